From an optimization exercise on the open Yosys and OpenROAD flow, aimed at small area; shortcuts taken in it are not production practice.
Where RTL was checked, it was by simulation tests only, not by an equivalence proof against the original.
Order is by start time. A run may have started before the one above it ended, and the first run may already hold edits.
Some runs may be left out. An edit can pass the tests and still lose a function that they never use.
The RTL of runs 1 and 6 was laid out without a check of its function.
No activity file was given, so power comes from the tool's default toggle rates.

## run.sh

```bash
#!/bin/bash
# synth_recipe.tcl (not shown) runs the flow's synth.tcl, then flattens the netlist and writes it again
# the make line also repeats each setting of config.mk as NAME=value (left out here)
make -C /OpenROAD-flow-scripts/flow DESIGN_CONFIG=/design/flow/config.mk WORK_HOME=/design/flow/orfs CLKGATE_MAP_FILE= SYNTH_SCRIPT=/design/flow/synth_recipe.tcl finish
```

## config.mk

```make
export PLATFORM = sky130hd
export DESIGN_NAME = myModule
export DESIGN_NICKNAME = myModule
export VERILOG_FILES = /design/flow/design.v
export SDC_FILE = /design/flow/constraint.sdc
export NUM_CORES = 4
export LEC_CHECK = 0
export CAP_MARGIN = 20
export CORE_MARGIN = 2
export CORE_UTILIZATION = 40
export SLEW_MARGIN = 20
```

## constraint.sdc

```tcl
create_clock -name core_clock -period 5.0 [get_ports {clock}]
set_input_delay 1.0000 -clock core_clock [delete_from_list [all_inputs] [get_ports {clock}]]
set_output_delay 1.0000 -clock core_clock [all_outputs]
set_load 0.01 [all_outputs]
```

## design.v

```verilog
module myModule(readerClockActive, C, D, V, clock, rst, three, faultLED, rstLED, doneLED);
        output reg rstLED;
        input wire clock;
        input wire rst;
        input wire D;
        output reg V;
        output reg readerClockActive;
        output reg C;
        output reg three;
        output reg faultLED;
        output reg doneLED;
        localparam integer WINDOW      = 1000;   
        localparam integer LOW_START   = 5000;   
        localparam integer HIGH_START  = 5100;   
        localparam integer STEP        = 1000;   
        localparam integer DOWN_LIMIT  = 5;      
        localparam integer DONE_COUNT  = 20;     
        integer regClockCounter;
        integer prevOneCount;
        integer numOneBlocks;
        integer prevZeroCount;
        integer numZeroBlocks;
        integer numFPGAClocks;
        integer threeConsecutive;
        integer timeUp;
        integer timeDown;
        reg firstTime;
        integer incrementCount;
        reg hasBeenActive;
        reg prevRST;
        integer lowVal;
        integer highVal;
        always @ (posedge clock)
        if (rst)
        begin
                regClockCounter <= 0;
                prevOneCount <= 0;
                numOneBlocks <= 0;
                prevZeroCount <= 0;
                numZeroBlocks <= 0;
                numFPGAClocks <= 0;
                threeConsecutive <= 0;
                timeUp <= 0;
                timeDown <= 0;
                firstTime <= 0;
                incrementCount <= 0;
                hasBeenActive <= 0;
                prevRST <= 0;
                lowVal <= LOW_START;
                highVal <= HIGH_START;
                rstLED <= 0;
                V <= 0;
                readerClockActive <= 0;
                C <= 0;
                three <= 0;
                faultLED <= 0;
                doneLED <= 0;
        end else
        begin
                V<=1;
                if(timeUp<lowVal || timeUp>highVal)
                begin
                        faultLED <= 0;
                        if((regClockCounter>=10 && regClockCounter<=14) || (regClockCounter>=23 || regClockCounter<=1))
                        begin
                                C <= 1;
                        end else
                        begin
                                C <= 0;
                        end    
                end
                if(timeUp>=lowVal && timeUp<=highVal)
                begin
                        faultLED <= 1;
                        rstLED <= 0;
                        if((regClockCounter>=2 && regClockCounter<=3) || (regClockCounter>=5 && regClockCounter<=6) ||
                           (regClockCounter>=8 && regClockCounter<=9) || (regClockCounter>=12 && regClockCounter <=13) ||
                           (regClockCounter>=15 && regClockCounter<=16) || (regClockCounter>=18 && regClockCounter<=19) ||
                           (regClockCounter>=21 && regClockCounter<=22) || (regClockCounter>=24 && regClockCounter<=25))
                        begin
                                C <= 1;
                        end else
                        begin
                                C <= 0;
                        end    
                end
                if(regClockCounter<25)
                begin
                        regClockCounter <= regClockCounter + 1;
                end else
                begin
                        regClockCounter <= 0;
                end
                if(D==0)
                begin
                        prevZeroCount <= prevZeroCount + 1;
                        prevOneCount <= 0;
                end
                if(D==1)
                begin
                        prevOneCount <= prevOneCount + 1;
                        prevZeroCount <= 0;
                end
                if(prevOneCount > 3)
                begin
                        prevOneCount <= 0;
                        prevZeroCount <= 0;
                        numOneBlocks <= numOneBlocks + 1;
                end
                if(prevZeroCount > 3)
                begin
                        prevZeroCount <= 0;
                        prevOneCount <= 0;
                        numZeroBlocks <= numZeroBlocks + 1;
                end
                if(numFPGAClocks < WINDOW)
                begin
                        numFPGAClocks <= numFPGAClocks + 1;
                end
                if(numFPGAClocks == WINDOW && (numOneBlocks < 3 || numZeroBlocks < 3))
                begin
                        readerClockActive <= 0;
                        numOneBlocks <= 0;
                        numZeroBlocks <= 0;
                        numFPGAClocks <= 0;
                        threeConsecutive <= 0;
                        timeDown <= timeDown + 1;
                end
                if(numFPGAClocks == WINDOW && numOneBlocks > 2 && numZeroBlocks > 2)
                begin
                        readerClockActive <= 1;
                        numOneBlocks <= 0;
                        numZeroBlocks <= 0;
                        numFPGAClocks <= 0;
                        threeConsecutive <= threeConsecutive + 1;
                        timeDown <= 0;
                end
                if(threeConsecutive >= 3)
                begin
                        three <= 1;
                        hasBeenActive <= 1;
                        if(firstTime==0)
                        begin
                                firstTime <= 1;
                        end
                end else
                begin
                        three <= 0;
                end
                if(timeDown >= DOWN_LIMIT)
                begin
                        rstLED <= 1;
                        hasBeenActive <= 0;
                        timeUp <= 0;
                end
                if(prevRST==0 && rstLED==1 && firstTime!=0)
                begin
                        lowVal <= lowVal + STEP;
                        highVal <= highVal + STEP;
                        incrementCount <= incrementCount + 1;
                end
                if(rstLED==0)
                begin
                        prevRST <= 0;
                end else
                begin
                        prevRST <= 1;
                end
                if(incrementCount>DONE_COUNT)
                begin
                        doneLED <= 1;
                end else
                begin
                        doneLED <= 0;
                end
                if(hasBeenActive == 1)
                begin
                        timeUp <= timeUp + 1;
                end else
                begin
                        timeUp <= 0;
                end
        end
endmodule
```

==> reports/results.ini, run 1 <==
[global_routing]
first_global_vias=14600
overflow=0
track_usage_pct=15.4
grt_pass1_wl_um=66700
antenna_found_initial=0
grt_max_degree=64

[floorplanning]
initial_core_util_pct=40.7
die_y_um=222
io_pins=10
coreArea_um2=46800
dieArea_um2=49400
rows=79
die_x_um=222

[sta]
slew_viol_final=0
holdWs_ns=0.448
max_freq_mhz=293
fin_setup_tns_ns=0
rsz0062_at_grt=false
setup_viol=0
period_needed_ns=3.42
tightest_slew_ns=1.13
worst_clock_skew_ns=0.0118
final_hold_viol_count=0
slew_headroom_pct=24.6
fin_crit_sh_pct=68.3

[routing]
drc_errors=0
vias=15400
drt-initial-drc-count=719
first_pass_iters=5
final_antenna_net_count=0
routed_via_density=5.23
wl_um=38500
wl_per_cell_um=13.1

[synth]
synth_enable_flop_cells=0
synth_fp_nets=2387
synthArstFlopShare_pct=0
synthCells=2303
ys.flop_type=dfxtp_1
syn_area_per_cell_um2=8.27
ys_seq_elements=388
syn-cell-area_um2=19000
ys_warn_count=1
ys_types=65
ys_seq_area_share_pct=40.8

[worst_setup_path]
slowest_delay_ns=0.84
crit_path_start_kind=flip-flop
crit_path_max_fanout=56
rr_worst_depth=7
cp_slowest_cell=or3_2
required_ns=5.41
path_class=reg2reg
cp_cell_sequence=nor4_1 > nand4_1 > o31ai_1 > o21a_1 > or3_2 > buf_4 > nor2_1
r2r_end=numFPGAClocks[26]
r2r_setup_slack_ns=1.58
cp.arrival_ns=3.83
end_kind=flip-flop
reg2reg_from=numZeroBlocks[2]

[min_path]
hp-start=lowVal[26]
hold_depth=2
worst_hold_path_type=reg2reg
holdPathEnd=lowVal[26]

[placed_design]
gp_congestion=0.808
dp_cells=2861
dp_hpwl_um=26400
port-buffer-count=9

[final_layout]
drive_above_1_share_pct=5.15
finalNonFillerCells=2937
area_growth_syn_to_layout_pct=11.1
fin_util_pct=45.3
layout.nets=2384
diodes=0

[clock_tree]
htree_levels=2
cts_tree=yes
hold_buffers=0
cts_sinks=388
cts_resized=0
cts_buffers=43
clock_latency_ns=0.54
cts_buffer_depth=3
cts_root_buf=clkbuf_16
clk_pin_slew_worst_paths_ns=0.06
post_cts_buffers=0

[power_and_ir_drop]
p_per_area_nw_per_um2=301
ir_worst_vdd_mv=0.234
p_leak_nw=7.42

[run_status]
outcome=timing/DRC/antenna clean

[flow_run]
maxCapViolCount=0

## per-stage QoR
step | setup slack (ns) | power (mW) | instance area, um^2
finish | 1.58 | 6.38 | 21200
global route | 1.14 | 6.61 | 21200
CTS | 1.53 | 6.48 | 21100
detailed placement | 1.54 | 3.27 | 19700
global placement | 1.70 | 3.26 | 19700
floorplan | 2.56 | 3.24 | 19000
## worst max-delay path, delay by kind of cell, from the launching register on
kind,cells,cell delay (ns)
AND/OR/NAND/NOR,4,1.48
flip-flops,1,0.35
buffers and inverters,1,0.44
AO/OA/AOI/OAI,2,0.98
## placed cells by master (no fill, tap or decap), types with 6 or more instances in the layout
master             n
a211oi_1          10
a21oi_1          109
a31o_2             6
and2_1            20
and3_1            50
and4_1            34
buf_4             14
clkbuf_1           6
clkbuf_16         43
clkbuf_8          10
clkdlybuf4s50_1    8
clkinv_2           9
dfxtp_1          388
ha_1              81
inv_1            121
nand2_1          165
nand3_1          122
nand3b_1          11
nand4_1           83
nor2_1           379
nor2b_1            7
nor3_1            60
nor4_1            78
nor4_2             6
o211ai_1           9
o21ai_0           63
or2_2              8
or3_1             45
or4_1              9
xnor2_1          153
xor2_1           137
## Yosys cell counts, types with 4 or more instances
cell type | instances | area [um^2]
a31o_2 | 6 | 52.6
clkbuf_1 | 53 | 199
and3_1 | 50 | 313
xor2_1 | 137 | 1200
nor4_2 | 4 | 50.1
nor3_1 | 60 | 300
inv_1 | 121 | 454
and4_1 | 34 | 298
buf_1 | 6 | 22.5
ha_1 | 81 | 1010
nor4_1 | 80 | 500
o211ai_1 | 9 | 67.6
nor3b_1 | 5 | 37.5
and2_1 | 20 | 125
dfxtp_1 | 388 | 7770
nand2_1 | 167 | 627
nand2b_1 | 4 | 25.0
xnor2_1 | 153 | 1340
buf_2 | 10 | 50.1
o31ai_1 | 4 | 30.0
a21o_1 | 5 | 37.5
o2111ai_1 | 6 | 52.6
nor2_1 | 379 | 1420
a211oi_1 | 10 | 75.1
a21oi_1 | 109 | 546
or2_2 | 8 | 50.1
a31oi_1 | 4 | 25.0
nand3b_1 | 11 | 82.6
or4_1 | 9 | 67.6
o21ai_0 | 63 | 315
or3_1 | 46 | 288
nand3_1 | 122 | 611
nand4_1 | 83 | 519
nor2b_1 | 7 | 43.8
## cell type report
type / count / area (um^2)
Clock buffer: 59 / 1240
Clock inverter: 16 / 190
Fill cell: 4636 / 25600
Inverter: 122 / 458
Multi-Input combinational cell: 1722 / 10600
Sequential cell: 388 / 7770
Tap cell: 607 / 759
Timing Repair Buffer: 23 / 200
## report_power, final
| part | switching, mW | internal (mW) | total, mW |
|---|---|---|---|
| registers | 0.00935 | 3.10 | 3.11 |
| logic | 0.0659 | 0.0229 | 0.0888 |
| clock network | 1.25 | 1.93 | 3.18 |
| total | 1.33 | 5.05 | 6.38 |
## metal layers
metal | vias up | GRT usage [%] | wire length, um
li1 | 7969 | - | -
met1 | 7178 | 20.7 | 19300
met2 | 139 | 25.8 | 17400
met3 | 64 | 2.33 | 1060
met4 | 0 | 3.97 | 736
met5 | - | 0 | 0
## state kept, by name, summed over array words and instances, names as in the netlist
name	flops
timeDown	32
prevZeroCount	32
V	1
readerClockActive	1
rstLED	1
firstTime	1
prevRST	1
C	1
prevOneCount	32
three	1
doneLED	1
numFPGAClocks	32
highVal	29
hasBeenActive	1
numOneBlocks	32
lowVal	29
timeUp	32
incrementCount	32
numZeroBlocks	32
threeConsecutive	32
faultLED	1
regClockCounter	32
## logic make-up after synthesis
logic type / after synthesis / share of synthesized area (%)
flip-flops: 388 / 40.8
AND/OR/NAND/NOR: 1105 / 28.9
buffers and inverters: 193 / 3.96
AO/OA/AOI/OAI: 243 / 7.51
adder cells (fa/ha/maj): 81 / 5.32
multiplexers: 3 / 0.158
XOR/XNOR: 290 / 13.3
## worst max path at each step
| stage | slack (ns) | start | end |
|---|---|---|---|
| floorplan | 2.56 | numFPGAClocks[17] | threeConsecutive[17] |
| global placement | 1.70 | numZeroBlocks[16] | numZeroBlocks[2] |
| detailed placement | 1.54 | numZeroBlocks[2] | numFPGAClocks[26] |
| CTS | 1.53 | numZeroBlocks[2] | numFPGAClocks[26] |
| global route | 1.14 | numOneBlocks[2] | numFPGAClocks[26] |
| finish | 1.58 | numZeroBlocks[2] | numFPGAClocks[26] |
==> inputs of run 2 (changes only) <==
==> design.v (replaced) <==
module myModule(readerClockActive, C, D, V, clock, rst, three, faultLED, rstLED, doneLED);
        output reg rstLED;
        input wire clock;
        input wire rst;
        input wire D;
        output reg V;
        output wire readerClockActive;
        output reg C;
        output reg three;
        output reg faultLED;
        output reg doneLED;
        reg [4:0] rc;
        reg [6:0] q;
        reg       pol;
        reg [2:0] cnt;
        reg [1:0] nOne, nZero;
        reg       A;
        reg [2:0] n;
        reg       hBA, firstTime, prevRST;
        reg [11:0] K;
        reg [11:0] hi;
        reg [9:0]  lo;
        reg        past;
        assign readerClockActive = A;
        wire rcEnd  = (rc == 5'd25);
        wire winEnd = (q == 7'd38 && rc == 5'd12) || (q == 7'd76 && rcEnd);
        wire blk    = (cnt == 3'd4);
        wire active = (nOne == 2'd3) && (nZero == 2'd3);
        wire tc3    = A && (n == 3'd3);
        wire td5    = !A && (n == 3'd5);
        wire inWin  = !past && (hi == K) && (lo <= 10'd100);
        wire cNorm  = (rc >= 5'd10 && rc <= 5'd14) || rc >= 5'd23 || rc <= 5'd1;
        wire cFast  = (rc == 2) || (rc == 3) || (rc == 5) || (rc == 6) || (rc == 8) || (rc == 9) ||
                      (rc == 12) || (rc == 13) || (rc == 15) || (rc == 16) || (rc == 18) || (rc == 19) ||
                      (rc == 21) || (rc == 22) || (rc == 24) || (rc == 25);
        always @(posedge clock)
        if (rst) begin
                rc <= 0; q <= 0; pol <= 0; cnt <= 0; nOne <= 0; nZero <= 0;
                A <= 0; n <= 0; hBA <= 0; firstTime <= 0; prevRST <= 0;
                K <= 12'd5; hi <= 0; lo <= 0; past <= 0;
                rstLED <= 0; V <= 0; C <= 0; three <= 0; faultLED <= 0; doneLED <= 0;
        end else begin
                V <= 1;
                rc <= rcEnd ? 5'd0 : rc + 5'd1;
                if (rcEnd) q <= (q == 7'd76) ? 7'd0 : q + 7'd1;
                pol <= D;
                cnt <= blk ? 3'd0 : (D == pol) ? cnt + 3'd1 : 3'd1;
                if (winEnd) begin
                        nOne <= 0; nZero <= 0;
                        A <= active;
                        if (active) n <= !A ? 3'd1 : (n == 3'd3) ? n : n + 3'd1;
                        else        n <=  A ? 3'd1 : (n == 3'd5) ? n : n + 3'd1;
                end else if (blk) begin
                        if (pol && nOne != 2'd3) nOne <= nOne + 2'd1;
                        if (!pol && nZero != 2'd3) nZero <= nZero + 2'd1;
                end
                three <= tc3;
                if (td5) hBA <= 0; else if (tc3) hBA <= 1;
                if (tc3) firstTime <= 1;
                faultLED <= inWin;
                C <= inWin ? cFast : cNorm;
                if (td5) rstLED <= 1; else if (inWin) rstLED <= 0;
                prevRST <= rstLED;
                if (!prevRST && rstLED && firstTime) K <= K + 12'd1;
                doneLED <= (K > 12'd25);
                if (!hBA) begin
                        hi <= 0; lo <= 0; past <= 0;
                end else begin
                        lo <= (lo == 10'd999) ? 10'd0 : lo + 10'd1;
                        if (lo == 10'd999) hi <= hi + 12'd1;
                        if (hi == K && lo == 10'd100) past <= 1;
                end
        end
endmodule
==> run 2 against run 1 <==
  * Largest power group is now registers
  * Synthesized cell count is 84% lower
  * Clock skew decreased by 0.0038 ns
  * Total power shrank 84%
  * Synthesized area down 83%
  * Flip-flop and latch count decreased by 320
  * Sequential power decreased by 82%
  * Critical path type is now in2reg
  * Worst setup slack gained 0.94 ns
  * Via count is 84% lower
==> reports/results.ini, run 2 <==
[min_path]
worst_hold_path_type=reg2reg

[floorplanning]
rows=33
initial_core_util_pct=40.7
die_x_um=94.8
die_y_um=94.8
coreArea_um2=8090
io_pins=10
dieArea_um2=8980

[synth]
ys_seq_area_share_pct=41.3
synthCells=367
synth_top_cell_by_area=dfxtp_1
synth_common_cells=dfxtp_1, nor2_1, xnor2_1, nand2_1
syn-cell-area_um2=3300
ys.flop_type=dfxtp_1
synth_enable_flop_cells=0
synth_fa_ha_area_share_pct=7.97
ys_warn_count=1
synth.most_common_cell=dfxtp_1
synthTopCellsByArea=dfxtp_1, ha_1, xnor2_1, nor2_1, xor2_1
synth-compound-area-share_pct=6.91
ys_types=47
syn_area_per_cell_um2=8.98
synth_mux_area_share_pct=1.82
synthArstFlopShare_pct=0
synth-simple-area-share_pct=24.8
ys_seq_elements=68
synth_top_family_by_area=simple AND/OR/NAND/NOR gates
synth_xor_area_share_pct=12.8
synth_fp_nets=391
synth_top_area_share_pct=41.3

[worst_setup_path]
cp_cell_sequence=clkdlybuf4s50_1 > buf_4 > inv_2 > nand2_1 > or2_2 > nor2_1
required_ns=5.30
slowest_delay_ns=0.50
cp_top_family=simple AND/OR/NAND/NOR gates
path_class=in2reg
path_buf_inv=3
crit_path_max_fanout=24
cp_slowest_cell=or2_2
end_kind=flip-flop
crit_path_start_kind=input pin
cp.arrival_ns=2.77

[placed_design]
gp_congestion=0.768
port-buffer-count=9
dp_hpwl_um=4150

[sta]
final_hold_viol_count=0
worst_clock_skew_ns=0.00803
max_freq_mhz=404
slew_headroom_pct=63.0
tightest_slew_ns=0.554
rsz0062_at_grt=false
fin_crit_sh_pct=49.5
fin_setup_tns_ns=0
period_needed_ns=2.47
setup_viol=0
slew_viol_final=0

[final_layout]
layout.nets=401
area_growth_syn_to_layout_pct=10.4
layout_commonest_cell=dfxtp_1
largestRegisters=K (12), hi (12), lo (10)
diodes=0
final_cell_mix=dfxtp_1, nor2_1, xnor2_1
drive_above_1_share_pct=7.09

[routing]
routed_via_density=4.98
vias=2419
wl_um=5900
drc_errors=0
drt-initial-drc-count=66
final_antenna_net_count=0
first_pass_iters=4
wl_per_cell_um=12.1

[flow_run]
maxCapViolCount=0

[clock_tree]
post_cts_buffers=0
cts_buffers=9
cts_sinks=68
cts_tree=yes
hold_buffers=0
cts_root_buf=clkbuf_8
clk_pin_slew_worst_paths_ns=0.07
cts_buffer_depth=2
cts_resized=0
clock_latency_ns=0.35
htree_levels=3

[global_routing]
first_global_vias=2260
antenna_found_initial=0
overflow=0
track_usage_pct=14.6
grt_pass1_wl_um=10100
grt_max_degree=25

[power_and_ir_drop]
p_leak_nw=1.32
ir_worst_vdd_mv=0.118
finalPower_mw=1.00
p_per_area_nw_per_um2=275

[run_status]
outcome=timing/DRC/antenna clean

-- run 2: cell count changes after synthesis, sizes merged, moves of 99 or more --
cell	before	now
dfxtp	388	68
inv	121	22
nand2	167	23
nand3	123	10
nor2	379	56
xnor2	153	28
xor2	137	20
-- run 2: final cells by class --
cell class,count,area [um^2]
clock buffer,11,151
clock inverter,4,25.0
fill,811,4450
inverter,22,82.6
multi-input combinational,266,1790
sequential,68,1360
tap,105,131
timing repair buffer,10,97.6
-- run 2: path summary, 6_finish.rpt --
check | start | to | slack (ns) | cells past startpoint
max | rst | lo[5] | 2.53 | 6
min | firstTime | firstTime | 0.45 | 1
max reg2reg | rc[1] | n[1] | 2.97 | 7
min reg2reg | firstTime | firstTime | 0.45 | 1
-- run 2: through the flow --
step / hold WS, ns / util [%] / setup WS [ns] / instances / instance area [um^2]
detailed placement: 0.440 / 42.8 / 2.14 / 471 / 3460
finish: 0.452 / 45.0 / 2.53 / 486 / 3640
global placement: 0.431 / 42.8 / 2.13 / 471 / 3460
floorplan: 0.418 / - / 3.15 / 367 / 3300
global route: 0.489 / 45.0 / 2.39 / 486 / 3640
CTS: 0.456 / 45.0 / 2.50 / 486 / 3640
-- run 2: cell families (layout without fill, tap and decap cells) --
| kind of cell | Yosys count | in the layout |
|---|---|---|
| xor+xnor | 48 | 48 |
| flops | 68 | 68 |
| buf+inv | 33 | 47 |
| fa+ha+maj | 21 | 21 |
| simple gates | 155 | 155 |
| mux | 6 | 6 |
| compound gates | 36 | 36 |
-- run 2: layer usage --
layer	wire length (um)	share of wire [%]	GRT usage (%)
met1	2990	51	18.3
met2	2540	43	22.6
met3	198	3.4	3.11
met4	161	2.7	9.66
met5	0	0	0
-- run 2: worst register-to-register path: cells and delay by family, from the launching register on --
family / cells / cell delay [ns]
AO/OA/AOI/OAI: 2 / 0.24
adder cells (fa/ha/maj): 1 / 0.22
buffers and inverters: 1 / 0.12
flip-flops: 1 / 0.37
AND/OR/NAND/NOR: 3 / 1.03
-- run 2: power by group --
group          total [mW]  internal (mW)  leakage, nW  switching, mW
sequential          0.553          0.547        0.550        0.00616
clock               0.413          0.202       0.0872          0.211
combinational      0.0358         0.0165        0.681         0.0193
==> inputs of run 3 (changes only) <==
==> design.v (replaced) <==
module myModule(readerClockActive, C, D, V, clock, rst, three, faultLED, rstLED, doneLED);
        output reg rstLED;
        input wire clock;
        input wire rst;
        input wire D;
        output reg V;
        output wire readerClockActive;
        output wire C;
        output reg three;
        output reg faultLED;
        output reg doneLED;
        reg        p;
        reg [3:0]  m;
        reg [2:0]  a;
        reg [3:0]  b;
        reg        pol;
        reg [2:0]  cnt;
        reg [1:0]  nOne, nZero;
        reg        A;
        reg [2:0]  n;
        reg        hBA, firstTime, prevRST;
        reg [11:0] K;
        reg [11:0] hd;
        reg [9:0]  lo;
        reg        P;
        assign readerClockActive = A;
        wire winEnd = (m == 4'b1111) && (a[0] & a[2]) && (!b[1] & !b[2]);
        wire same   = (D == pol);
        wire blk    = cnt[0] & cnt[2];
        wire active = nOne[1] & !nOne[0] & nZero[1] & !nZero[0];
        wire tc3    = A & n[2] & n[0];
        wire td5    = !A & n[2] & !n[1];
        wire nsat   = A ? (n[2] & n[0]) : (n[2] & !n[1]);
        wire hdE    = (hd == 12'b0);
        wire inWin  = hdE && (faultLED ? !(!lo[0] & lo[1] & !lo[4] & lo[7] & lo[9]) : !P);
        wire wrap   = (lo == 10'b1010110010);
        wire inc    = !prevRST && rstLED && firstTime;
        assign C = V & (faultLED ? ((!m[2] & !m[3]) | (!m[0] & m[2]) | (!m[1] & m[2] & !p) | (m[1] & m[2] & m[3] & p))
                                 : ((m[0] & m[2]) | (m[1] & m[3])));
        always @(posedge clock) begin
                if (rst) begin
                        p <= 0; m <= 4'd14; a <= 3'd2; b <= 4'd3;
                end else begin
                        p <= !p;
                        m <= {m[2:0], (m[0] & !m[3]) | (!m[0] & m[3]) | (m[0] & !m[1] & m[2])};
                        a <= {a[1:0], (!a[1] & !a[2]) | (a[1] & a[2])};
                        b <= {b[2:0], (b[0] & !b[3]) | (!b[1] & !b[2]) | (!b[0] & b[3])};
                end
                pol <= D;
                if (rst) cnt <= 3'b001;
                else cnt <= {!(blk | (cnt[0] & cnt[1] & same) | (cnt[2] & same)), !blk, blk | (!cnt[0] & same)};
                if (rst || winEnd) begin
                        nOne <= 0; nZero <= 0;
                end else if (blk) begin
                        if (pol) nOne <= {nOne[1] | nOne[0], !nOne[1]};
                        else nZero <= {nZero[1] | nZero[0], !nZero[1]};
                end
                if (rst) begin
                        A <= 0; n <= 0;
                end else if (winEnd) begin
                        A <= active;
                        if (active != A) n <= 3'b001;
                        else if (!nsat) n <= {n[1:0], !n[2]};
                end
                three     <= !rst && tc3;
                hBA       <= !rst && !td5 && (tc3 || hBA);
                firstTime <= !rst && (firstTime || tc3);
                faultLED  <= !rst && inWin;
                rstLED    <= !rst && (td5 || (rstLED && !inWin));
                prevRST   <= rstLED;
                V         <= !rst;
                if (rst) K <= 12'b000000010100;
                else if (inc) K <= {K[10:0], ~(K[11] ^ K[0] ^ K[3] ^ K[5])};
                doneLED   <= !rst && (doneLED || (!K[1] & !K[4] & K[6]));
                P         <= rst || (hBA && (P || faultLED));
                if (!hBA) begin
                        lo <= 0;
                        hd <= K;
                end else begin
                        lo <= wrap ? 10'd0 : {lo[8:0], ~(lo[9] ^ lo[6])};
                        if (wrap) hd <= {~(hd[0] ^ hd[1] ^ hd[4] ^ hd[6]), hd[11:1]};
                end
        end
endmodule
==> run 3 against run 2 <==
  * Still clean on timing, DRC and antenna
  * Sequential power is 3.6% higher
  * Design area is 22% lower
  * First-iteration DRC count is 39% higher
  * Global-route usage is 0.51 points higher
  * Die area is 24% lower
  * Synthesized area is 26% lower
  * Non-clock buffer count stayed put
  * Sequential share of layout area is 14 points higher
  * Combinational power is 14% lower
  * Critical path type is now reg2out
==> reports/results.ini, run 3 <==
[sta]
setup_viol=0
holdWs_ns=0.417
fin_setup_tns_ns=0
final_hold_viol_count=0
max_freq_mhz=357
fin_ws_ns=2.20
worst_clock_skew_ns=0.00485
rsz0062_at_grt=false
slew_viol_final=0
tightest_slew_ns=0.812
fin_crit_sh_pct=56.1
period_needed_ns=2.80
slew_headroom_pct=45.8

[synth]
syn_area_per_cell_um2=10.5
synth_top_area_share_pct=44.8
ys_seq_area_share_pct=59.5
ys_types=44
synth_top_family_by_area=simple AND/OR/NAND/NOR gates
synthArstFlopShare_pct=0
syn-cell-area_um2=2460
synthCells=234
synth-simple-area-share_pct=18.4
synth_common_cells=dfxtp_1, nand2_1, a21oi_1, nor2_1, edfxtp_1
synth_fa_ha_area_share_pct=0.509
ys_warn_count=1
synth.most_common_cell=dfxtp_1
synth_top_cell_by_area=dfxtp_1
ys.flop_type=dfxtp_1
synth_mux_area_share_pct=5.45
synth_fp_nets=238
synth_enable_flop_cells=12
synth_xor_area_share_pct=3.77
ys_seq_elements=67
synthTopCellsByArea=dfxtp_1, edfxtp_1, mux2_2, nand2_1, a21oi_1
synth-compound-area-share_pct=9.83

[worst_setup_path]
reg2reg_from=hBA
cp.arrival_ns=1.80
cp_slowest_cell=clkdlybuf4s50_1
cp_num_cells=5
rr_worst_depth=2
crit_start=m[3]
crit_path_start_kind=flip-flop
cp_top_family=buffers and inverters
end_kind=output pin
path_class=reg2out
r2r_end=hd[10]
setup.worst_path.end=C
cp_cell_sequence=nand3_1 > o2111a_1 > o21ai_0 > and3_1 > clkdlybuf4s50_1
path_buf_inv=1
crit_path_max_fanout=6
required_ns=4.00
slowest_delay_ns=0.53
r2r_setup_slack_ns=3.19

[routing]
routed_via_density=4.95
first_pass_iters=4
wl_um=4170
wl_per_cell_um=12.7
final_antenna_net_count=0
vias=1619
drt-initial-drc-count=92
drc_errors=0

[placed_design]
dp_hpwl_um=2820
dp_cells=311
port-buffer-count=9
placed_area_um2=2620
pre_cts_slack_ns=2.52
gp_congestion=0.747

[global_routing]
grt_pass1_wl_um=7560
overflow=0
antenna_found_initial=0
track_usage_pct=15.1
first_global_vias=1620
grt_max_degree=33

[clock_tree]
clk_pin_slew_worst_paths_ns=0.06
cts_root_buf=clkbuf_8
cts_sinks=67
cts_buffers=9
cts_buffer_depth=2
clock_latency_ns=0.33
cts_resized=0
htree_levels=3
cts_tree=yes
post_cts_buffers=0
hold_buffers=0

[floorplanning]
dieArea_um2=6780
coreArea_um2=5920
die_x_um=82.4
initial_core_util_pct=41.5
io_pins=10
die_y_um=82.4
rows=28

[final_layout]
largestRegisters=K (12), hd (12), lo (10)
final_cell_mix=dfxtp_1, nand2_1, a21oi_1
fin_util_pct=47.8
area_growth_syn_to_layout_pct=15.1
drive_above_1_share_pct=13.1
finalNonFillerCells=327
fin_area_um2=2830
layout.nets=251
diodes=0
layout_commonest_cell=dfxtp_1

[power_and_ir_drop]
finalPower_mw=1.05
p_per_area_nw_per_um2=373
ir_worst_vdd_mv=0.190
p_leak_nw=1.05

[run_status]
outcome=timing/DRC/antenna clean

[min_path]
worst_hold_path_type=reg2reg

[flow_run]
maxCapViolCount=0

run 3: cell families (layout without fill, tap and decap cells):
logic type,after synthesis,after routing
adder cells (fa/ha/maj),1,1
AND/OR/NAND/NOR,88,88
buffers and inverters,16,34
AO/OA/AOI/OAI,41,41
XOR/XNOR,9,9
flip-flops,67,67
multiplexers,12,12
run 3: how the worst min path moves through the flow:
stage | cells past startpoint | endpoint | from
after floorplan | 0 | prevRST | rstLED
after global placement | 0 | prevRST | rstLED
after detailed placement | 0 | prevRST | rstLED
after CTS | 0 | prevRST | rstLED
after global routing | 0 | prevRST | rstLED
final | 0 | prevRST | rstLED
run 3: power breakdown:
group | switching [mW] | internal [mW] | leakage [nW]
registers | 0.0109 | 0.562 | 0.588
clock network | 0.185 | 0.265 | 0.108
logic | 0.0145 | 0.0163 | 0.357
total | 0.211 | 0.843 | 1.05
run 3: area by class of cell:
class                           instances  area [um^2]
Clock buffer                           16          211
Tap cell                               75         93.8
Fill cell                             556         3090
Inverter                                8         30.0
Timing Repair Buffer                   10         97.6
Multi-Input combinational cell        151          933
Sequential cell                        67         1460
run 3: per-layer routing:
| metal | share of wire [%] | vias to the layer above | wire length, um | global-route usage (%) |
|---|---|---|---|---|
| met5 | 0 | - | 0 | 0 |
| met4 | 1.6 | 0 | 67 | 7.67 |
| li1 | - | 833 | - | - |
| met2 | 44 | 25 | 1820 | 21.1 |
| met3 | 3.1 | 10 | 129 | 4.57 |
| met1 | 52 | 751 | 2150 | 21.0 |
==> inputs of run 4 (changes only) <==
==> flow/run.sh (new file) <==
#!/bin/bash
# Standard ORFS layout (standard.sh, unchanged synthesis) with:
#  - port buffers of the smallest buffer cell,
#  - a clock tree of few large buffers without dummy loads,
#  - power recovery (downsizing of non-critical gates) after global routing.
set -o pipefail
bash standard.sh finish \
  BUFFER_PORTS_ARGS="-buffer_cell sky130_fd_sc_hd__buf_1" \
  CTS_ARGS="-sink_clustering_enable -sink_clustering_size 100 -sink_clustering_max_diameter 1000 -buf_list sky130_fd_sc_hd__clkbuf_16 -root_buf sky130_fd_sc_hd__clkbuf_16 -dont_use_dummy_load -repair_clock_nets" \
  RECOVER_POWER=100 \
  > standard.log 2>&1
==> standard.sh (new file) <==
#!/bin/bash
# synth_recipe.tcl (not shown) runs the flow's synth.tcl, then flattens the netlist and writes it again
# the make line also repeats each setting of config.mk as NAME=value (left out here)
make -C /OpenROAD-flow-scripts/flow DESIGN_CONFIG=/design/flow/config.mk WORK_HOME=/design/flow/orfs CLKGATE_MAP_FILE= SYNTH_SCRIPT=/design/flow/synth_recipe.tcl "${@:-finish}"
removed: run.sh
==> run 4 against run 3 <==
  * Still clean on timing, DRC and antenna
  * Design area shrank 1.6%
  * Final cell count fell by 2.1%
  * Worst setup slack gained 0.098 ns
  * Routed wire length fell by 0.50%
  * Synthesized area did not move
  * Die area is the same
  * Combinational power down 9.7%
  * Utilization fell by 0.78 points
  * Sequential share of layout area up 0.86 points
  * Flip-flop and latch count did not move
  * Clock power rose by 11%
  * Critical endpoint is now nZero[0]
  * Largest power group unchanged
==> reports/results.ini, run 4 <==
[power_and_ir_drop]
ir_worst_vdd_mv=0.186
p_per_area_nw_per_um2=397
finalPower_mw=1.10
p_leak_nw=1.03

[final_layout]
layout.nets=251
final_cell_mix=dfxtp_1, nand2_1, a21oi_1
largestRegisters=K (12), hd (12), lo (10)
drive_above_1_share_pct=11.0
fin_area_um2=2780
layout_commonest_cell=dfxtp_1
area_growth_syn_to_layout_pct=13.2
fillers=565
diodes=0
fin_util_pct=47.0

[routing]
drt-initial-drc-count=104
routed_via_density=5.00
wl_um=4150
final_antenna_net_count=0
wl_per_cell_um=13.0
drc_errors=0
vias=1601
first_pass_iters=4

[global_routing]
grt_pass1_wl_um=6930
first_global_vias=1498
track_usage_pct=14.2
antenna_found_initial=0
overflow=0
grt_max_degree=33

[worst_setup_path]
slowest_delay_ns=0.93
cp_num_cells=5
end_kind=flip-flop
path_class=in2reg
crit_path_max_fanout=32
cp_slowest_cell=clkbuf_1
cp_cell_sequence=buf_1 > clkbuf_1 > clkinv_1 > nand2_1 > a211oi_1
crit_start=rst
cp.arrival_ns=2.91
r2r_setup_slack_ns=3.22
required_ns=5.21
reg2reg_from=hBA
r2r_end=hd[1]
rr_worst_depth=2
path_buf_inv=3
setup.worst_path.end=nZero[0]
crit_path_start_kind=input pin
cp_top_family=buffers and inverters

[floorplanning]
io_pins=10
coreArea_um2=5920
die_x_um=82.4
die_y_um=82.4
dieArea_um2=6780
rows=28
initial_core_util_pct=41.5

[synth]
synthArstFlopShare_pct=0
synthTopCellsByArea=dfxtp_1, edfxtp_1, mux2_2, nand2_1, a21oi_1
syn-cell-area_um2=2460
synthCells=234
synth_top_area_share_pct=44.8
ys_types=44
synth_enable_flop_cells=12
ys.flop_type=dfxtp_1
synth_common_cells=dfxtp_1, nand2_1, a21oi_1, nor2_1, edfxtp_1
synth.most_common_cell=dfxtp_1
synth_fp_nets=238
ys_seq_elements=67
syn_area_per_cell_um2=10.5
ys_seq_area_share_pct=59.5
synth_top_cell_by_area=dfxtp_1
ys_warn_count=1

[flow_run]
maxCapViolCount=0

[clock_tree]
clock_latency_ns=0.32
cts_buffer_depth=2
post_cts_buffers=0
cts_sinks=67
hold_buffers=0
cts_root_buf=clkbuf_16
cts_tree=yes
cts_buffers=9
cts_resized=0
htree_levels=3
clk_pin_slew_worst_paths_ns=0.05

[sta]
tightest_slew_ns=1.28
period_needed_ns=2.71
slew_viol_final=0
slew_headroom_pct=14.5
final_hold_viol_count=0
max_freq_mhz=370
fin_crit_sh_pct=54.1
setup_viol=0
fin_setup_tns_ns=0
worst_clock_skew_ns=0.00970
rsz0062_at_grt=false

[placed_design]
placed_area_um2=2560
dp_hpwl_um=2740
port-buffer-count=9
gp_congestion=0.764

[min_path]
hold_depth=0
worst_hold_path_type=reg2reg

[run_status]
outcome=timing/DRC/antenna clean

[run 4: cell counts after synthesis]
No cell type changed its count.
[run 4: worst min-delay path by stage]
| stage | from | end | slack (ns) |
|---|---|---|---|
| after global routing | rstLED | prevRST | 0.43 |
| after CTS | rstLED | prevRST | 0.42 |
| after detailed placement | rstLED | prevRST | 0.41 |
| after floorplan | rstLED | prevRST | 0.41 |
| after global placement | rstLED | prevRST | 0.40 |
| final | rstLED | prevRST | 0.42 |
[run 4: per-layer routing]
layer	GRT usage, %	vias up	part of all wire (%)
li1	-	829	-
met5	0	-	0
met3	4.02	13	3.5
met1	18.6	736	51
met4	10.0	0	3.3
met2	19.9	23	42
[run 4: kinds of logic (layout without fill, tap and decap cells)]
family | count (synthesis) | after routing | share of synthesized area, %
AOI/OAI and AO/OA | 41 | 41 | 9.83
xor gates and xnor gates | 9 | 9 | 3.77
adders and majority gates | 1 | 1 | 0.509
buffers and inverters | 16 | 27 | 2.50
DFF | 67 | 67 | 59.5
muxes | 12 | 12 | 5.45
and+or+nand+nor | 88 | 88 | 18.4
[run 4: area by class of cell]
type                       count  area (um^2)  share of cell area [%]
sequential                    67         1460                    52.5
multi-input combinational    151          933                    33.6
clock buffer                   9          225                    8.10
tap                           75         93.8                    3.37
timing repair buffer          10         37.5                    1.35
inverter                       8         30.0                    1.08
[run 4: worst reg2reg max path: cells and delay by family, from the launching register on]
kind / cells / cell delay, ns
buffers and inverters: 1 / 0.25
DFF: 1 / 0.86
AOI/OAI and AO/OA: 1 / 0.34
[run 4: where the power goes]
part | leakage [nW] | switching, mW | total [mW] | internal (mW)
Sequential | 0.588 | 0.0108 | 0.574 | 0.563
Clock | 0.111 | 0.188 | 0.502 | 0.314
Combinational | 0.328 | 0.0143 | 0.0278 | 0.0136
[run 4: stage by stage]
step / instances / worst slack [ns] / hold slack, ns
final: 320 / 2.29 / 0.419
after global routing: 320 / 1.93 / 0.433
after CTS: 320 / 2.57 / 0.419
after detailed placement: 311 / 2.90 / 0.410
after global placement: 311 / 2.94 / 0.399
after floorplan: 234 / 3.10 / 0.410
==> inputs of run 5 (changes only) <==
==> flow/run.sh (replaced) <==
#!/bin/bash
# Standard ORFS layout (standard.sh, unchanged synthesis) with:
#  - port buffers of the smallest buffer cell,
#  - a clock tree of small clock buffers without dummy loads,
#  - power recovery (downsizing of non-critical gates) after global routing.
# The whole make output goes to standard.log; ORFS's per-step logs stay under orfs/logs.
set -o pipefail
bash standard.sh finish \
  BUFFER_PORTS_ARGS="-buffer_cell sky130_fd_sc_hd__buf_1" \
  CTS_ARGS="-sink_clustering_enable -buf_list sky130_fd_sc_hd__clkbuf_4 -root_buf sky130_fd_sc_hd__clkbuf_4 -tree_buf sky130_fd_sc_hd__clkbuf_4 -sink_clustering_buffer sky130_fd_sc_hd__clkbuf_4 -dont_use_dummy_load -repair_clock_nets" \
  RECOVER_POWER=100 \
  > standard.log 2>&1
==> run 5 against run 4 <==
  * Largest cell class unchanged
  * Highest routed layer unchanged
  * Maximum frequency rose by 3.9%
  * Total power down 24%
  * Sequential power about the same
  * Utilization fell by 2.7 points
  * Non-clock buffer count unchanged
==> reports/results.ini, run 5 <==
[final_layout]
diodes=0
layout.nets=251
drive_above_1_share_pct=11.0
final_cell_mix=dfxtp_1, nand2_1, a21oi_1
fillers=580
area_growth_syn_to_layout_pct=6.83
largestRegisters=K (12), hd (12), lo (10)
layout_commonest_cell=dfxtp_1

[synth]
synth.most_common_cell=dfxtp_1
synth_fp_nets=238
ys_seq_area_share_pct=59.5
ys_types=44
ys.flop_type=dfxtp_1
ys_warn_count=1
syn-cell-area_um2=2460
synthCells=234
syn_area_per_cell_um2=10.5
synth_common_cells=dfxtp_1, nand2_1, a21oi_1, nor2_1, edfxtp_1
synth_top_cell_by_area=dfxtp_1
synthTopCellsByArea=dfxtp_1, edfxtp_1, mux2_2, nand2_1, a21oi_1
synthArstFlopShare_pct=0
ys_seq_elements=67
synth_enable_flop_cells=12
synth_top_area_share_pct=44.8

[power_and_ir_drop]
pwr-share-comb_pct=3.3
p_seq_share_pct=67.9
p_sw_mw=0.184
switching_share_pct=21.8
ir_worst_vdd_mv=0.136
p_per_area_nw_per_um2=321
clkPwrFrac_pct=28.8
p_leak_nw=0.958
p_int_mw=0.658

[worst_setup_path]
crit_path_max_fanout=32
r2r_setup_slack_ns=3.20
reg2reg_from=hBA
crit_path_start_kind=input pin
crit_start=rst
path_class=in2reg
cp.arrival_ns=2.90
end_kind=flip-flop
required_ns=5.30

[routing]
wl_per_cell_um=12.7
vias=1603
drt-initial-drc-count=85
final_antenna_net_count=0
first_pass_iters=4
wl_um=4060
routed_via_density=5.01
drc_errors=0

[placed_design]
dp_hpwl_um=2740
port-buffer-count=9
gp_congestion=0.764

[floorplanning]
rows=28
initial_core_util_pct=41.5
dieArea_um2=6780
io_pins=10
die_y_um=82.4
coreArea_um2=5920
die_x_um=82.4

[run_status]
outcome=timing/DRC/antenna clean

[sta]
period_needed_ns=2.60
worst_clock_skew_ns=0.0215
slew_viol_final=0
fin_crit_sh_pct=52.1
final_hold_viol_count=0
holdWs_ns=0.424
max_freq_mhz=384
setup_viol=0
rsz0062_at_grt=false
tightest_slew_ns=1.29
slew_headroom_pct=13.9
fin_setup_tns_ns=0

[min_path]
hp-start=rstLED
worst_hold_path_type=reg2reg

[clock_tree]
htree_levels=3
cts_root_buf=clkbuf_4
clk_pin_slew_worst_paths_ns=0.09
cts_sinks=67
cts_resized=0
hold_buffers=0
cts_buffer_depth=2
post_cts_buffers=0
cts_tree=yes
cts_buffers=9
clock_latency_ns=0.41

[global_routing]
grt_pass1_wl_um=6840
overflow=0
first_global_vias=1486
track_usage_pct=14.0
antenna_found_initial=0
grt_max_degree=33

[flow_run]
maxCapViolCount=0

## run 5: worst max-delay path, cell delays in order
cell      delay (ns)
buf_1           0.06
clkbuf_1        0.94
clkinv_1        0.55
nand2_1         0.27
a211oi_1        0.06
## run 5: cell type report
class | count | area [um^2] | area share (%)
clock buffer | 9 | 67.6 | 2.58
inverter | 8 | 30.0 | 1.14
multi-input combinational | 151 | 933 | 35.6
sequential | 67 | 1460 | 55.7
tap | 75 | 93.8 | 3.58
timing repair buffer | 10 | 37.5 | 1.43
## run 5: metrics by stage
step                utilization [%]  worst slack [ns]  cell area (um^2)  instances  power (mW)
floorplan                         -              3.10              2460        234       0.605
global placement               43.2              2.94              2560        311       0.612
detailed placement             43.2              2.90              2560        311       0.613
CTS                            44.4              2.47              2630        320       0.852
global route                   44.3              2.05              2620        320       0.879
finish                         44.3              2.40              2620        320       0.842
## run 5: kinds of logic (layout without fill, tap and decap cells)
group | Yosys count | in the layout | share of synthesized area [%]
simple gates | 88 | 88 | 18.4
compound gates | 41 | 41 | 9.83
flops | 67 | 67 | 59.5
mux | 12 | 12 | 5.45
fa+ha+maj | 1 | 1 | 0.509
buf+inv | 16 | 27 | 2.50
xor+xnor | 9 | 9 | 3.77
## run 5: power by group through the flow
stage / combinational [mW] / sequential, mW / clock [mW]
3_5_place_dp: 0.0286 / 0.585 / 0
4_1_cts: 0.0287 / 0.572 / 0.251
6_report: 0.0277 / 0.572 / 0.243
5_1_grt: 0.0321 / 0.575 / 0.272
3_3_place_gp: 0.0280 / 0.584 / 0
2_1_floorplan: 0.0225 / 0.582 / 0
## run 5: path summary, 6_finish.rpt
check             end  depth (start not counted)
max          nZero[0]                          5
min           prevRST                          0
max reg2reg     hd[1]                          2
min reg2reg   prevRST                          0
## run 5: routing by layer
metal,vias to the layer above,part of all wire (%),GRT usage (%)
li1,831,-,-
met1,735,52,18.9
met2,27,41,18.9
met3,10,4.2,5.00
met4,0,2.4,9.00
met5,-,0,0
==> inputs of run 6 (changes only) <==
--- a/design.v
+++ b/design.v
@@ -4,5 +4,5 @@
         input wire rst;
         input wire D;
-        output reg V;
+        output wire V;
         output wire readerClockActive;
         output wire C;
@@ -29,7 +29,7 @@
         wire blk    = cnt[0] & cnt[2];
         wire active = nOne[1] & !nOne[0] & nZero[1] & !nZero[0];
-        wire tc3    = A & n[2] & n[0];
-        wire td5    = !A & n[2] & !n[1];
-        wire nsat   = A ? (n[2] & n[0]) : (n[2] & !n[1]);
+        wire tc3    = A & !n[0] & !n[2];
+        wire td5    = n[0] & n[1] & n[2];
+        assign V    = !(n[2] & !n[1]);
         wire hdE    = (hd == 12'b0);
         wire inWin  = hdE && (faultLED ? !(!lo[0] & lo[1] & !lo[4] & lo[7] & lo[9]) : !P);
@@ -57,10 +57,11 @@
                 end
                 if (rst) begin
-                        A <= 0; n <= 0;
+                        A <= 0; n <= 3'b101;
                 end else if (winEnd) begin
                         A <= active;
-                        if (active != A) n <= 3'b001;
-                        else if (!nsat) n <= {n[1:0], !n[2]};
-                end
+                        n <= {(n[0] & !A & !active) | (n[0] & A & active),
+                              !((!n[0] & !n[1]) | (A & !active) | (!A & active)),
+                              (!n[0] & !n[2] & !A) | (n[0] & n[1]) | (A & !active) | (!A & active)};
+                end else if (!V) n <= 3'b000;
                 three     <= !rst && tc3;
                 hBA       <= !rst && !td5 && (tc3 || hBA);
@@ -69,5 +70,4 @@
                 rstLED    <= !rst && (td5 || (rstLED && !inWin));
                 prevRST   <= rstLED;
-                V         <= !rst;
                 if (rst) K <= 12'b000000010100;
                 else if (inc) K <= {K[10:0], ~(K[11] ^ K[0] ^ K[3] ^ K[5])};
==> flow/run.sh (replaced) <==
#!/bin/bash
# Layout flow: the standard ORFS flow (standard.sh) with these changes:
#  - synthesis: the standard script, except that the final ABC technology
#    mapping uses an area-oriented script (flow/area.abc) instead of ORFS's
#    speed script; every step before it, so every register, is unchanged;
#  - port buffers use the smallest buffer cell;
#  - a clock tree of clkbuf_4 buffers, without dummy loads;
#  - power recovery (downsizing of non-critical gates) after global routing.
# make's full output goes to standard.log; ORFS's per-step logs are under orfs/logs.
set -o pipefail
HERE=$(pwd)
{
  echo 'proc abc {args} { set i [lsearch -exact $args -script]; if {$i >= 0} { lset args [expr {$i+1}] $::env(MY_ABC_SCRIPT) }; yosys abc {*}$args }'
  cat synth_recipe.tcl
} > my_synth.tcl
export MY_ABC_SCRIPT=$HERE/flow/area.abc
bash standard.sh finish \
  SYNTH_SCRIPT=$HERE/my_synth.tcl \
  BUFFER_PORTS_ARGS="-buffer_cell sky130_fd_sc_hd__buf_1" \
  CTS_ARGS="-sink_clustering_enable -buf_list sky130_fd_sc_hd__clkbuf_4 -root_buf sky130_fd_sc_hd__clkbuf_4 -tree_buf sky130_fd_sc_hd__clkbuf_4 -sink_clustering_buffer sky130_fd_sc_hd__clkbuf_4 -dont_use_dummy_load -repair_clock_nets" \
  RECOVER_POWER=100 \
  > standard.log 2>&1
==> flow/area.abc (new file) <==
&get -n
&st
&syn2
&dch -f
&nf -a -R 1000
&put
strash
dch -f
amap
==> run 6 against run 5 <==
  * Still clean on timing, DRC and antenna
  * Clock skew decreased by 0.0028 ns
  * Synthesized area is 6.0% lower
  * First-iteration DRC count down 28%
  * Clock power fell by 3%
  * Die area down 5.7%
  * Critical endpoint is now n[0]
  * Largest power group unchanged
==> reports/results.ini, run 6 <==
[clock_tree]
cts_buffers=9
cts_sinks=66
clock_latency_ns=0.39
cts_tree=yes
post_cts_buffers=0
clk_pin_slew_worst_paths_ns=0.10
cts_buffer_depth=2
htree_levels=3
cts_root_buf=clkbuf_4
hold_buffers=0
cts_resized=0

[sta]
slew_viol_final=0
tightest_slew_ns=1.05
rsz0062_at_grt=false
worst_clock_skew_ns=0.0188
fin_crit_sh_pct=54.6
slew_headroom_pct=29.8
max_freq_mhz=366
setup_viol=0
holdWs_ns=0.394
fin_setup_tns_ns=0
final_hold_viol_count=0
period_needed_ns=2.73

[synth]
ys_warn_count=1
synthCells=237
synth_top_cell_by_area=dfxtp_1
syn_area_per_cell_um2=9.74
synth_fp_nets=241
ys.flop_type=dfxtp_1
ys_types=29
ys_seq_area_share_pct=62.4
synth_top_area_share_pct=46.8
ys_seq_elements=66
syn-cell-area_um2=2310
synthTopCellsByArea=dfxtp_1, edfxtp_1, nor2_1, clkinv_1, a21oi_1
synth.most_common_cell=dfxtp_1
synth_enable_flop_cells=12
synthArstFlopShare_pct=0
synth_common_cells=dfxtp_1, nor2_1, clkinv_1, a21oi_1, nand2_1

[routing]
wl_um=4040
wl_per_cell_um=12.3
drc_errors=0
vias=1658
first_pass_iters=4
drt-initial-drc-count=61
routed_via_density=5.05
final_antenna_net_count=0

[worst_setup_path]
slowest_delay_ns=0.78
cp_cell_sequence=buf_1 > clkbuf_1 > clkinv_1 > nand2_1 > a21oi_1 > a41oi_1
end_kind=flip-flop
required_ns=5.31
crit_path_start_kind=input pin
path_class=in2reg
cp_top_family=buffers and inverters
cp.arrival_ns=3.04
path_buf_inv=3
cp_slowest_cell=clkbuf_1
crit_path_max_fanout=25

[global_routing]
grt_pass1_wl_um=7020
grt_max_degree=26
track_usage_pct=14.5
antenna_found_initial=0
first_global_vias=1546
overflow=0

[final_layout]
final_cell_mix=dfxtp_1, nor2_1, clkinv_1
largestRegisters=K (12), hd (12), lo (10)
drive_above_1_share_pct=3.52
layout_commonest_cell=dfxtp_1
fin_util_pct=45.2
layout.nets=262
area_growth_syn_to_layout_pct=8.46
finalNonFillerCells=328
diodes=0

[floorplanning]
rows=27
io_pins=10
initial_core_util_pct=41.7
die_y_um=80.0
dieArea_um2=6400
die_x_um=80.0
coreArea_um2=5540

[placed_design]
port-buffer-count=9
dp_hpwl_um=2770
gp_congestion=0.806
dp_cells=319

[flow_run]
maxCapViolCount=0

[min_path]
worst_hold_path_type=reg2reg

[power_and_ir_drop]
ir_worst_vdd_mv=0.171
p_per_area_nw_per_um2=330
p_leak_nw=0.899

[run_status]
outcome=timing/DRC/antenna clean

## run 6: changes by cell type after synthesis, sizes merged, moves of 7 or more
cell,delta
mux2,-11
nand2,-16
inv,-7
nor2,+24
clkinv,+34
clkbuf,-7
and2,-9
## run 6: final timing paths
kind / endpoint / slack [ns] / startpoint / cells after the start
worst max-delay path: n[0] / 2.27 / rst / 6
worst min-delay path: prevRST / 0.39 / rstLED / 0
worst max register to register: K[0] / 3.02 / rstLED / 5
worst min register to register: prevRST / 0.39 / rstLED / 0
## run 6: kinds of logic after synthesis
group / Yosys count / share of synthesized area, %
AO/OA/AOI/OAI: 61 / 17.2
adder cells (fa/ha/maj): 1 / 0.542
buffers and inverters: 35 / 5.69
flip-flops: 66 / 62.4
AND/OR/NAND/NOR: 74 / 14.1
## run 6: metrics by stage
step | instance area, um^2 | setup WS, ns | power [mW]
6_report | 2500 | 2.27 | 0.827
5_1_grt | 2500 | 2.02 | 0.867
4_1_cts | 2510 | 2.31 | 0.844
3_5_place_dp | 2440 | 2.67 | 0.604
3_3_place_gp | 2440 | 2.75 | 0.604
2_1_floorplan | 2310 | 2.97 | 0.593
## run 6: per-layer routing
layer	vias to the layer above	share of wire, %	GRT usage [%]
met2	21	44	20.9
met4	0	1.0	7.29
met3	4	3.4	5.88
li1	879	-	-
met1	754	51	18.8
met5	-	0	0
## run 6: power by group
part           switching (mW)  internal, mW  total [mW]
registers             0.00855         0.552       0.561
logic                  0.0189        0.0114      0.0304
clock network           0.152        0.0836       0.236
total                   0.180         0.647       0.827
## run 6: final cells by class
class                           count  area [um^2]
Multi-Input combinational cell    136          736
Clock buffer                        9         67.6
Fill cell                         554         3040
Tap cell                           72         90.1
Inverter                           35          131
Timing Repair Buffer               10         37.5
Sequential cell                    66         1440
==> inputs of run 7 (changes only) <==
--- a/design.v
+++ b/design.v
@@ -24,4 +24,10 @@
         reg [9:0]  lo;
         reg        P;
+        localparam [11:0] K_INV  = 12'b101010101010;
+        localparam [11:0] HD_INV = 12'b010101010101;
+        localparam [9:0]  LO_INV = 10'b1010101010;
+        wire [11:0] KT  = K ^ K_INV;
+        wire [11:0] hdT = hd ^ HD_INV;
+        wire [9:0]  loT = lo ^ LO_INV;
         assign readerClockActive = A;
         wire winEnd = (m == 4'b1111) && (a[0] & a[2]) && (!b[1] & !b[2]);
@@ -32,7 +38,7 @@
         wire td5    = n[0] & n[1] & n[2];
         assign V    = !(n[2] & !n[1]);
-        wire hdE    = (hd == 12'b0);
-        wire inWin  = hdE && (faultLED ? !(!lo[0] & lo[1] & !lo[4] & lo[7] & lo[9]) : !P);
-        wire wrap   = (lo == 10'b1010110010);
+        wire hdE    = (hdT == 12'b0);
+        wire inWin  = hdE && (faultLED ? !(!loT[0] & loT[1] & !loT[4] & loT[7] & loT[9]) : !P);
+        wire wrap   = (loT == 10'b1010110010);
         wire inc    = !prevRST && rstLED && firstTime;
         assign C = V & (faultLED ? ((!m[2] & !m[3]) | (!m[0] & m[2]) | (!m[1] & m[2] & !p) | (m[1] & m[2] & m[3] & p))
@@ -70,14 +76,14 @@
                 rstLED    <= !rst && (td5 || (rstLED && !inWin));
                 prevRST   <= rstLED;
-                if (rst) K <= 12'b000000010100;
-                else if (inc) K <= {K[10:0], ~(K[11] ^ K[0] ^ K[3] ^ K[5])};
-                doneLED   <= !rst && (doneLED || (!K[1] & !K[4] & K[6]));
+                if (rst) K <= 12'b000000010100 ^ K_INV;
+                else if (inc) K <= {KT[10:0], ~(KT[11] ^ KT[0] ^ KT[3] ^ KT[5])} ^ K_INV;
+                doneLED   <= !rst && (doneLED || (!KT[1] & !KT[4] & KT[6]));
                 P         <= rst || (hBA && (P || faultLED));
                 if (!hBA) begin
-                        lo <= 0;
-                        hd <= K;
+                        lo <= LO_INV;
+                        hd <= KT ^ HD_INV;
                 end else begin
-                        lo <= wrap ? 10'd0 : {lo[8:0], ~(lo[9] ^ lo[6])};
-                        if (wrap) hd <= {~(hd[0] ^ hd[1] ^ hd[4] ^ hd[6]), hd[11:1]};
+                        lo <= (wrap ? 10'd0 : {loT[8:0], ~(loT[9] ^ loT[6])}) ^ LO_INV;
+                        if (wrap) hd <= {~(hdT[0] ^ hdT[1] ^ hdT[4] ^ hdT[6]), hdT[11:1]} ^ HD_INV;
                 end
         end
==> run 7 against run 6 <==
  * Routed wire length grew 0.84%
  * Design area shrank 1.8%
  * Register-to-register slack lost 0.60 ns
  * Critical path type is now reg2reg
  * Non-clock buffer count grew 1
  * First-iteration DRC count grew 62%
  * Largest cell class unchanged
==> reports/results.ini, run 7 <==
[clock_tree]
cts_sinks=66
cts_tree=yes
post_cts_buffers=0
clk_pin_slew_worst_paths_ns=0.09
cts_buffers=9
cts_buffer_depth=2
htree_levels=3
cts_root_buf=clkbuf_4
hold_buffers=0
cts_resized=0
clock_latency_ns=0.40

[routing]
vias=1615
first_pass_iters=4
wl_per_cell_um=12.8
final_antenna_net_count=0
routed_via_density=5.08
drc_errors=0
wl_um=4080
drt-initial-drc-count=99

[placed_design]
pre_cts_slack_ns=2.04
gp_congestion=0.791
port-buffer-count=9
placed_area_um2=2410
dp_cells=309
dp_hpwl_um=2830

[flow_run]
maxCapViolCount=0

[power_and_ir_drop]
finalPower_mw=0.830
ir_worst_vdd_mv=0.170
p_leak_nw=0.871
p_per_area_nw_per_um2=338

[synth]
syn-cell-area_um2=2260
ys_types=31
synth_top_area_share_pct=47.8
ys_warn_count=1
synth_fa_ha_area_share_pct=0.554
synthArstFlopShare_pct=0
synth_mux_area_share_pct=0
synthTopCellsByArea=dfxtp_1, edfxtp_1, clkinv_1, nor2_1, o22ai_1
synth_top_cell_by_area=dfxtp_1
synth_enable_flop_cells=12
ys.flop_type=dfxtp_1
synth.most_common_cell=dfxtp_1
synth-compound-area-share_pct=18.4
synthCells=226
synth_fp_nets=230
syn_area_per_cell_um2=10.0
synth_xor_area_share_pct=0.388
synth_common_cells=dfxtp_1, clkinv_1, nor2_1, nand2_1, a21oi_1
ys_seq_elements=66
ys_seq_area_share_pct=63.8
synth_top_family_by_area=compound AO/OA/AOI/OAI gates
synth-simple-area-share_pct=11.9

[sta]
rsz0062_at_grt=false
final_hold_viol_count=0
setup_viol=0
fin_crit_sh_pct=51.6
slew_viol_final=0
fin_setup_tns_ns=0
fin_ws_ns=2.42
slew_headroom_pct=46.3
max_freq_mhz=387
holdWs_ns=0.386
period_needed_ns=2.58
tightest_slew_ns=0.806
worst_clock_skew_ns=0.0257

[final_layout]
area_growth_syn_to_layout_pct=8.80
fin_util_pct=44.9
diodes=0
final_cell_mix=dfxtp_1, clkinv_1, nor2_1
layout.nets=252
drive_above_1_share_pct=3.66
finalNonFillerCells=318
fin_area_um2=2460
largestRegisters=K (12), hd (12), lo (10)
layout_commonest_cell=dfxtp_1

[worst_setup_path]
cp.arrival_ns=2.59
slowest_delay_ns=0.70
crit_path_start_kind=flip-flop
path_buf_inv=1
rr_worst_depth=3
cp_slowest_cell=o41ai_1
cp_num_cells=3
cp_top_family=compound AO/OA/AOI/OAI gates
crit_path_max_fanout=14
cp_cell_sequence=or4_1 > o41ai_1 > clkbuf_1
required_ns=5.01
path_class=reg2reg
end_kind=flip-flop

[min_path]
hold_depth=1
worst_hold_path_type=reg2reg

[global_routing]
grt_pass1_wl_um=6820
first_global_vias=1464
overflow=0
track_usage_pct=14.5
grt_max_degree=20
antenna_found_initial=0

[floorplanning]
coreArea_um2=5470
io_pins=10
rows=27
die_y_um=79.2
dieArea_um2=6270
die_x_um=79.2
initial_core_util_pct=41.3

[run_status]
outcome=timing/DRC/antenna clean

run 7: kinds of logic (layout without fill, tap and decap cells):
| logic type | after synthesis | count (layout) |
|---|---|---|
| DFF | 66 | 66 |
| xor gates and xnor gates | 1 | 1 |
| AOI/OAI and AO/OA | 66 | 66 |
| and+or+nand+nor | 62 | 62 |
| adders and majority gates | 1 | 1 |
| buffers and inverters | 30 | 50 |
run 7: area by class of cell:
cell class	count	area, um^2
clock buffers	9	67.6
flip-flops and latches	66	1440
fillers	547	3010
repair buffers	11	41.3
multi-input cells	130	706
well taps	72	90.1
inverters	30	113
run 7: power by group:
group | internal [mW] | switching (mW) | total [mW]
Sequential | 0.552 | 0.00855 | 0.561
Clock | 0.0836 | 0.154 | 0.237
Combinational | 0.0115 | 0.0202 | 0.0317
run 7: worst paths after layout:
check,start,to,slack (ns)
worst max-delay path,lo[7],hd[5],2.42
worst min-delay path,lo[0],lo[1],0.39
worst max register to register,lo[7],hd[5],2.42
worst min register to register,lo[0],lo[1],0.39
run 7: worst reg2reg max path, stage by stage, from the launching register on:
cell,delay (ns)
dfxtp_1,0.32
or4_1,0.55
o41ai_1,0.70
clkbuf_1,0.63
run 7: per-layer routing:
metal | vias up | track usage [%] | share of wire (%)
li1 | 852 | - | -
met1 | 734 | 18.6 | 51
met4 | 0 | 5.69 | 1.6
met5 | - | 0 | 0
met2 | 24 | 21.1 | 43
met3 | 5 | 6.82 | 4.3
==> inputs of run 8 (changes only) <==
--- a/config.mk
+++ b/config.mk
@@ -8,4 +8,4 @@
 export CAP_MARGIN = 20
 export CORE_MARGIN = 2
-export CORE_UTILIZATION = 40
+export CORE_UTILIZATION = 70
 export SLEW_MARGIN = 20
==> run 8 against run 7 <==
  * Still clean on timing, DRC and antenna
  * Utilization is 34 points higher
  * Non-clock buffer count unchanged
  * Sequential power about the same
  * Worst hold slack improved by 0.010 ns
  * Synthesized area stayed put
  * Routed wire length is 3.0% higher
  * Flip-flop and latch count stayed put
  * Global-route usage increased by 12 points
  * Combinational power rose by 2%
  * Sequential share of layout area rose by 0.85 points
  * Total power is 0.18% higher
  * Highest routed layer unchanged
==> reports/results.ini, run 8 <==
[run_status]
outcome=timing/DRC/antenna clean

[clock_tree]
hold_buffers=0
post_cts_buffers=0
cts_sinks=66
cts_root_buf=clkbuf_4
htree_levels=3
cts_buffer_depth=2
cts_buffers=9
cts_resized=0
clk_pin_slew_worst_paths_ns=0.09
clock_latency_ns=0.40
cts_tree=yes

[global_routing]
antenna_found_initial=0
overflow=0
track_usage_pct=26.7
grt_max_degree=20
busiest_layer=met2
first_global_vias=1607
grtUsageMet1_pct=31.9
grtUsageMet3_pct=9.17
grt_pass1_wl_um=7000
gr-usage-met2_pct=43.2

[routing]
routed_via_density=5.83
first_pass_iters=4
vias=1692
wl_um=4200
drc_errors=0
final_antenna_net_count=0
drt-initial-drc-count=112
wl_per_cell_um=14.5

[synth]
synth_top_area_share_pct=47.8
ys.flop_type=dfxtp_1
synth_enable_flop_cells=12
ys_seq_elements=66
synthArstFlopShare_pct=0
synthCells=226
ys_warn_count=1
syn-cell-area_um2=2260
synth_top_cell_by_area=dfxtp_1
synthTopCellsByArea=dfxtp_1, edfxtp_1, clkinv_1, nor2_1, o22ai_1
synth_common_cells=dfxtp_1, clkinv_1, nor2_1, nand2_1, a21oi_1
syn_area_per_cell_um2=10.0
ys_seq_area_share_pct=63.8
ys_types=31
synth.most_common_cell=dfxtp_1
synth_fp_nets=230

[final_layout]
diodes=0
largestRegisters=K (12), hd (12), lo (10)
layout.nets=252
layout_commonest_cell=dfxtp_1
final_cell_mix=dfxtp_1, clkinv_1, nor2_1
area_growth_syn_to_layout_pct=7.25
drive_above_1_share_pct=3.66

[worst_setup_path]
crit_path_max_fanout=4
required_ns=4.00
end_kind=output pin
cp.arrival_ns=1.61
path_class=reg2out
crit_path_start_kind=flip-flop

[sta]
holdWs_ns=0.397
period_needed_ns=2.61
setup_viol=0
slew_headroom_pct=40.7
fin_crit_sh_pct=52.1
worst_clock_skew_ns=0.0149
final_hold_viol_count=0
slew_viol_final=0
rsz0062_at_grt=false
fin_setup_tns_ns=0
tightest_slew_ns=0.879
max_freq_mhz=384

[power_and_ir_drop]
p_per_area_nw_per_um2=343
ir_worst_vdd_mv=0.226
p_leak_nw=0.871

[floorplanning]
rows=20
initial_core_util_pct=74.0
dieArea_um2=3700
die_x_um=60.8
coreArea_um2=3050
io_pins=10
die_y_um=60.8

[min_path]
worst_hold_path_type=reg2reg

[placed_design]
gp_congestion=0.783
dp_hpwl_um=3000
port-buffer-count=9

[flow_run]
maxCapViolCount=0

run 8: final cells by class:
cell class | instances | area (um^2)
Multi-Input combinational cell | 130 | 706
Tap cell | 44 | 55.1
Sequential cell | 66 | 1440
Timing Repair Buffer | 11 | 41.3
Fill cell | 223 | 629
Inverter | 30 | 113
Clock buffer | 9 | 67.6
run 8: cells by family (layout without fill, tap and decap cells):
family / Yosys count / count (layout) / synth area share, %
flops: 66 / 66 / 63.8
xor+xnor: 1 / 1 / 0.388
simple gates: 62 / 62 / 11.9
compound gates: 66 / 66 / 18.4
fa+ha+maj: 1 / 1 / 0.554
buf+inv: 30 / 50 / 4.98
run 8: per-stage QoR:
stage | power (mW) | area [um^2] | util (%) | worst slack (ns) | cells
floorplan | 0.595 | 2260 | - | 1.80 | 226
global placement | 0.602 | 2370 | 77.7 | 2.25 | 281
detailed placement | 0.606 | 2370 | 77.7 | 2.07 | 281
CTS | 0.836 | 2440 | 79.9 | 2.37 | 290
global route | 0.862 | 2420 | 79.4 | 2.23 | 290
finish | 0.831 | 2420 | 79.4 | 2.39 | 290
run 8: path summary, 6_finish.rpt:
kind / slack (ns) / startpoint / endpoint / cells after the start
worst max-delay path: 2.39 / m[3] / C / 5
worst min-delay path: 0.40 / rstLED / prevRST / 0
worst max register to register: 2.41 / lo[7] / hd[11] / 3
worst min register to register: 0.40 / rstLED / prevRST / 0
run 8: routing by layer:
| metal | vias to the layer above | wire (um) |
|---|---|---|
| met3 | 13 | 222 |
| met2 | 57 | 2030 |
| li1 | 860 | - |
| met4 | 0 | 117 |
| met5 | - | 0 |
| met1 | 762 | 1830 |
run 8: power breakdown:
part	total (mW)	leakage [nW]	internal (mW)	switching [mW]
Combinational	0.0323	0.257	0.0116	0.0208
Sequential	0.561	0.572	0.552	0.00885
Clock	0.238	0.0414	0.0835	0.154
Total	0.831	0.871	0.648	0.184
run 8: worst max-delay path: stages (launching register included):
cell and delay (ns):
dfxtp_1 0.38, nand2_1 0.11, a22oi_1 0.16, o21ai_0 0.11
a221oi_1 0.28, buf_1 0.18
==> inputs of run 9 (changes only) <==
==> design.v (replaced) <==
module myModule(readerClockActive, C, D, V, clock, rst, three, faultLED, rstLED, doneLED);
        output wire rstLED;
        input wire clock;
        input wire rst;
        input wire D;
        output wire V;
        output wire readerClockActive;
        output wire C;
        output wire three;
        output wire faultLED;
        output wire doneLED;
        localparam [3:0]  M_INV  = 4'b1010;
        localparam [2:0]  A3_INV = 3'b010;
        localparam [3:0]  B_INV  = 4'b0000;
        localparam [2:0]  CNT_INV = 3'b000;
        localparam [1:0]  N1_INV = 2'b00;
        localparam [1:0]  N0_INV = 2'b00;
        localparam [2:0]  N_INV  = 3'b000;
        localparam [11:0] K_INV  = 12'b101010101010;
        localparam [11:0] HD_INV = 12'b010101010101;
        localparam [9:0]  LO_INV = 10'b1010101010;
        localparam [12:0] F_INV  = 13'b0000000010000;    
        reg [3:0]  m;
        reg [2:0]  a;
        reg [3:0]  b;
        reg [2:0]  cnt;
        reg [1:0]  nOne, nZero;
        reg [2:0]  n;
        reg [11:0] K;
        reg [11:0] hd;
        reg [9:0]  lo;
        reg [10:0] f;
        wire [3:0]  mT = m ^ M_INV;
        wire [2:0]  aT = a ^ A3_INV;
        wire [3:0]  bT = b ^ B_INV;
        wire [2:0]  cntT = cnt ^ CNT_INV;
        wire [1:0]  nOneT = nOne ^ N1_INV;
        wire [1:0]  nZeroT = nZero ^ N0_INV;
        wire [2:0]  nT = n ^ N_INV;
        wire [11:0] KT  = K ^ K_INV;
        wire [11:0] hdT = hd ^ HD_INV;
        wire [9:0]  loT = lo ^ LO_INV;
        wire [10:0] fT = f ^ F_INV[10:0];
        wire p = fT[0], pol = fT[1], A = fT[2], threeT = fT[3], hBA = fT[4], firstTime = fT[5];
        wire prevRST = fT[6], rstLEDT = fT[7], faultLEDT = fT[8], doneLEDT = fT[9], P = fT[10];
        assign readerClockActive = A;
        assign three = threeT;
        assign rstLED = rstLEDT;
        assign faultLED = faultLEDT;
        assign doneLED = doneLEDT;
        wire winEnd = (mT == 4'b1111) && (aT[0] & aT[2]) && (!bT[1] & !bT[2]);
        wire same   = (D == pol);
        wire blk    = cntT[0] & cntT[2];
        wire active = nOneT[1] & !nOneT[0] & nZeroT[1] & !nZeroT[0];
        wire tc3    = A & !nT[0] & !nT[2];
        wire td5    = nT[0] & nT[1] & nT[2];
        assign V    = !(nT[2] & !nT[1]);
        wire hdE    = (hdT == 12'b0);
        wire inWin  = hdE && (faultLEDT ? !(!loT[0] & loT[1] & !loT[4] & loT[7] & loT[9]) : !P);
        wire wrap   = (loT == 10'b1010110010);
        wire inc    = !prevRST && rstLEDT && firstTime;
        assign C = V & (faultLEDT ? ((!mT[2] & !mT[3]) | (!mT[0] & mT[2]) | (!mT[1] & mT[2] & !p) | (mT[1] & mT[2] & mT[3] & p))
                                  : ((mT[0] & mT[2]) | (mT[1] & mT[3])));
        wire [3:0] mN = rst ? 4'd14 : {mT[2:0], (mT[0] & !mT[3]) | (!mT[0] & mT[3]) | (mT[0] & !mT[1] & mT[2])};
        wire [2:0] aN = rst ? 3'd2 : {aT[1:0], (!aT[1] & !aT[2]) | (aT[1] & aT[2])};
        wire [3:0] bN = rst ? 4'd3 : {bT[2:0], (bT[0] & !bT[3]) | (!bT[1] & !bT[2]) | (!bT[0] & bT[3])};
        wire [2:0] cntN = rst ? 3'b001 : {!(blk | (cntT[0] & cntT[1] & same) | (cntT[2] & same)), !blk, blk | (!cntT[0] & same)};
        wire [1:0] nOneN = (rst || winEnd) ? 2'b00 : (blk & pol) ? {nOneT[1] | nOneT[0], !nOneT[1]} : nOneT;
        wire [1:0] nZeroN = (rst || winEnd) ? 2'b00 : (blk & !pol) ? {nZeroT[1] | nZeroT[0], !nZeroT[1]} : nZeroT;
        wire AN = rst ? 1'b0 : winEnd ? active : A;
        wire [2:0] nN = rst ? 3'b101 :
                        winEnd ? {(nT[0] & !A & !active) | (nT[0] & A & active),
                                  !((!nT[0] & !nT[1]) | (A & !active) | (!A & active)),
                                  (!nT[0] & !nT[2] & !A) | (nT[0] & nT[1]) | (A & !active) | (!A & active)} :
                        !V ? 3'b000 : nT;
        wire [11:0] KN = rst ? 12'b000000010100 : inc ? {KT[10:0], ~(KT[11] ^ KT[0] ^ KT[3] ^ KT[5])} : KT;
        wire [9:0] loN = (!hBA || wrap) ? 10'd0 : {loT[8:0], ~(loT[9] ^ loT[6])};
        wire [10:0] fN;
        assign fN[0]  = !rst && !p;
        assign fN[1]  = D;
        assign fN[2]  = AN;
        assign fN[3]  = !rst && tc3;
        assign fN[4]  = !rst && !td5 && (tc3 || hBA);
        assign fN[5]  = !rst && (firstTime || tc3);
        assign fN[6]  = rstLEDT;
        assign fN[7]  = !rst && (td5 || (rstLEDT && !inWin));
        assign fN[8]  = !rst && inWin;
        assign fN[9]  = !rst && (doneLEDT || (!KT[1] & !KT[4] & KT[6]));
        assign fN[10] = rst || (hBA && (P || faultLEDT));
        always @(posedge clock) begin
                m <= mN ^ M_INV;
                a <= aN ^ A3_INV;
                b <= bN ^ B_INV;
                cnt <= cntN ^ CNT_INV;
                nOne <= nOneN ^ N1_INV;
                nZero <= nZeroN ^ N0_INV;
                n <= nN ^ N_INV;
                K <= KN ^ K_INV;
                if (!hBA) hd <= KT ^ HD_INV;
                else if (wrap) hd <= {~(hdT[0] ^ hdT[1] ^ hdT[4] ^ hdT[6]), hdT[11:1]} ^ HD_INV;
                lo <= loN ^ LO_INV;
                f <= fN ^ F_INV[10:0];
        end
endmodule
--- a/config.mk
+++ b/config.mk
@@ -8,4 +8,4 @@
 export CAP_MARGIN = 20
 export CORE_MARGIN = 2
-export CORE_UTILIZATION = 70
+export CORE_UTILIZATION = 40
 export SLEW_MARGIN = 20
==> run 9 against run 8 <==
  * Final cell count grew 6.6%
  * Sequential power hardly changed
  * Clock-buffer cell count stayed put
  * Register-to-register slack got worse by 0.10 ns
  * Highest routed layer unchanged
  * Worst setup slack worse by 0.084 ns
  * Worst hold slack worse by 0.034 ns
  * First-iteration DRC count down 54%
  * Synthesized cell count fell by 3.5%
  * Total power is essentially flat
  * Non-clock buffer count decreased by 1
==> reports/results.ini, run 9 <==
[synth]
ys.flop_type=dfxtp_1
synth_common_cells=dfxtp_1, nor2_1, clkinv_1, nand2_1, a21oi_1
ys_seq_area_share_pct=64.5
synth.most_common_cell=dfxtp_1
synthCells=218
synthArstFlopShare_pct=0
synthTopCellsByArea=dfxtp_1, edfxtp_1, nor2_1, o22ai_1, clkinv_1
ys_seq_elements=66
synth_top_cell_by_area=dfxtp_1
syn-cell-area_um2=2230
synth_top_area_share_pct=48.4
synth_enable_flop_cells=12
ys_types=27
ys_warn_count=1
synth_fp_nets=222
syn_area_per_cell_um2=10.2

[sta]
fin_crit_sh_pct=53.8
final_hold_viol_count=0
setup_viol=0
max_freq_mhz=372
fin_setup_tns_ns=0
tightest_slew_ns=0.936
slew_headroom_pct=37.6
worst_clock_skew_ns=0.0239
slew_viol_final=0
period_needed_ns=2.69
rsz0062_at_grt=false

[run_status]
outcome=timing/DRC/antenna clean

[min_path]
hp-start=f[7]
worst_hold_path_type=reg2reg

[global_routing]
gr-usage-met2_pct=20.1
antenna_found_initial=0
first_global_vias=1458
overflow=0
grtUsageMet1_pct=18.4
busiest_layer=met2
track_usage_pct=14.0
grt_max_degree=22
grtUsageMet3_pct=3.64
grt_pass1_wl_um=6640

[worst_setup_path]
slowest_delay_ns=0.72
cp.arrival_ns=3.03
crit_path_start_kind=flip-flop
end_kind=flip-flop
required_ns=5.34
crit_path_max_fanout=17
path_common_cell=clkinv_1
cp_cell_sequence=clkinv_1 > o21ai_0 > clkbuf_1 > clkinv_1 > nand2_1
reg2reg_from=f[4]
cp_slowest_cell=clkbuf_1
path_class=reg2reg
crit_start=f[4]

[clock_tree]
clk_pin_slew_worst_paths_ns=0.10
cts_resized=0
clock_latency_ns=0.39
cts_root_buf=clkbuf_4
cts_buffer_depth=2
cts_tree=yes
cts_sinks=66
hold_buffers=0
htree_levels=3
cts_buffers=9
post_cts_buffers=0

[final_layout]
drive_above_1_share_pct=3.80
register_area_um2=1440
fillers=534
fin_area_um2=2430
area_growth_syn_to_layout_pct=8.74
final_cell_mix=dfxtp_1, nor2_1, clkinv_1
finalNonFillerCells=309
layout.nets=243
layout_commonest_cell=dfxtp_1
diodes=0
fin_util_pct=44.7
largestRegisters=K (12), hd (12), f (11)
multi_input_area_um2=713

[floorplanning]
rows=27
coreArea_um2=5440
die_x_um=78.7
initial_core_util_pct=41.1
io_pins=10
dieArea_um2=6200
die_y_um=78.7

[routing]
wl_per_cell_um=12.4
vias=1569
final_antenna_net_count=0
routed_via_density=5.08
drc_errors=0
wl_um=3840
first_pass_iters=4
drt-initial-drc-count=51

[flow_run]
maxCapViolCount=0

[power_and_ir_drop]
p_leak_nw=0.873
p_per_area_nw_per_um2=342
ir_worst_vdd_mv=0.210

[placed_design]
port-buffer-count=9
gp_congestion=0.791
dp_hpwl_um=2670
placed_area_um2=2360
dp_cells=300

[run 9: cell types whose count changed after synthesis, sizes merged, moves of 2 or more]
cell    change
nor2        +6
nor2b       +2
clkinv      -9
o21ai       -6
a211oi      +3
or2         -2
nand2       -2
[run 9: final timing paths]
check / to / cells past startpoint / slack (ns)
hold reg to reg: f[6] / 0 / 0.36
hold / removal: f[6] / 0 / 0.36
setup reg to reg: lo[9] / 5 / 2.31
setup / recovery: lo[9] / 5 / 2.31
[run 9: per-layer routing]
layer	up-vias	wire length [um]
met5	-	0
met4	0	116
met3	10	129
met2	22	1590
met1	696	2000
li1	841	-
[run 9: cell type report]
cell class                 count  share of cell area, %
timing repair buffer          10                   1.55
sequential                    66                   59.4
multi-input combinational    131                   29.4
clock buffer                   9                   2.78
inverter                      21                   3.25
tap                           72                   3.71
[run 9: logic make-up (layout without fill, tap and decap cells)]
kind of cell | count (synthesis) | in the layout | share of synthesized area [%]
DFF | 66 | 66 | 64.5
buffers and inverters | 21 | 40 | 3.53
and+or+nand+nor | 67 | 67 | 13.2
adders and majority gates | 1 | 1 | 0.560
AOI/OAI and AO/OA | 63 | 63 | 18.2
[run 9: stage by stage]
step / hold WS, ns / setup slack, ns / power (mW)
6_report: 0.363 / 2.31 / 0.831
4_1_cts: 0.377 / 2.34 / 0.840
5_1_grt: 0.378 / 1.98 / 0.870
3_5_place_dp: 0.362 / 2.11 / 0.605
2_1_floorplan: 0.353 / 2.38 / 0.595
3_3_place_gp: 0.360 / 2.18 / 0.604
[run 9: power by group]
group | internal (mW) | total, mW | switching (mW)
Clock | 0.0836 | 0.239 | 0.155
Sequential | 0.553 | 0.562 | 0.00915
Combinational | 0.0111 | 0.0298 | 0.0187
[run 9: worst max-delay path: cells and delay by family (launching register included)]
family                 cells  cell delay [ns]
AOI/OAI and AO/OA          1             0.19
DFF                        1             0.68
buffers and inverters      3             1.59
and+or+nand+nor            1             0.16
==> inputs of run 10 (changes only) <==
--- a/design.v
+++ b/design.v
@@ -53,7 +53,7 @@
         wire blk    = cntT[0] & cntT[2];
         wire active = nOneT[1] & !nOneT[0] & nZeroT[1] & !nZeroT[0];
-        wire tc3    = A & !nT[0] & !nT[2];
-        wire td5    = nT[0] & nT[1] & nT[2];
-        assign V    = !(nT[2] & !nT[1]);
+        wire tc3    = (nT[2] & A);
+        wire td5    = (!nT[0] & !nT[1] & !nT[2]);
+        assign V    = !((!nT[0] & nT[2]));
         wire hdE    = (hdT == 12'b0);
         wire inWin  = hdE && (faultLEDT ? !(!loT[0] & loT[1] & !loT[4] & loT[7] & loT[9]) : !P);
@@ -69,9 +69,5 @@
         wire [1:0] nZeroN = (rst || winEnd) ? 2'b00 : (blk & !pol) ? {nZeroT[1] | nZeroT[0], !nZeroT[1]} : nZeroT;
         wire AN = rst ? 1'b0 : winEnd ? active : A;
-        wire [2:0] nN = rst ? 3'b101 :
-                        winEnd ? {(nT[0] & !A & !active) | (nT[0] & A & active),
-                                  !((!nT[0] & !nT[1]) | (A & !active) | (!A & active)),
-                                  (!nT[0] & !nT[2] & !A) | (nT[0] & nT[1]) | (A & !active) | (!A & active)} :
-                        !V ? 3'b000 : nT;
+        wire [2:0] nN = rst ? 3'd4 : winEnd ? {(nT[0] & nT[1] & !A & !active) | (nT[0] & A & active), !((!nT[0] & !nT[1] & !active) | (nT[2] & !A & !active)), (nT[1] & !A & !active) | (A & active)} : !V ? 3'd1 : nT;
         wire [11:0] KN = rst ? 12'b000000010100 : inc ? {KT[10:0], ~(KT[11] ^ KT[0] ^ KT[3] ^ KT[5])} : KT;
         wire [9:0] loN = (!hBA || wrap) ? 10'd0 : {loT[8:0], ~(loT[9] ^ loT[6])};
==> run 10 against run 9 <==
  * Still clean on timing, DRC and antenna
  * Sequential power up 0.7%
  * Worst hold slack better by 0.028 ns
  * Utilization is 0.25 points lower
  * Worst setup slack improved by 0.035 ns
  * Die area down 0.58%
  * Non-clock buffer count unchanged
  * Synthesized cell count shrank 0.92%
  * First-iteration DRC count increased by 84%
  * Global-route usage increased by 0.70 points
  * Total power up 0.82%
  * Maximum frequency increased by 1.3%
  * Critical path type is now reg2out
  * Critical endpoint is now C
  * Largest power group unchanged
==> reports/results.ini, run 10 <==
[clock_tree]
cts_tree=yes
cts_resized=0
hold_buffers=0
clock_latency_ns=0.40
cts_buffers=9
cts_buffer_depth=2
htree_levels=3
clk_pin_slew_worst_paths_ns=0.10
post_cts_buffers=0
cts_root_buf=clkbuf_4
cts_sinks=66

[final_layout]
drive_above_1_share_pct=3.83
finalNonFillerCells=307
fin_area_um2=2410
layout.nets=241
largestRegisters=K (12), hd (12), f (11)
area_growth_syn_to_layout_pct=8.79
fillers=525
diodes=0
layout_commonest_cell=dfxtp_1
final_cell_mix=dfxtp_1, nor2_1, clkinv_1
fin_util_pct=44.4

[routing]
routed_via_density=5.14
vias=1578
first_pass_iters=4
wl_per_cell_um=12.8
drt-initial-drc-count=94
drc_errors=0
final_antenna_net_count=0
wl_um=3940

[sta]
final_hold_viol_count=0
tightest_slew_ns=0.928
fin_setup_tns_ns=0
holdWs_ns=0.391
max_freq_mhz=376
fin_crit_sh_pct=53.1
slew_headroom_pct=38.1
rsz0062_at_grt=false
worst_clock_skew_ns=0.0220
period_needed_ns=2.66
setup_viol=0
fin_ws_ns=2.34
slew_viol_final=0

[synth]
synth_top_family_by_area=compound AO/OA/AOI/OAI gates
ys.flop_type=dfxtp_1
syn_area_per_cell_um2=10.3
syn-cell-area_um2=2220
synth_common_cells=dfxtp_1, nor2_1, clkinv_1, a21oi_1
ys_seq_elements=66
synthCells=216
synth_fa_ha_area_share_pct=0.564
ys_types=28
synth_xor_area_share_pct=0
synth-simple-area-share_pct=13.2
ys_seq_area_share_pct=64.9
synth_mux_area_share_pct=0
synth_fp_nets=220
synth_top_area_share_pct=48.7
synth_top_cell_by_area=dfxtp_1
synth_enable_flop_cells=12
ys_warn_count=1
synth-compound-area-share_pct=18.3
synth.most_common_cell=dfxtp_1
synthArstFlopShare_pct=0
synthTopCellsByArea=dfxtp_1, edfxtp_1, nor2_1, a21oi_1, o22ai_1

[worst_setup_path]
cp_cell_sequence=nor2_1 > a221oi_1 > o21a_1 > a211oi_1 > buf_1
cp_slowest_cell=dfxtp_1
cp.arrival_ns=1.66
path_buf_inv=1
path_class=reg2out
crit_path_start_kind=flip-flop
end_kind=output pin
crit_path_max_fanout=4
slowest_delay_ns=0.33
cp_top_family=compound AO/OA/AOI/OAI gates
required_ns=4.00

[power_and_ir_drop]
clkPwrFrac_pct=28.3
p_int_mw=0.651
ir_worst_vdd_mv=0.191
p_per_area_nw_per_um2=347
finalPower_mw=0.838
p_leak_nw=0.855
p_seq_share_pct=67.5
p_sw_mw=0.186
switching_share_pct=22.2
pwr-share-comb_pct=4.2

[floorplanning]
dieArea_um2=6160
coreArea_um2=5440
rows=27
die_x_um=78.5
io_pins=10
die_y_um=78.5
initial_core_util_pct=40.8

[global_routing]
track_usage_pct=14.7
grt_pass1_wl_um=6840
overflow=0
antenna_found_initial=0
grt_max_degree=22
first_global_vias=1517

[placed_design]
gp_congestion=0.729
placed_area_um2=2350
dp_cells=298
port-buffer-count=9
dp_hpwl_um=2750
pre_cts_slack_ns=2.11

[run_status]
outcome=timing/DRC/antenna clean

[flow_run]
maxCapViolCount=0

[min_path]
worst_hold_path_type=reg2reg

run 10: power by group through the flow:
stage               sequential [mW]  clock, mW  combinational, mW
floorplan                     0.576          0             0.0247
global placement              0.578          0             0.0347
detailed placement            0.578          0             0.0355
CTS                           0.566      0.247             0.0357
global route                  0.568      0.264             0.0408
finish                        0.566      0.237             0.0353
run 10: routing by layer:
metal | wire length (um) | track usage [%] | up-vias
met1 | 1970 | 19.2 | 721
met2 | 1720 | 21.3 | 22
met4 | 136 | 11.1 | 0
met3 | 116 | 3.10 | 11
li1 | - | - | 824
met5 | 0 | 0 | -
run 10: final cells by class:
type | instances | area, um^2 | share of cell area, %
sequential | 66 | 1440 | 59.7
multi-input combinational | 132 | 711 | 29.4
tap | 72 | 90.1 | 3.73
clock buffer | 9 | 67.6 | 2.80
inverter | 18 | 67.6 | 2.80
timing repair buffer | 10 | 37.5 | 1.55
run 10: final timing paths:
path	startpoint	to	slack, ns	cells after the start
setup reg to reg	f[4]	lo[7]	2.35	5
hold reg to reg	lo[2]	lo[3]	0.39	1
hold / removal	lo[2]	lo[3]	0.39	1
setup / recovery	m[1]	C	2.34	5
run 10: worst reg2reg max path, cell delays in order (launching register included):
cell and delay, ns:
dfxtp_1 0.65, clkinv_1 0.50, o21ai_0 0.31, clkbuf_1 0.65
clkinv_1 0.35, nand2_1 0.15
run 10: cell families (layout without fill, tap and decap cells):
| family | Yosys count | in the layout |
|---|---|---|
| buffers and inverters | 18 | 37 |
| DFF | 66 | 66 |
| and+or+nand+nor | 67 | 67 |
| adders and majority gates | 1 | 1 |
| AOI/OAI and AO/OA | 64 | 64 |
==> inputs of run 11 (changes only) <==
--- a/design.v
+++ b/design.v
@@ -20,5 +20,5 @@
         localparam [11:0] HD_INV = 12'b010101010101;
         localparam [9:0]  LO_INV = 10'b1010101010;
-        localparam [12:0] F_INV  = 13'b0000000010000;    
+        localparam [9:0]  F_INV  = 10'b0000000000;    
         reg [3:0]  m;
         reg [2:0]  a;
@@ -30,5 +30,5 @@
         reg [11:0] hd;
         reg [9:0]  lo;
-        reg [10:0] f;
+        reg [9:0]  f;
         wire [3:0]  mT = m ^ M_INV;
         wire [2:0]  aT = a ^ A3_INV;
@@ -41,7 +41,7 @@
         wire [11:0] hdT = hd ^ HD_INV;
         wire [9:0]  loT = lo ^ LO_INV;
-        wire [10:0] fT = f ^ F_INV[10:0];
+        wire [9:0]  fT = f ^ F_INV;
         wire p = fT[0], pol = fT[1], A = fT[2], threeT = fT[3], hBA = fT[4], firstTime = fT[5];
-        wire prevRST = fT[6], rstLEDT = fT[7], faultLEDT = fT[8], doneLEDT = fT[9], P = fT[10];
+        wire rstLEDT = fT[6], faultLEDT = fT[7], doneLEDT = fT[8], P = fT[9];
         assign readerClockActive = A;
         assign three = threeT;
@@ -59,5 +59,5 @@
         wire inWin  = hdE && (faultLEDT ? !(!loT[0] & loT[1] & !loT[4] & loT[7] & loT[9]) : !P);
         wire wrap   = (loT == 10'b1010110010);
-        wire inc    = !prevRST && rstLEDT && firstTime;
+        wire inc    = td5 && !rstLEDT && firstTime;
         assign C = V & (faultLEDT ? ((!mT[2] & !mT[3]) | (!mT[0] & mT[2]) | (!mT[1] & mT[2] & !p) | (mT[1] & mT[2] & mT[3] & p))
                                   : ((mT[0] & mT[2]) | (mT[1] & mT[3])));
@@ -72,5 +72,5 @@
         wire [11:0] KN = rst ? 12'b000000010100 : inc ? {KT[10:0], ~(KT[11] ^ KT[0] ^ KT[3] ^ KT[5])} : KT;
         wire [9:0] loN = (!hBA || wrap) ? 10'd0 : {loT[8:0], ~(loT[9] ^ loT[6])};
-        wire [10:0] fN;
+        wire [9:0]  fN;
         assign fN[0]  = !rst && !p;
         assign fN[1]  = D;
@@ -79,9 +79,8 @@
         assign fN[4]  = !rst && !td5 && (tc3 || hBA);
         assign fN[5]  = !rst && (firstTime || tc3);
-        assign fN[6]  = rstLEDT;
-        assign fN[7]  = !rst && (td5 || (rstLEDT && !inWin));
-        assign fN[8]  = !rst && inWin;
-        assign fN[9]  = !rst && (doneLEDT || (!KT[1] & !KT[4] & KT[6]));
-        assign fN[10] = rst || (hBA && (P || faultLEDT));
+        assign fN[6]  = !rst && (td5 || (rstLEDT && !inWin));
+        assign fN[7]  = !rst && inWin;
+        assign fN[8]  = !rst && (doneLEDT || (!hdT[1] & !hdT[4] & hdT[6] & !P));
+        assign fN[9]  = rst || (hBA && (P || faultLEDT));
         always @(posedge clock) begin
                 m <= mN ^ M_INV;
@@ -96,5 +95,5 @@
                 else if (wrap) hd <= {~(hdT[0] ^ hdT[1] ^ hdT[4] ^ hdT[6]), hdT[11:1]} ^ HD_INV;
                 lo <= loN ^ LO_INV;
-                f <= fN ^ F_INV[10:0];
+                f <= fN ^ F_INV;
         end
 endmodule
==> run 11 against run 10 <==
  * Still clean on timing, DRC and antenna
  * Combinational power fell by 3%
  * Synthesized cell count is 0.93% higher
  * Clock skew grew 0.0016 ns
  * Synthesized area decreased by 0.73%
  * Critical path depth decreased by 2
  * First-iteration DRC count fell by 20%
  * Critical endpoint is now hd[10]
==> reports/results.ini, run 11 <==
[run_status]
outcome=timing/DRC/antenna clean

[floorplanning]
io_pins=10
initial_core_util_pct=40.8
dieArea_um2=6120
die_y_um=78.2
rows=27
die_x_um=78.2
coreArea_um2=5410

[sta]
tightest_slew_ns=1.04
period_needed_ns=2.72
slew_headroom_pct=29.8
fin_crit_sh_pct=54.4
worst_clock_skew_ns=0.0236
final_hold_viol_count=0
rsz0062_at_grt=false
max_freq_mhz=368
setup_viol=0
fin_setup_tns_ns=0
slew_viol_final=0

[routing]
route.met2.wl_um=1820
highest_layer=met4
final_antenna_net_count=0
drc_errors=0
first_pass_iters=4
routed-wl-met3_um=158
wl_um=3990
routed_via_density=5.08
wl_met1_um=1970
drt-initial-drc-count=75
vias=1579
wl_per_cell_um=12.8

[final_layout]
finalNonFillerCells=311
final_cell_mix=dfxtp_1, nor2_1, clkinv_1
layout_commonest_cell=dfxtp_1
drive_above_1_share_pct=3.77
layout.nets=245
fillers=535
area_growth_syn_to_layout_pct=9.20
largestRegisters=K (12), hd (12)
diodes=0

[worst_setup_path]
crit_path_max_fanout=12
cp.arrival_ns=2.74
path_class=reg2reg
crit_path_start_kind=flip-flop
end_kind=flip-flop
required_ns=5.02
cp_cell_sequence=or4_1 > o41ai_1 > clkbuf_1
cp_slowest_cell=o41ai_1
slowest_delay_ns=0.91
path_buf_inv=1
cp_top_family=compound AO/OA/AOI/OAI gates

[power_and_ir_drop]
p_leak_nw=0.844
p_per_area_nw_per_um2=344
ir_worst_vdd_mv=0.227

[synth]
ys_types=26
syn_area_per_cell_um2=10.1
synthCells=218
synth_top_cell_by_area=dfxtp_1
ys_warn_count=1
ys_seq_area_share_pct=64.5
syn-cell-area_um2=2200
synth_enable_flop_cells=12
ys.flop_type=dfxtp_1
ys_seq_elements=65
synth.most_common_cell=dfxtp_1
synthArstFlopShare_pct=0
synthTopCellsByArea=dfxtp_1, edfxtp_1, nor2_1, o22ai_1, a21oi_1
synth_common_cells=dfxtp_1, nor2_1, clkinv_1
synth_fp_nets=222
synth_top_area_share_pct=48.2

[clock_tree]
htree_levels=3
cts_tree=yes
cts_root_buf=clkbuf_4
cts_buffer_depth=2
clk_pin_slew_worst_paths_ns=0.09
clock_latency_ns=0.39
cts_resized=0
post_cts_buffers=0
cts_buffers=9
cts_sinks=65
hold_buffers=0

[global_routing]
antenna_found_initial=0
track_usage_pct=14.7
first_global_vias=1490
overflow=0
grt_max_degree=25
grt_pass1_wl_um=6840

[flow_run]
maxCapViolCount=0

[placed_design]
port-buffer-count=9
dp_hpwl_um=2750
dp_cells=302
gp_congestion=0.725

[min_path]
worst_hold_path_type=reg2reg

## run 11: logic make-up (layout without fill, tap and decap cells)
group,count (synthesis),after routing,share of synthesized area [%]
buffers and inverters,18,39,3.07
adders and majority gates,1,1,0.568
DFF,65,65,64.5
AOI/OAI and AO/OA,63,63,18.1
and+or+nand+nor,71,71,13.8
## run 11: routing by layer
metal  vias to the layer above  track usage, %
met3                         5            5.86
met2                        21            22.2
li1                        830               -
met4                         0            6.32
met5                         -               0
met1                       723            18.7
## run 11: worst reg2reg max path, delay by kind of cell (launching register included)
family | cells | cell delay [ns]
AO/OA/AOI/OAI | 1 | 0.91
buffers and inverters | 1 | 0.58
AND/OR/NAND/NOR | 1 | 0.55
flip-flops | 1 | 0.32
## run 11: final cells by class
| cell class | count | area, um^2 | area share [%] |
|---|---|---|---|
| inverter | 18 | 67.6 | 2.81 |
| clock buffer | 9 | 67.6 | 2.81 |
| timing repair buffer | 12 | 45.0 | 1.87 |
| sequential | 65 | 1420 | 59.1 |
| multi-input combinational | 135 | 714 | 29.7 |
| tap | 72 | 90.1 | 3.74 |
## run 11: where the power goes
group,total [mW],switching [mW],internal [mW]
clock network,0.236,0.152,0.0836
registers,0.557,0.0111,0.546
logic,0.0344,0.0212,0.0132
total,0.827,0.184,0.643
## run 11: final timing paths
check	cells past startpoint	end	slack (ns)	from
worst max-delay path	3	hd[10]	2.28	lo[1]
worst min register to register	1	lo[3]	0.39	lo[2]
worst max register to register	3	hd[10]	2.28	lo[1]
worst min-delay path	1	lo[3]	0.39	lo[2]
## run 11: through the flow
step                instance area (um^2)  worst slack (ns)  total power, mW  hold slack [ns]  util [%]
finish                              2410              2.28            0.827            0.393      44.5
global route                        2410              2.12            0.863            0.414      44.5
CTS                                 2420              2.38            0.841            0.397      44.9
detailed placement                  2360              2.83            0.605            0.375      43.6
global placement                    2360              2.84            0.605            0.374      43.6
floorplan                           2200              1.79            0.592            0.354         -

re-timing with driven ports:
The flow's constraints put no driver on any port. The routed layouts listed below were extracted and timed again, unchanged, in two steps.
Step 1 assumes that a clkbuf_16 drives the clock port and a buf_2 every other input.
Step 2 times the ports against the registers' clock, not the clock port: input delays grow and output delays shrink by t, the midpoint of the rising clock arrivals with the driver on.
a / b / c = no drivers / after step 1 / after step 2; a / b = the first two.
run | shift t [ns] | slack for setup (ns) | worst setup path after step 2 | pins driven straight from the clock port
run 1 | 0.585 | 1.583 / 1.583 / 1.583 | register to register | 1
run 2 | 0.382 | 2.527 / 2.539 / 2.158 | input to register | 1
run 3 | 0.355 | 2.197 / 2.171 / 2.526 | register to output | 1
run 4 | 0.350 | 2.295 / 2.307 / 1.957 | input to register | 1
run 5 | 0.423 | 2.396 / 2.400 / 1.977 | input to register | 1
run 6 | 0.405 | 2.271 / 2.273 / 1.867 | input to register | 1
run 7 | 0.409 | 2.418 / 2.394 / 2.062 | input to register | 1
run 8 | 0.407 | 2.393 / 2.374 / 2.055 | input to register | 1
run 9 | 0.408 | 2.309 / 2.309 / 2.120 | input to register | 1
run 10 | 0.415 | 2.344 / 2.316 / 2.129 | input to register | 1
run 11 | 0.405 | 2.282 / 2.282 / 2.098 | input to register | 1
After both steps setup and hold are still met in every run listed. The setup slack of run 5, which loses most, moves by +0.004 ns with the drivers and by -0.419 ns with both steps.
